What follows belongs to an exercise in optimizing a design on an open flow for small area; a production flow would make more cautious choices.
At most, simulation tests tie the RTL to the original design; equivalence was not proved.
Order is by start time. A run may have started before the one above it ended, and the first run may already hold edits.
Not every run is shown, and edits may drop behaviour that the tests do not exercise.
Function not checked in runs 2, 11 and 12: the RTL went through the layout flow alone.
No activity file was given, so power comes from the tool's default toggle rates. The flow treats the clock pin as an ideal source, which a real chip does not have.

[flow/design.v]
typedef logic [31:0] ThirtyTwoInput;
module ThirtyTwoByThirtyTwoMux(input ThirtyTwoInput [31:0] data_i, 
	input [4:0] selector_bits,
	output logic[31:0] data_o);
	generate
	   for(genvar iter=0;iter<32;iter++)begin
	      ThirtyTwoToOneMux muxArray(
					 .input_lines(
	{data_i[31][iter], data_i[30][iter], data_i[29][iter], data_i[28][iter],
	 data_i[27][iter], data_i[26][iter], data_i[25][iter], data_i[24][iter],
	 data_i[23][iter], data_i[22][iter], data_i[21][iter], data_i[20][iter],
	 data_i[19][iter], data_i[18][iter], data_i[17][iter], data_i[16][iter],
	 data_i[15][iter], data_i[14][iter], data_i[13][iter], data_i[12][iter],
	 data_i[11][iter], data_i[10][iter], data_i[ 9][iter], data_i[ 8][iter],
	 data_i[ 7][iter], data_i[ 6][iter], data_i[ 5][iter], data_i[ 4][iter],
	 data_i[ 3][iter], data_i[ 2][iter], data_i[ 1][iter], data_i[ 0][iter]
	                                               }),
					 .selector_bits(selector_bits),
					 .output_line(data_o[iter]));
	   end
	endgenerate
endmodule	 
module FourToOneMux(
		    input [3:0]  input_lines,
		    input [1:0]  selector_bits,
		    output logic output_line);
   always_comb begin
      case (selector_bits)
	2'b00: output_line = input_lines[0];
	2'b01: output_line = input_lines[1];
	2'b10: output_line = input_lines[2];
	2'b11: output_line = input_lines[3];  
      endcase
   end
endmodule
module EightToOneMux(
	input [7:0]input_lines,
	input [2:0]selector_bits,
	output logic output_line);
	logic muxZeroOut;
	logic muxOneOut;
	FourToOneMux mux0(
		.input_lines(input_lines[3:0]),
		.selector_bits(selector_bits[1:0]),
		.output_line(muxZeroOut));
	FourToOneMux mux1(
		.input_lines(input_lines[7:4]),
		.selector_bits(selector_bits[1:0]),
		.output_line(muxOneOut));
	always_comb begin
	   output_line =  
			  (muxOneOut & selector_bits[2])
	                  |
			  (muxZeroOut & (~selector_bits[2]));
	end
endmodule
module ThirtyTwoToOneMux(
	input [31:0] input_lines,
	input [4:0]  selector_bits,
	output logic output_line);
	logic muxZeroOut;
	logic muxOneOut;	
	logic muxTwoOut;
	logic muxThreeOut;
	logic[3:0] muxOutputs;
	EightToOneMux mux0(
		.input_lines(input_lines[7:0]),
		.selector_bits(selector_bits[2:0]),
		.output_line(muxZeroOut));
	EightToOneMux mux1(
		.input_lines(input_lines[15:8]),
		.selector_bits(selector_bits[2:0]),
		.output_line(muxOneOut));
	EightToOneMux mux2(
		.input_lines(input_lines[23:16]),
		.selector_bits(selector_bits[2:0]),
		.output_line(muxTwoOut));
	EightToOneMux mux3(
		.input_lines(input_lines[31:24]),
		.selector_bits(selector_bits[2:0]),
		.output_line(muxThreeOut));
	always_comb begin
		muxOutputs[0] = muxZeroOut;
		muxOutputs[1] = muxOneOut;
		muxOutputs[2] = muxTwoOut;
		muxOutputs[3] = muxThreeOut;
	end
	FourToOneMux mux4(
		.input_lines(muxOutputs),
		.selector_bits(selector_bits[4:3]),
		.output_line(output_line));
endmodule  
module priority_encoder(input[31:0] data_i,output logic[4:0] data_o, output logic valid_o);
	always_comb begin
		casex(data_i)
		  32'bxxxxxxxxxxxxxxxxxxxxxxxxxxxxxxx1: data_o= 5'b00000;
		  32'bxxxxxxxxxxxxxxxxxxxxxxxxxxxxxx10: data_o= 5'b00001; 
		  32'bxxxxxxxxxxxxxxxxxxxxxxxxxxxxx100: data_o= 5'b00010; 
		  32'bxxxxxxxxxxxxxxxxxxxxxxxxxxxx1000: data_o= 5'b00011; 
		  32'bxxxxxxxxxxxxxxxxxxxxxxxxxxx10000: data_o= 5'b00100; 
		  32'bxxxxxxxxxxxxxxxxxxxxxxxxxx100000: data_o= 5'b00101; 
		  32'bxxxxxxxxxxxxxxxxxxxxxxxxx1000000: data_o= 5'b00110; 
		  32'bxxxxxxxxxxxxxxxxxxxxxxxx10000000: data_o= 5'b00111; 
		  32'bxxxxxxxxxxxxxxxxxxxxxxx100000000: data_o= 5'b01000; 
		  32'bxxxxxxxxxxxxxxxxxxxxxx1000000000: data_o= 5'b01001; 
		  32'bxxxxxxxxxxxxxxxxxxxxx10000000000: data_o= 5'b01010; 
		  32'bxxxxxxxxxxxxxxxxxxxx100000000000: data_o= 5'b01011; 
		  32'bxxxxxxxxxxxxxxxxxxx1000000000000: data_o= 5'b01100; 
		  32'bxxxxxxxxxxxxxxxxxx10000000000000: data_o= 5'b01101; 
		  32'bxxxxxxxxxxxxxxxxx100000000000000: data_o= 5'b01110; 
		  32'bxxxxxxxxxxxxxxxx1000000000000000: data_o= 5'b01111; 
		  32'bxxxxxxxxxxxxxxx10000000000000000: data_o= 5'b10000; 
		  32'bxxxxxxxxxxxxxx100000000000000000: data_o= 5'b10001; 
		  32'bxxxxxxxxxxxxx1000000000000000000: data_o= 5'b10010; 
		  32'bxxxxxxxxxxxx10000000000000000000: data_o= 5'b10011; 
		  32'bxxxxxxxxxxx100000000000000000000: data_o= 5'b10100; 
		  32'bxxxxxxxxxx1000000000000000000000: data_o= 5'b10101; 
		  32'bxxxxxxxxx10000000000000000000000: data_o= 5'b10110; 
		  32'bxxxxxxxx100000000000000000000000: data_o= 5'b10111; 
		  32'bxxxxxxx1000000000000000000000000: data_o= 5'b11000; 
		  32'bxxxxxx10000000000000000000000000: data_o= 5'b11001; 
		  32'bxxxxx100000000000000000000000000: data_o= 5'b11010; 
		  32'bxxxx1000000000000000000000000000: data_o= 5'b11011; 
		  32'bxxx10000000000000000000000000000: data_o= 5'b11100; 
		  32'bxx100000000000000000000000000000: data_o= 5'b11101; 
		  32'bx1000000000000000000000000000000: data_o= 5'b11110; 
		  default: data_o= 5'b11111; 
		endcase  
	   if(data_i == '0) valid_o = '0;
	   else valid_o = '1;
	end  
endmodule
module cam_decoder #(parameter WIDTH = 32,
		     parameter ADDR_WIDTH = 5,
	             parameter DEPTH = (1<<ADDR_WIDTH)
		    )
   (
    input 			write_enable_i,
    input [ADDR_WIDTH - 1 : 0] 	write_index_i,
    output logic [DEPTH - 1 :0 ] write_enable_o
    );
   logic [DEPTH -1 : 0] 	en_addr_write; 
   always_comb begin      
	for(int iter = 0; iter < DEPTH; iter++) begin
		en_addr_write[iter] = (iter == write_index_i);
		write_enable_o[iter] = en_addr_write[iter] & write_enable_i;
	end  
   end  
endmodule  
module flipflop
(
    input 	 clk,
    input 	 reset, 
    input 	 data_i,
    input 	 write_enable_i,
    input 	 search_enable_i,
    input 	 search_i,
    output reg 	 data_o,
    output logic match_o
);
   always_ff @(posedge clk) begin
      if (reset) data_o <= '0;
      else if (write_enable_i) data_o <= data_i;
   end
   always_comb begin
      match_o = search_enable_i & (search_i == data_o);
   end
endmodule
module row #(parameter WIDTH=32)
(
 input 			clk,
 input 			reset, 
 input [WIDTH-1:0] 	data_i,
 input 			write_enable_i,
 input 			search_enable_i,
 input [WIDTH-1:0] 	search_data_i,
 output reg [WIDTH-1:0] data_o,
 output 		match_o,
 output reg 		read_valid_o 		
);
   logic [WIDTH-1:0]      match;
   always_ff @(posedge clk) begin
      if (reset) read_valid_o <= '0;
      else if (write_enable_i) read_valid_o <= '1;
   end
   generate 
      for (genvar j = 0; j < WIDTH; j++) begin
         flipflop membit(.clk,
			 .reset,
                         .data_i(data_i[j]),
                         .write_enable_i,
                         .search_enable_i,
                         .search_i(search_data_i[j]),
                         .data_o(data_o[j]),
                         .match_o(match[j])
                        );
      end                
   endgenerate
   logic combined;
   always_comb begin
      combined = &match;
   end
   assign match_o = combined & read_valid_o;
endmodule
module cam #(parameter WIDTH = 32,parameter ADDR_WIDTH = 5)
  (
   input 			clk_i, 
   input 			rst_i,
   input 			read_enable_i, 
   input [ADDR_WIDTH - 1 : 0 ] 	read_index_i,
   input 			write_enable_i,
   input [ADDR_WIDTH - 1 : 0 ] 	write_index_i,
   input [WIDTH - 1 : 0 ] 	write_data_i,
   input 			search_enable_i, 
   input [WIDTH - 1 : 0 ] 	search_data_i,
   output logic			read_valid_o,
   output [WIDTH - 1 : 0] 	read_value_o,
   output 			search_valid_o,
   output [ADDR_WIDTH - 1 : 0 ] search_index_o
   );  
   wire [ADDR_WIDTH - 1 : 0 ] 	read_index;
   wire [WIDTH - 1 : 0] 	dec_write_enable;
   typedef logic [31:0] 	ThirtyTwoInput;
   ThirtyTwoInput [WIDTH - 1 : 0] row_out_into_mux;
   wire [ADDR_WIDTH - 1 : 0 ] 	selector_bits;
   wire [WIDTH - 1 : 0] 	input_line;
   logic [WIDTH - 1 : 0] 	match;   
   logic [WIDTH - 1 : 0] 	readlogic;
   cam_decoder decoder(.*,.write_enable_o(dec_write_enable));
   generate 
      for (genvar j = 0; j < WIDTH; j++) begin
         row		 membit(.clk(clk_i),
				.reset(rst_i),
				.data_i(write_data_i), 
				.write_enable_i(dec_write_enable[j]),
				.search_enable_i,
				.search_data_i, 
				.data_o(row_out_into_mux[j]), 
				.match_o(match[j]),
				.read_valid_o(readlogic[j])
				);
      end                
   endgenerate
   always_comb begin
      read_valid_o = readlogic[read_index_i];
   end
   ThirtyTwoByThirtyTwoMux mux(.data_i(row_out_into_mux),.selector_bits(read_index_i),.data_o(read_value_o) );
   priority_encoder priority_en(.data_i(match),.data_o(search_index_o),.valid_o(search_valid_o));
endmodule  
[flow/run.sh]
#!/bin/bash
# synth_recipe.tcl (not shown) runs the flow's synth.tcl, then flattens the netlist and writes it again
# the make line also repeats each setting of config.mk as NAME=value (left out here)
make -C /OpenROAD-flow-scripts/flow DESIGN_CONFIG=/design/flow/config.mk WORK_HOME=/design/flow/orfs CLKGATE_MAP_FILE= SYNTH_SCRIPT=/design/flow/synth_recipe.tcl finish
[flow/config.mk]
export PLATFORM = sky130hd
export DESIGN_NAME = cam
export DESIGN_NICKNAME = cam
export VERILOG_FILES = /design/flow/design.v
export SDC_FILE = /design/flow/constraint.sdc
export NUM_CORES = 4
export LEC_CHECK = 0
export CAP_MARGIN = 20
export CORE_MARGIN = 2
export CORE_UTILIZATION = 40
export SETUP_SLACK_MARGIN = 0.3
export SLEW_MARGIN = 20
[flow/constraint.sdc]
create_clock -name core_clock -period 10.0 [get_ports {clk_i}]
set_input_delay 2.0000 -clock core_clock [delete_from_list [all_inputs] [get_ports {clk_i}]]
set_output_delay 2.0000 -clock core_clock [all_outputs]
set_load 0.01 [all_outputs]
==> impl_metrics.tcl, run 1 <==
set metrics [dict create \
    status "complete, no violations" \
    cap_violations 0 \
    p_comb_frac 0.124 \
    r2r_slack_ns 9.06 \
    route.detailed.drc 0 \
    yosysTopAreaCell "dfxtp_1" \
    cts-root-buf "clkbuf_16" \
    fin_skew_ns 0 \
    cts_buffer_depth 3 \
    r2r_end "genblk1[12].membit.read_valid_o$_SDFFE_PP0P_" \
    synth_enable_flop_cells 0 \
    slew-limit-headroom 0.04309 \
    fmax_ghz 0.1130 \
    finalSetupViolations 0 \
    area_growth_pct 9.559 \
    critPathLaunchType "input port" \
    die_h_microns 385.5 \
    swShare 0.2874 \
    grt_pass1_vias 51760 \
    synthFlopType "dfxtp_1" \
    dieArea_sq_um 148600 \
    hp-start "genblk1[25].membit.genblk1[14].membit.data_o$_SDFFE_PP0P_" \
    ys_seq_area_frac 0.3631 \
    fin_crit_sh 0.8851 \
    initial_utilization 0.4043 \
    hold_class "flop to flop" \
    antenna_found_initial 20 \
    layout_min_cycle_time_ns 8.851 \
    worstReg2RegStart "genblk1[12].membit.read_valid_o$_SDFFE_PP0P_" \
    async_flop_share 0 \
    seq_power_share 0.428 \
    synth_top_area_frac 0.3631 \
    ios 118 \
    fin_tns_setup_ns 0 \
    drt_pre_antenna_iters 6 \
    crit_fanout 12 \
    path_class "input port to primary output" \
    drt_wl_total_microns 283000 \
    finalMaxSlewViolations 0 \
    final_nets 7108 \
    worstPathRequired_ns 8.00 \
    crit_path_end_kind "primary output" \
    ys_seq_elements 1056 \
    postCtsResizedCells 0 \
    port_buffers 116 \
    pwr-share-clk 0.448 \
    vias 56720 \
    ys_types 61 \
    synthCells 7306 \
    holdPathStages 2 \
    ctsHoldBuffers 0 \
    hold_end "genblk1[25].membit.genblk1[14].membit.data_o$_SDFFE_PP0P_" \
    clk_latency_ns 0.77 \
    postSynthAreaPerCell_sq_um 7.969 \
    gp_congestion 1.098 \
    cts_sinks 1056 \
    yosys-top-cells-area "dfxtp_1 36%, nand2_1 14%, a21oi_1 9.5%" \
    rr_worst_depth 2 \
    drtAntennaViolNets 0 \
    final_common_cell "nand2_1" \
    peakVddDrop_mv 0.1409 \
    place_ws_ns 1.573 \
    numCtsBuffers 114 \
    clkSlewWorstSetupHoldPaths_ns 0.06 \
    switchingPower_mw 2.867 \
    wire_per_inst_microns 31.35 \
    die_w_microns 385.5 \
    p_per_area_nw_per_um2 156.4 \
    grt_max_degree 218 \
    drt_iter0_drc 9448 \
    fin_area_sq_um 63780 \
    grt_pass1_wl_microns 390100 \
    fin_ws_ns 1.149 \
    hold_ws_ns 0.4666 \
    cp.arrival_ns 6.85 \
    worst_pin_slew_ns 1.427 \
    overflow 0 \
    layout_common_cells "2101 x nand2_1, 1106 x a21oi_1, 1056 x dfxtp_1, 578 x xor2_1, 435 x xnor2_1" \
    cts_tree "built" \
    ys_warn_count 8 \
    post_cts_buffers 0 \
    htree_levels 3 \
    grt_use_total 0.3668 \
    power_leakage_nw 21.74 \
    dpl.hpwl_microns 184100 \
    p_int_mw 7.109 \
    num_rows 139 \
    drive_gt1_frac 0.1133 \
    core_sq_um 144000 \
    grt_setup_unrepaired "false" \
    netlist_area_sq_um 58220 \
    avgViaCountPerCell 6.284 \
    timing.final.hold_violations 0 \
    placed_area_sq_um 59900 \
]
## worst max path at each step
| stage | start | endpoint | slack (ns) | depth (start not counted) |
|---|---|---|---|---|
| after floorplan | search_data_i[28] | search_index_o[1] | 3.88 | 11 |
| after global placement | search_data_i[24] | search_index_o[2] | 1.59 | 12 |
| after detailed placement | search_data_i[24] | search_index_o[2] | 1.57 | 12 |
| after CTS | search_data_i[8] | search_index_o[2] | 1.52 | 12 |
| after global routing | search_data_i[24] | search_index_o[2] | 1.29 | 12 |
| final | search_data_i[1] | search_index_o[0] | 1.15 | 11 |
## cell usage after synthesis, types with 3 or more instances
master	n
o21ai_0	65
a31oi_1	3
nand2_1	2106
mux2_2	160
o211ai_1	15
buf_1	28
or4_1	12
nor3_1	38
mux4_2	119
clkbuf_1	516
mux2i_1	66
nor4_2	12
and4_1	5
o32ai_1	10
a211oi_1	57
a21o_1	18
dfxtp_1	1056
inv_1	11
a221oi_1	112
xnor2_1	435
nor4_1	149
a21oi_1	1106
buf_2	50
xor2_1	578
nand4_1	125
nand3_1	50
buf_4	62
nor2_1	147
nor3_2	3
a22oi_1	64
nor2b_1	7
o221ai_1	12
buf_6	58
nand2b_1	10
a221o_1	5
o2111ai_1	6
## worst max-delay path, stage by stage
cell             delay (ns)
buf_2                  0.66
buf_4                  0.46
xor2_1                 0.11
nor4_1                 0.33
nand4_1                0.20
nor4_1                 1.15
o21ba_2                0.30
nor2_1                 0.04
o32ai_1                0.57
a211o_1                0.37
clkdlybuf4s50_1        0.61
## registers in the layout, indices dropped and copies added (netlist names)
| register | count |
|---|---|
| genblk1.membit.genblk1.membit.data_o | 1024 |
| genblk1.membit.read_valid_o | 32 |
## power groups by stage
stage	clock network [mW]	logic, mW	registers [mW]
2_1_floorplan	0	0.668	4.35
3_3_place_gp	0	1.15	4.36
3_5_place_dp	0	1.15	4.36
4_1_cts	4.47	1.15	4.27
5_1_grt	4.64	1.22	4.27
6_report	4.46	1.24	4.27
## per-stage QoR
step	power, mW	instances	util
detailed placement	5.514	8815	0.4160
finish	9.977	9026	0.4429
global placement	5.513	8815	0.4160
global route	10.14	9020	0.4428
CTS	9.892	9017	0.4426
floorplan	5.021	7306	-
## logic make-up (layout without fill, tap and decap cells)
kind of cell / count (synthesis) / count (layout) / synth area share
buf+inv: 728 / 537 / 0.05977
compound gates: 1487 / 1487 / 0.1447
mux: 345 / 345 / 0.08833
other cells: 0 / 8 / 0
flops: 1056 / 1056 / 0.3631
xor+xnor: 1015 / 1015 / 0.1530
simple gates: 2675 / 2675 / 0.1912
## final cells by class
class	instances	area, sq um
fillers	14240	80220
multi-input cells	5522	33750
flip-flops and latches	1056	21140
clock buffers	170	3427
repair buffers	322	2603
well taps	1903	2381
clock inverters	32	414.1
inverters	13	51.30
diodes	8	20.02
## layer usage
metal  part of all wire  vias up  GRT usage  wire (microns)
li1                   -    24120          -               -
met1               0.37    26980     0.4762          103900
met2               0.39     4573     0.4992          110600
met3               0.16     1027     0.1470           46270
met4              0.078       26     0.2345           22000
met5            0.00061        -          0             173
==> run 2, diff against run 1 <==
==> flow/design.v (replaced) <==
module read_col (input [31:0] sel, input [31:0] d, output y);
   assign y = |(sel & d);
endmodule
module row_match (input [31:0] q, input [31:0] s, input v, output m);
   assign m = v & (q == s);
endmodule
module cam #(parameter WIDTH = 32, parameter ADDR_WIDTH = 5)
  (
   input                         clk_i,
   input                         rst_i,
   input                         read_enable_i,
   input  [ADDR_WIDTH - 1 : 0]   read_index_i,
   input                         write_enable_i,
   input  [ADDR_WIDTH - 1 : 0]   write_index_i,
   input  [WIDTH - 1 : 0]        write_data_i,
   input                         search_enable_i,
   input  [WIDTH - 1 : 0]        search_data_i,
   output logic                  read_valid_o,
   output logic [WIDTH - 1 : 0]  read_value_o,
   output logic                  search_valid_o,
   output logic [ADDR_WIDTH - 1 : 0] search_index_o
   );
   localparam DEPTH = 1 << ADDR_WIDTH;
   logic [DEPTH - 1 : 0][WIDTH - 1 : 0] mem;
   logic [WIDTH - 1 : 0][DEPTH - 1 : 0] mem_t;
   logic [DEPTH - 1 : 0] valid;
   logic [DEPTH - 1 : 0] wen;
   logic [DEPTH - 1 : 0] rsel;
   logic [DEPTH - 1 : 0] match;
   generate
      for (genvar j = 0; j < DEPTH; j++) begin : g_row
         assign wen[j] = write_enable_i & (write_index_i == j);
         always_ff @(posedge clk_i)
           if (wen[j]) mem[j] <= write_data_i;
         always_ff @(posedge clk_i)
           if (rst_i) valid[j] <= 1'b0;
           else if (wen[j]) valid[j] <= 1'b1;
         assign rsel[j]  = (read_index_i == j);
         row_match u_match (.q(mem[j]), .s(search_data_i), .v(valid[j]), .m(match[j]));
         for (genvar b = 0; b < WIDTH; b++) begin : g_t
            assign mem_t[b][j] = mem[j][b];
         end
      end
      for (genvar b = 0; b < WIDTH; b++) begin : g_col
         read_col u_col (.sel(rsel), .d(mem_t[b]), .y(read_value_o[b]));
      end
   endgenerate
   assign read_valid_o = |(rsel & valid);
   always_comb begin
      search_valid_o = search_enable_i & (|match);
      search_index_o = '0;
      for (int j = DEPTH - 1; j >= 0; j--)
        if (match[j]) search_index_o = j[ADDR_WIDTH - 1 : 0];
   end
endmodule
--- a/flow/config.mk
+++ b/flow/config.mk
@@ -9,4 +9,6 @@
 export CORE_MARGIN = 2
-export CORE_UTILIZATION = 40
+export CORE_UTILIZATION = 60
 export SETUP_SLACK_MARGIN = 0.3
 export SLEW_MARGIN = 20
+export SYNTH_HIERARCHICAL = 1
+export SYNTH_MINIMUM_KEEP_SIZE = 0
==> run 2 against run 1 <==
Compared with the run above:
- total power is 4.5% lower
- via count is 40% lower
- hold slack better by 0.038 ns
- sequential power is 16% higher
- clock skew stayed put
- highest routed layer unchanged
- largest cell class is now sequential cells
- combinational power is 43% lower
==> impl_metrics.tcl, run 2 <==
set metrics [dict create \
    status "complete, no violations" \
    numCtsBuffers 108 \
    slew-limit-headroom 0.1218 \
    cts_tree "built" \
    peakVddDrop_mv 0.1639 \
    vias 33980 \
    crit_path_end_kind "primary output" \
    slowest_stage "nor4_1" \
    cts-root-buf "clkbuf_16" \
    dpl.hpwl_microns 115900 \
    fin_crit_sh 0.8516 \
    postCtsResizedCells 0 \
    gp_congestion 0.9913 \
    htree_levels 3 \
    fin_skew_ns 0 \
    ys_warn_count 7 \
    max_stage_delay_ns 0.97 \
    r2r_end "valid[5]$_SDFFE_PP0P_" \
    post_cts_buffers 0 \
    drive_gt1_frac 0.1164 \
    hold_end "valid[10]$_SDFFE_PP0P_" \
    startpoint "search_data_i[2]" \
    drtAntennaViolNets 0 \
    antenna_found_initial 8 \
    holdPathStages 2 \
    power_leakage_nw 18.36 \
    drt_pre_antenna_iters 6 \
    clkSlewWorstSetupHoldPaths_ns 0.06 \
    netlist_area_sq_um 49340 \
    hold_class "flop to flop" \
    ys_seq_area_frac 0.6362 \
    timing.final.hold_violations 0 \
    initial_utilization 0.6038 \
    cts_buffer_depth 3 \
    critPathLaunchType "input port" \
    ios 118 \
    synthCells 3437 \
    num_rows 105 \
    crit_fanout 26 \
    multi_input_area_sq_um 18260 \
    worst_pin_slew_ns 1.314 \
    route.detailed.drc 0 \
    clk_latency_ns 0.67 \
    cap_violations 0 \
    wire_per_inst_microns 33.99 \
    layout_min_cycle_time_ns 8.516 \
    grt_use_total 0.3931 \
    path_class "input port to primary output" \
    die_h_microns 290.8 \
    ys_types 49 \
    top_regs "mem: 1024 flops, valid: 32 flops" \
    ctsHoldBuffers 0 \
    drt_iter0_drc 4136 \
    rr_worst_depth 2 \
    fmax_ghz 0.1174 \
    core_sq_um 81720 \
    async_flop_share 0 \
    synth_top_area_frac 0.6233 \
    layout_common_cells "1024 x edfxtp_1, 992 x xor2_1, 480 x a22oi_1, 229 x nor4_1, 161 x nand4_1" \
    crit_family "simple AND/OR/NAND/NOR gates" \
    synth_enable_flop_cells 1024 \
    fin_ws_ns 1.484 \
    ys_seq_elements 1056 \
    avgViaCountPerCell 6.899 \
    largest_reg_flops 1024 \
    overflow 0 \
    cts_sinks 1056 \
    path_depth 11 \
    port_buffers 116 \
    hp-start "valid[10]$_SDFFE_PP0P_" \
    final_nets 3841 \
    finalMaxSlewViolations 0 \
    worstReg2RegStart "valid[5]$_SDFFE_PP0P_" \
    top_register "mem" \
    finalSetupViolations 0 \
    r2r_slack_ns 9.35 \
    netlist_top_cells_count "1024 x edfxtp_1, 992 x xor2_1, 480 x a22oi_1" \
    yosys-top-cells-area "edfxtp_1 62%, xor2_1 18%, a22oi_1 7.3%" \
    fin_tns_setup_ns 0 \
    grt_pass1_vias 33750 \
    crit_chain "buf_2 -> xor2_1 -> nor4_1 -> nand4_1 -> nor3_2 -> nor2_1 -> o31ai_1 -> a211oi_1 -> o311ai_0 -> a32o_1 -> clkdlybuf4s50_1" \
    synthFlopType "edfxtp_1" \
    cp.arrival_ns 6.52 \
    grt_max_degree 34 \
    area_growth_pct 14.37 \
    dieArea_sq_um 84540 \
    worstPathRequired_ns 8.00 \
    final_common_cell "edfxtp_1" \
    yosysTopAreaCell "edfxtp_1" \
    drt_wl_total_microns 167400 \
    grt_setup_unrepaired "false" \
    die_w_microns 290.8 \
    fillCellCount 5695 \
    p_per_area_nw_per_um2 168.8 \
    yosysMostFrequentCell "edfxtp_1" \
    grt_pass1_wl_microns 235300 \
    cp_num_buf_inv 2 \
    postSynthAreaPerCell_sq_um 14.35 \
    regArea_sq_um 31390 \
    hold_ws_ns 0.5045 \
    place_ws_ns 1.589 \
]
[run 2: cell types whose count changed after synthesis, sizes merged, moves of 68 or more]
| cell | before | now |
|---|---|---|
| nand2 | 2106 | 20 |
| dfxtp | 1056 | 32 |
| xor2 | 579 | 992 |
| mux4 | 119 | 0 |
| a22oi | 64 | 512 |
| xnor2 | 436 | 32 |
| mux2 | 160 | 1 |
| buf | 199 | 10 |
| edfxtp | 0 | 1024 |
| a21oi | 1106 | 9 |
| clkbuf | 516 | 11 |
| nor4 | 162 | 230 |
| a221oi | 112 | 4 |
[run 2: worst min-delay path, stage by stage (launching register included)]
cell and delay (ns):
dfxtp_1 0.35, nor2_1 0.05, nor2_1 0.07
[run 2: stage by stage]
step / cell area, sq um / std cells / util / power [mW]
finish: 56430 / 4925 / 0.6905 / 9.524
CTS: 56280 / 4912 / 0.6887 / 9.529
floorplan: 49340 / 3437 / - / 5.320
global route: 56420 / 4922 / 0.6904 / 9.761
global placement: 52820 / 4710 / 0.6464 / 5.711
detailed placement: 52910 / 4715 / 0.6475 / 5.733
[run 2: cell families (layout without fill, tap and decap cells)]
family                 Yosys count  after routing  synth area share
buffers and inverters           28            440          0.002764
other                            0              6                 0
AND/OR/NAND/NOR                769            769           0.09074
multiplexers                     3              3         0.0007100
XOR/XNOR                      1024           1024            0.1818
AO/OA/AOI/OAI                  557            557           0.08777
flip-flops                    1056           1056            0.6362
[run 2: Yosys stat by module, one instance, submodules excluded]
module | flops+latches | times used
cam | 1056 | 1
row_match | 0 | 32
read_col | 0 | 32
[run 2: power breakdown]
| part | internal [mW] | switching (mW) |
|---|---|---|
| registers | 4.91 | 0.0335 |
| logic | 0.236 | 0.478 |
| clock network | 2.18 | 1.69 |
[run 2: cell type report]
type	count	share of cell area
clock inverter	69	0.01007
antenna	6	0.0002661
clock buffer	128	0.04960
inverter	7	0.0004657
tap	1070	0.02373
multi-input combinational	2353	0.3237
timing repair buffer	236	0.03588
sequential	1056	0.5563
[run 2: worst max path at each step]
stage | to | slack, ns
5_1_grt | search_index_o[1] | 1.44
3_3_place_gp | search_index_o[1] | 1.58
4_1_cts | search_index_o[1] | 1.57
3_5_place_dp | search_index_o[1] | 1.59
6_report | search_index_o[1] | 1.48
2_1_floorplan | read_value_o[0] | 3.05
[run 2: per-layer routing]
layer | track usage | wire length (microns) | share of wire
met4 | 0.2752 | 13530 | 0.081
met2 | 0.6389 | 79180 | 0.47
met5 | 0 | 26 | 0.00016
met1 | 0.4708 | 57820 | 0.35
met3 | 0.08313 | 16820 | 0.10
==> run 3, diff against run 2 <==
--- a/flow/design.v
+++ b/flow/design.v
@@ -1,3 +1,18 @@
+module aoi222 (input a1, a2, b1, b2, c1, c2, output y);
+   assign y = ~((a1 & a2) | (b1 & b2) | (c1 & c2));
+endmodule
+module ao221 (input a1, a2, b1, b2, c, output y);
+   assign y = (a1 & a2) | (b1 & b2) | c;
+endmodule
 module read_col (input [31:0] sel, input [31:0] d, output y);
-   assign y = |(sel & d);
+   logic [9:0] t;
+   logic [2:0] u;
+   for (genvar k = 0; k < 10; k++) begin : g_t
+      aoi222 u_t (.a1(sel[3*k]), .a2(d[3*k]), .b1(sel[3*k+1]), .b2(d[3*k+1]),
+                  .c1(sel[3*k+2]), .c2(d[3*k+2]), .y(t[k]));
+   end
+   assign u[0] = ~&t[3:0];
+   assign u[1] = ~&t[7:4];
+   assign u[2] = ~&t[9:8];
+   ao221 u_last (.a1(sel[30]), .a2(d[30]), .b1(sel[31]), .b2(d[31]), .c(|u), .y(y));
 endmodule
--- a/flow/config.mk
+++ b/flow/config.mk
@@ -7,7 +7,10 @@
 export LEC_CHECK = 0
-export CAP_MARGIN = 20
+export CAP_MARGIN = 0
 export CORE_MARGIN = 2
 export CORE_UTILIZATION = 60
+export CTS_BUF_LIST = sky130_fd_sc_hd__clkbuf_8
+export CTS_CLUSTER_DIAMETER = 50
+export CTS_CLUSTER_SIZE = 16
 export SETUP_SLACK_MARGIN = 0.3
-export SLEW_MARGIN = 20
+export SLEW_MARGIN = 0
 export SYNTH_HIERARCHICAL = 1
==> run 3 against run 2 <==
Compared with the run above:
- still clean on timing, DRC and antenna
- sequential share of layout area up 2.1 points
- total power fell by 8.2%
- combinational power rose by 2%
- worst setup slack better by 0.14 ns
- via count down 4.3%
- global-route usage fell by 3.6 points
- sequential cell count is the same
- cell area is 3.6% lower
- hold slack better by 0.017 ns
- critical path type unchanged
- critical endpoint is now search_index_o[0]
==> impl_metrics.tcl, run 3 <==
set metrics [dict create \
    power_leakage_nw 17.92 \
    final_common_cell "edfxtp_1" \
    yosys-top-cells-area "edfxtp_1 63%, xor2_1 18%, a222oi_1 6.6%" \
    crit_top_cell "a221oi_1" \
    highest_layer "met5" \
    grt_pass1_wl_microns 213700 \
    layout_min_cycle_time_ns 8.380 \
    drt_wl_total_microns 149900 \
    initial_utilization 0.6045 \
    crit_path_end_kind "primary output" \
    synth_top_area_frac 0.6335 \
    async_flop_share 0 \
    area_growth_pct 12.02 \
    dp_cells 4511 \
    yosysMostFrequentCell "edfxtp_1" \
    fin_crit_sh 0.8380 \
    cts_sinks 1056 \
    status "complete, no violations" \
    grt_setup_unrepaired "false" \
    grt_pass1_vias 31720 \
    ctsHoldBuffers 0 \
    netlist_top_cells_count "1024 x edfxtp_1, 992 x xor2_1, 320 x a222oi_1" \
    overflow 0 \
    dpl.hpwl_microns 100500 \
    drt_pre_antenna_iters 9 \
    fin_skew_ns 0 \
    drtAntennaViolNets 0 \
    synthFlopType "edfxtp_1" \
    wire_per_inst_microns 31.76 \
    cts_tree "built" \
    worstPathRequired_ns 8.00 \
    max_stage_delay_ns 0.74 \
    finalSetupViolations 0 \
    drt_iter0_drc 5246 \
    port_buffers 116 \
    finalMaxSlewViolations 0 \
    ys_warn_count 7 \
    postSynthAreaPerCell_sq_um 14.96 \
    grt_use_total 0.3575 \
    cp.arrival_ns 6.38 \
    numCtsBuffers 111 \
    layout_common_cells "1024 x edfxtp_1, 992 x xor2_1, 320 x a222oi_1, 230 x nor4_1, 113 x clkbuf_8" \
    p_per_area_nw_per_um2 160.7 \
    num_rows 104 \
    yosysTopAreaCell "edfxtp_1" \
    ys_types 49 \
    die_w_microns 288.4 \
    top_regs "mem: 1024 flops, valid: 32 flops" \
    htree_levels 3 \
    cap_violations 0 \
    wl_met3_microns 15450 \
    synthCells 3245 \
    largest_reg_flops 1024 \
    die_h_microns 288.4 \
    worst_pin_slew_ns 1.263 \
    drive_gt1_frac 0.1205 \
    avgViaCountPerCell 6.893 \
    ys_seq_area_frac 0.6467 \
    critPathLaunchType "input port" \
    post_cts_buffers 0 \
    final_nets 3643 \
    synth_enable_flop_cells 1024 \
    slowest_stage "nor4_1" \
    route.detailed.drc 0 \
    dieArea_sq_um 83190 \
    slew-limit-headroom 0.1555 \
    crit_chain "buf_2 -> xor2_1 -> nor4_1 -> nand4_1 -> nor3_2 -> nor2b_1 -> o21bai_1 -> a221oi_1 -> o221ai_1 -> a221oi_1 -> clkdlybuf4s50_1" \
    ys_seq_elements 1056 \
    top_register "mem" \
    cts-root-buf "clkbuf_8" \
    fmax_ghz 0.1193 \
    path_class "input port to primary output" \
    postCtsResizedCells 0 \
    crit_fanout 21 \
    vias 32520 \
    netlist_area_sq_um 48540 \
    antenna_found_initial 6 \
    fin_tns_setup_ns 0 \
    fin_cells 4718 \
    clk_latency_ns 0.76 \
    cts_buffer_depth 3 \
    wl_met1_microns 56140 \
    peakVddDrop_mv 0.1541 \
    grt_max_degree 34 \
    core_sq_um 80290 \
    timing.final.hold_violations 0 \
    hold_class "flop to flop" \
    ios 118 \
    clkSlewWorstSetupHoldPaths_ns 0.09 \
    gp_congestion 1.018 \
    route.met2.wl_microns 71520 \
]
-- run 3: cell count changes in the layout (fill, tap and decap cells not counted), sizes merged, moves of 26 or more --
| cell | delta |
|---|---|
| a221o | +32 |
| or4 | -32 |
| clkinv | -26 |
| or3 | +32 |
| a222oi | +320 |
| nand4 | -64 |
| a22oi | -512 |
| inv | +38 |
| nand2 | +32 |
-- run 3: worst paths after layout --
kind	start	end	slack, ns	cells after the start
worst max-delay path	search_data_i[28]	search_index_o[0]	1.62	11
worst min-delay path	valid[6]$_SDFFE_PP0P_	valid[6]$_SDFFE_PP0P_	0.52	2
worst max register to register	valid[1]$_SDFFE_PP0P_	valid[1]$_SDFFE_PP0P_	9.23	2
worst min register to register	valid[6]$_SDFFE_PP0P_	valid[6]$_SDFFE_PP0P_	0.52	2
-- run 3: layout make-up --
type	count	area, sq um
Antenna cell	6	15.01
Clock buffer	113	1555
Clock inverter	88	913.4
Fill cell	5626	25920
Inverter	7	26.28
Multi-Input combinational cell	2161	17310
Sequential cell	1056	31390
Tap cell	1060	1326
Timing Repair Buffer	227	1834
-- run 3: worst max-delay path, delay by kind of cell --
kind	cells	cell delay [ns]
XOR/XNOR	1	0.18
AND/OR/NAND/NOR	4	1.67
AO/OA/AOI/OAI	4	1.33
buffers and inverters	2	1.19
-- run 3: cells by family after synthesis --
| logic type | count (synthesis) | share of synthesized area |
|---|---|---|
| flops | 1056 | 0.6467 |
| buf+inv | 28 | 0.002810 |
| xor+xnor | 1024 | 0.1848 |
| compound gates | 397 | 0.07932 |
| mux | 3 | 0.0007217 |
| simple gates | 737 | 0.08564 |
-- run 3: power breakdown --
| group | leakage (nW) | total (mW) | internal (mW) | switching [mW] |
|---|---|---|---|---|
| combinational | 7.18 | 0.726 | 0.249 | 0.477 |
| sequential | 9.48 | 4.93 | 4.90 | 0.0336 |
| clock | 1.25 | 3.08 | 1.36 | 1.72 |
| total | 17.9 | 8.74 | 6.51 | 2.23 |
-- run 3: per-stage QoR --
step | utilization | instance area, sq um | setup WS, ns | total power, mW | hold slack (ns)
after floorplan | - | 48540 | 3.562 | 5.336 | 0.4541
after global placement | 0.6463 | 51890 | 1.782 | 5.731 | 0.4917
after detailed placement | 0.6463 | 51890 | 1.724 | 5.746 | 0.5047
after CTS | 0.6770 | 54360 | 1.714 | 8.762 | 0.5216
after global routing | 0.6771 | 54360 | 1.491 | 8.981 | 0.5472
final | 0.6772 | 54370 | 1.620 | 8.740 | 0.5212
-- run 3: modules after synthesis, one instance, submodules excluded --
module / cell area, sq um / cells
row_match: 355.3 / 44
aoi222: 10.01 / 1
read_col: 22.52 / 4
cam: 32920 / 1357
ao221: 10.01 / 1
-- run 3: metal layers --
| layer | global-route usage | vias up |
|---|---|---|
| li1 | - | 13870 |
| met1 | 0.4778 | 16370 |
| met2 | 0.5886 | 1986 |
| met3 | 0.05932 | 290 |
| met4 | 0.1430 | 4 |
| met5 | 0 | - |
==> run 4, diff against run 3 <==
--- a/flow/config.mk
+++ b/flow/config.mk
@@ -10,5 +10,5 @@
 export CORE_UTILIZATION = 60
-export CTS_BUF_LIST = sky130_fd_sc_hd__clkbuf_8
-export CTS_CLUSTER_DIAMETER = 50
-export CTS_CLUSTER_SIZE = 16
+export CTS_BUF_LIST = sky130_fd_sc_hd__clkbuf_16
+export CTS_CLUSTER_DIAMETER = 80
+export CTS_CLUSTER_SIZE = 28
 export SETUP_SLACK_MARGIN = 0.3
==> run 4 against run 3 <==
Compared with the run above:
- first-iteration DRC count fell by 0.27%
- largest power group unchanged
- clock skew stayed put
- largest cell class unchanged
- utilization fell by 1.1 points
- non-clock buffer count unchanged
- sequential share of layout area increased by 0.95 points
- worst setup slack worse by 0.067 ns
- still clean
- cell count down 2.6%
- clock-buffer cell count decreased by 61
- sequential cell count unchanged
==> impl_metrics.tcl, run 4 <==
set metrics [dict create \
    status "complete, no violations" \
    synthCells 3245 \
    final_common_cell "edfxtp_1" \
    final_core_util 0.6663 \
    critPathLaunchType "input port" \
    top_regs "mem: 1024 flops, valid: 32 flops" \
    post_cts_buffers 0 \
    drtAntennaViolNets 0 \
    ios 118 \
    largest_reg_flops 1024 \
    p_per_area_nw_per_um2 151.6 \
    synth_xor_area_frac 0.1848 \
    cp_num_buf_inv 2 \
    layout_common_cells "1024 x edfxtp_1, 992 x xor2_1, 320 x a222oi_1, 230 x nor4_1, 111 x buf_4" \
    avgViaCountPerCell 6.989 \
    postCtsResizedCells 0 \
    numCtsBuffers 49 \
    cp.arrival_ns 6.45 \
    muxShareOfSynthArea 0.0007218 \
    fmax_ghz 0.1184 \
    ys_warn_count 7 \
    path_class "input port to primary output" \
    grt_pass1_vias 31240 \
    drt_pre_antenna_iters 9 \
    finalMaxSlewViolations 0 \
    postSynthAreaPerCell_sq_um 14.96 \
    netlist_area_sq_um 48540 \
    grt_max_degree 34 \
    rr_worst_depth 2 \
    port_buffers 116 \
    route.detailed.drc 0 \
    grt_use_total 0.3532 \
    fin_area_sq_um 53500 \
    slowest_stage "nor4_1" \
    synth-compound-area-share 0.07932 \
    clk_latency_ns 0.65 \
    layout_min_cycle_time_ns 8.447 \
    synth_top_family_by_area "XOR/XNOR gates" \
    crit_chain "buf_2 -> xor2_1 -> nor4_1 -> nand4_1 -> nor3_2 -> nor2b_1 -> o21bai_1 -> a221oi_1 -> o221ai_1 -> a221oi_1 -> clkdlybuf4s50_1" \
    async_flop_share 0 \
    final_nets 3581 \
    dpl.hpwl_microns 100500 \
    r2r_slack_ns 9.25 \
    worstReg2RegStart "valid[1]$_SDFFE_PP0P_" \
    fin_cells 4595 \
    gp_congestion 1.018 \
    hold_class "flop to flop" \
    vias 32120 \
    cts_tree "built" \
    drt_iter0_drc 5232 \
    power_leakage_nw 17.49 \
    clkSlewWorstSetupHoldPaths_ns 0.09 \
    drt_wl_total_microns 148600 \
    yosysMostFrequentCell "edfxtp_1" \
    cts_sinks 1056 \
    crit_top_cell "a221oi_1" \
    top_register "mem" \
    crit_fanout 21 \
    grt_pass1_wl_microns 211300 \
    grt_setup_unrepaired "false" \
    hp-start "valid[11]$_SDFFE_PP0P_" \
    cts_buffer_depth 3 \
    num_rows 104 \
    die_h_microns 288.4 \
    wire_per_inst_microns 32.34 \
    die_w_microns 288.4 \
    antenna_found_initial 2 \
    htree_levels 2 \
    fin_crit_sh 0.8447 \
    ctsHoldBuffers 0 \
    worstPathRequired_ns 8.00 \
    core_sq_um 80290 \
    cap_violations 0 \
    initial_utilization 0.6045 \
    ys_types 49 \
    r2r_end "valid[1]$_SDFFE_PP0P_" \
    synth_top_area_frac 0.6335 \
    worst_pin_slew_ns 1.321 \
    drive_gt1_frac 0.09055 \
    crit_path_end_kind "primary output" \
    cts-root-buf "clkbuf_16" \
    dieArea_sq_um 83190 \
    area_growth_pct 10.22 \
    finalSetupViolations 0 \
    synthFlopType "edfxtp_1" \
    crit_family "simple AND/OR/NAND/NOR gates" \
    hold_end "valid[11]$_SDFFE_PP0P_" \
    placed_area_sq_um 51890 \
    netlist_top_cells_count "1024 x edfxtp_1, 992 x xor2_1, 320 x a222oi_1" \
    timing.final.hold_violations 0 \
    ys_seq_elements 1056 \
    holdPathStages 2 \
    fin_tns_setup_ns 0 \
    overflow 0 \
    post_synth_fa_ha_maj_area_fraction 0 \
    peakVddDrop_mv 0.2013 \
    fillCellCount 5677 \
    yosysTopAreaCell "edfxtp_1" \
    slew-limit-headroom 0.1165 \
    synth-simple-area-share 0.08564 \
    ys_seq_area_frac 0.6467 \
    fin_skew_ns 0 \
    dp_cells 4511 \
    synth_enable_flop_cells 1024 \
    p_total_mw 8.111 \
    yosys-top-cells-area "edfxtp_1 63%, xor2_1 18%, a222oi_1 6.6%" \
    max_stage_delay_ns 0.69 \
]
run 4: cell counts after synthesis:
No cell type changed its count.
run 4: layout make-up:
cell class              count  area (sq um)  share of cell area
clock inverters            31         304.0            0.005684
diodes                      1         2.502          0.00004678
well taps                1060          1326             0.02479
repair buffers            227          1834             0.03429
clock buffers              52          1301             0.02432
flip-flops and latches   1056         31390              0.5868
multi-input cells        2161         17310              0.3236
inverters                   7         26.28           0.0004912
run 4: modules after synthesis (local to each module, per instance):
module | cell area, sq um | times used | flip-flops and latches
row_match | 355.3 | 32 | 0
aoi222 | 10.01 | 320 | 0
read_col | 22.52 | 32 | 0
ao221 | 10.01 | 32 | 0
cam | 32920 | 1 | 1056
run 4: kinds of logic after synthesis:
| family | Yosys count |
|---|---|
| flip-flops | 1056 |
| XOR/XNOR | 1024 |
| AND/OR/NAND/NOR | 737 |
| AO/OA/AOI/OAI | 397 |
| buffers and inverters | 28 |
| multiplexers | 3 |
run 4: worst max-delay path by stage:
| stage | slack [ns] | endpoint | startpoint | cells after the start |
|---|---|---|---|---|
| 3_3_place_gp | 1.78 | search_index_o[0] | search_data_i[28] | 11 |
| 5_1_grt | 1.47 | search_index_o[0] | search_data_i[28] | 11 |
| 2_1_floorplan | 3.56 | read_value_o[0] | read_index_i[3] | 8 |
| 4_1_cts | 1.71 | search_index_o[0] | search_data_i[28] | 11 |
| 3_5_place_dp | 1.72 | search_index_o[0] | search_data_i[28] | 11 |
| 6_report | 1.55 | search_index_o[0] | search_data_i[28] | 11 |
run 4: layer usage:
| metal | vias up | wire length (microns) | GRT usage |
|---|---|---|---|
| met5 | - | 11 | 0 |
| met4 | 2 | 6455 | 0.1337 |
| met3 | 278 | 15150 | 0.04676 |
| met2 | 2034 | 71420 | 0.5875 |
| met1 | 16130 | 55550 | 0.4781 |
| li1 | 13670 | - | - |
run 4: worst register-to-register path: cells and delay by family (launching register included):
family,cells,cell delay [ns]
DFF,1,0.49
and+or+nand+nor,2,0.20
run 4: stage by stage:
stage | setup WS [ns] | hold WS [ns]
3_5_place_dp | 1.724 | 0.5047
5_1_grt | 1.474 | 0.5482
2_1_floorplan | 3.562 | 0.4541
3_3_place_gp | 1.782 | 0.4917
6_report | 1.553 | 0.5271
4_1_cts | 1.714 | 0.5233
run 4: power by group:
part           switching (mW)  internal, mW  leakage [nW]
combinational           0.477         0.249          7.18
clock                    1.42          1.03         0.823
sequential             0.0335          4.90          9.48
total                    1.93          6.18          17.5
==> run 5, diff against run 4 <==
==> flow/flow/run.sh (new file) <==
#!/bin/bash
# Own flow: the standard layout (standard.sh), with these changes:
#  - the port buffers are sky130 buf_2 cells instead of the resizer's default
#  - clock tree: larger sink clusters on clkbuf_16, no dummy loads
#  - power recovery after global routing downsizes cells with slack to spare
# Each step's full output goes to the ORFS logs under orfs/logs/, and
# standard.sh's own output to standard.log in this folder.
set -euo pipefail
export BUFFER_PORTS_ARGS="-buffer_cell sky130_fd_sc_hd__buf_2"
export CTS_ARGS="-sink_clustering_enable -repair_clock_nets -sink_clustering_size 28 -sink_clustering_max_diameter 80 -buf_list sky130_fd_sc_hd__clkbuf_16 -dont_use_dummy_load"
export RECOVER_POWER=100
bash standard.sh finish > standard.log 2>&1
==> flow/standard.sh (new file) <==
#!/bin/bash
# synth_recipe.tcl (not shown) runs the flow's synth.tcl, then flattens the netlist and writes it again
# the make line also repeats each setting of config.mk as NAME=value (left out here)
make -C /OpenROAD-flow-scripts/flow DESIGN_CONFIG=/design/flow/config.mk WORK_HOME=/design/flow/orfs CLKGATE_MAP_FILE= SYNTH_SCRIPT=/design/flow/synth_recipe.tcl "${@:-finish}"
--- a/flow/config.mk
+++ b/flow/config.mk
@@ -10,5 +10,2 @@
 export CORE_UTILIZATION = 60
-export CTS_BUF_LIST = sky130_fd_sc_hd__clkbuf_16
-export CTS_CLUSTER_DIAMETER = 80
-export CTS_CLUSTER_SIZE = 28
 export SETUP_SLACK_MARGIN = 0.3
removed: flow/run.sh
==> run 5 against run 4 <==
Compared with the run above:
- now fails the layout checks on capacitance limit, slew limit
- clock skew stayed put
- critical path depth stayed put
- sequential power hardly changed
- hold slack worse by 0.015 ns
- combinational power is 6.2% lower
- clock power is 11% lower
- sequential share of layout area is 1.4 points higher
- clock-buffer cell count is 3 lower
- utilization is 1.5 points lower
- die area stayed put
- highest routed layer unchanged
==> impl_metrics.tcl, run 5 <==
set metrics [dict create \
    postSynthAreaPerCell_sq_um 14.96 \
    port_buffers 116 \
    swShare 0.2321 \
    placed_area_sq_um 51290 \
    ys_seq_area_frac 0.6467 \
    hold_class "flop to flop" \
    grt_setup_unrepaired "false" \
    post_cts_buffers 0 \
    crit_path_end_kind "primary output" \
    cts-root-buf "clkbuf_16" \
    avgViaCountPerCell 7.025 \
    synth-compound-area-share 0.07932 \
    finalMaxSlewViolations 2133 \
    largest_reg_flops 1024 \
    power_leakage_nw 16.86 \
    dieArea_sq_um 83190 \
    path_class "input port to primary output" \
    fin_skew_ns 0 \
    synth_top_area_frac 0.6335 \
    holdPathStages 2 \
    rr_worst_depth 2 \
    ys_warn_count 7 \
    grtUsageMet3 0.05363 \
    switchingPower_mw 1.810 \
    top_regs "mem: 1024 flops, valid: 32 flops" \
    grt-busiest-layer "met2" \
    p_comb_frac 0.087 \
    post_synth_fa_ha_maj_area_fraction 0 \
    worstPathRequired_ns 8.00 \
    ctsHoldBuffers 0 \
    use_met2 0.6005 \
    peakVddDrop_mv 0.1784 \
    layout_common_cells "1024 x edfxtp_1, 992 x xor2_1, 320 x a222oi_1, 230 x nor4_1, 97 x nand4_1" \
    die_h_microns 288.4 \
    wire_per_inst_microns 33.06 \
    synth_xor_area_frac 0.1848 \
    fin_tns_setup_ns 0 \
    initial_utilization 0.6045 \
    netlist_top_cells_count "1024 x edfxtp_1, 992 x xor2_1, 320 x a222oi_1" \
    p_per_area_nw_per_um2 149.2 \
    ys_types 49 \
    cts_sinks 1056 \
    num_rows 104 \
    grt_pass1_wl_microns 212200 \
    netlist_area_sq_um 48540 \
    yosysTopAreaCell "edfxtp_1" \
    grt_use_met1 0.4700 \
    timing.final.hold_violations 0 \
    area_growth_pct 7.659 \
    cts_buffer_depth 3 \
    synth-simple-area-share 0.08564 \
    final_common_cell "edfxtp_1" \
    fmax_ghz 0.1114 \
    drt_wl_total_microns 150200 \
    hold_ws_ns 0.5119 \
    drtAntennaViolNets 0 \
    final_nets 3558 \
    crit_fanout 21 \
    synth_top_family_by_area "XOR/XNOR gates" \
    violations "capacitance limit, slew limit" \
    core_sq_um 80290 \
    layout_min_cycle_time_ns 8.977 \
    grt_max_degree 34 \
    cap_violations 65 \
    numCtsBuffers 49 \
    startpoint "search_data_i[28]" \
    worst_pin_slew_ns 3.706 \
    muxShareOfSynthArea 0.0007218 \
    ios 118 \
    gp_congestion 0.9712 \
    critPathLaunchType "input port" \
    cp.arrival_ns 6.98 \
    synthFlopType "edfxtp_1" \
    vias 31910 \
    drt_iter0_drc 4919 \
    async_flop_share 0 \
    clk_latency_ns 0.65 \
    synthCells 3245 \
    fin_area_sq_um 52250 \
    slew-limit-headroom -1.480 \
    fin_crit_sh 0.8977 \
    p_int_mw 5.987 \
    grt_use_total 0.3571 \
    grt_pass1_vias 31080 \
    htree_levels 2 \
    yosys-top-cells-area "edfxtp_1 63%, xor2_1 18%, a222oi_1 6.6%" \
    finalSetupViolations 0 \
    top_register "mem" \
    drt_pre_antenna_iters 14 \
    die_w_microns 288.4 \
    drive_gt1_frac 0.07075 \
    antenna_found_initial 7 \
    synth_enable_flop_cells 1024 \
    pwr-share-clk 0.279 \
    r2r_end "valid[30]$_SDFFE_PP0P_" \
    r2r_slack_ns 9.15 \
    seq_power_share 0.634 \
    yosysMostFrequentCell "edfxtp_1" \
    dpl.hpwl_microns 100900 \
    route.detailed.drc 0 \
    hold_end "valid[8]$_SDFFE_PP0P_" \
    postCtsResizedCells 0 \
    ys_seq_elements 1056 \
    clkSlewWorstSetupHoldPaths_ns 0.11 \
    status "complete, but fails checks" \
    worstReg2RegStart "valid[30]$_SDFFE_PP0P_" \
    hp-start "valid[8]$_SDFFE_PP0P_" \
    overflow 0 \
    cts_tree "built" \
]
[run 5: cell counts after synthesis]
No cell type changed its count.
[run 5: layout make-up]
type                            count  area, sq um
Multi-Input combinational cell   2161        17220
Antenna cell                        5        12.51
Timing Repair Buffer              204         1057
Fill cell                        5825        28030
Tap cell                         1060         1326
Inverter                            7        26.28
Sequential cell                  1056        31390
Clock buffer                       49         1226
[run 5: worst max-delay path by stage]
stage	endpoint	slack [ns]
final	search_index_o[0]	1.02
after global routing	search_valid_o	1.02
after CTS	search_index_o[0]	2.20
after detailed placement	search_index_o[0]	2.22
after global placement	search_index_o[0]	2.19
after floorplan	read_value_o[0]	3.56
[run 5: cells by family after synthesis]
| family | after synthesis |
|---|---|
| compound gates | 397 |
| xor+xnor | 1024 |
| flops | 1056 |
| buf+inv | 28 |
| simple gates | 737 |
| mux | 3 |
[run 5: power by group through the flow]
stage	Sequential, mW	Clock, mW	Combinational [mW]
6_report	4.94	2.18	0.681
5_1_grt	4.95	2.33	0.715
4_1_cts	4.93	2.19	0.683
3_5_place_dp	5.03	0	0.679
3_3_place_gp	5.03	0	0.665
2_1_floorplan	5.03	0	0.309
[run 5: stage by stage]
stage	util	cells	power, mW	setup slack (ns)
2_1_floorplan	-	3245	5.336	3.562
3_3_place_gp	0.6389	4488	5.696	2.187
3_5_place_dp	0.6389	4488	5.714	2.216
4_1_cts	0.6542	4537	7.803	2.205
5_1_grt	0.6507	4539	7.987	1.017
6_report	0.6508	4542	7.797	1.023
[run 5: routing by layer]
| metal | routed length, microns | share of wire |
|---|---|---|
| met5 | 46 | 0.00031 |
| met3 | 14840 | 0.099 |
| met4 | 6941 | 0.046 |
| met2 | 72800 | 0.48 |
| met1 | 55540 | 0.37 |
[run 5: per-module statistics from Yosys (local to each module, per instance)]
module | cell area [sq um] | flip-flops and latches | times used
read_col | 22.52 | 0 | 32
aoi222 | 10.01 | 0 | 320
cam | 32920 | 1056 | 1
row_match | 355.3 | 0 | 32
ao221 | 10.01 | 0 | 32
[run 5: worst max-delay path, cell delays in order]
cell	delay [ns]
clkbuf_1	1.29
clkbuf_1	0.77
xor2_1	0.15
nor4_1	0.79
nand4_1	0.38
nor3_2	0.44
a21oi_1	0.08
nor2_1	0.25
nor3_1	0.08
a221oi_1	0.47
buf_2	0.23
==> run 6, diff against run 5 <==
--- a/flow/flow/run.sh
+++ b/flow/flow/run.sh
@@ -4,3 +4,2 @@
 #  - clock tree: larger sink clusters on clkbuf_16, no dummy loads
-#  - power recovery after global routing downsizes cells with slack to spare
 # Each step's full output goes to the ORFS logs under orfs/logs/, and
@@ -10,3 +9,2 @@
 export CTS_ARGS="-sink_clustering_enable -repair_clock_nets -sink_clustering_size 28 -sink_clustering_max_diameter 80 -buf_list sky130_fd_sc_hd__clkbuf_16 -dont_use_dummy_load"
-export RECOVER_POWER=100
 bash standard.sh finish > standard.log 2>&1
==> run 6 against run 5 <==
Compared with the run above:
- now clean on timing, DRC and antenna
- clock skew unchanged
- combinational power is 1% higher
- via count down 0.52%
- wire length is 0.12% lower
- critical path type unchanged
- clock power about the same
- highest routed layer unchanged
- global-route usage is the same
- utilization increased by 0.36 points
- register-to-register slack better by 0.08 ns
==> impl_metrics.tcl, run 6 <==
set metrics [dict create \
    grt_pass1_wl_microns 212200 \
    crit_path_end_kind "primary output" \
    grt_use_total 0.3571 \
    switchingPower_mw 1.810 \
    numCtsBuffers 49 \
    ctsHoldBuffers 0 \
    postCtsResizedCells 0 \
    cap_violations 0 \
    p_comb_frac 0.089 \
    ys_warn_count 7 \
    grt_pass1_vias 31080 \
    placed_area_sq_um 51290 \
    layout_common_cells "1024 x edfxtp_1, 992 x xor2_1, 320 x a222oi_1, 230 x nor4_1, 116 x buf_2" \
    critPathLaunchType "input port" \
    cts-root-buf "clkbuf_16" \
    startpoint "search_data_i[1]" \
    grt_setup_unrepaired "false" \
    p_int_mw 5.990 \
    hp-start "valid[8]$_SDFFE_PP0P_" \
    p_per_area_nw_per_um2 148.5 \
    worstPathRequired_ns 8.00 \
    clkSlewWorstSetupHoldPaths_ns 0.11 \
    synthFlopType "edfxtp_1" \
    ys_types 49 \
    drtAntennaViolNets 0 \
    top_regs "mem: 1024 flops, valid: 32 flops" \
    pwr-share-clk 0.279 \
    worst_pin_slew_ns 1.299 \
    die_w_microns 288.4 \
    antenna_found_initial 10 \
    worstReg2RegStart "valid[30]$_SDFFE_PP0P_" \
    yosysMostFrequentCell "edfxtp_1" \
    yosys-top-cells-area "edfxtp_1 63%, xor2_1 18%, a222oi_1 6.6%" \
    avgViaCountPerCell 6.984 \
    ys_seq_area_frac 0.6467 \
    crit_fanout 18 \
    synth_top_area_frac 0.6335 \
    dpl.hpwl_microns 100900 \
    postSynthAreaPerCell_sq_um 14.96 \
    core_sq_um 80290 \
    hold_class "flop to flop" \
    drt_pre_antenna_iters 10 \
    grt_max_degree 34 \
    synthCells 3245 \
    async_flop_share 0 \
    drt_iter0_drc 5177 \
    ys_seq_elements 1056 \
    fin_cells 4545 \
    post_cts_buffers 0 \
    timing.final.hold_violations 0 \
    place_ws_ns 2.216 \
    rr_worst_depth 2 \
    finalSetupViolations 0 \
    area_growth_pct 8.249 \
    route.detailed.drc 0 \
    largest_reg_flops 1024 \
    peakVddDrop_mv 0.1778 \
    dieArea_sq_um 83190 \
    power_leakage_nw 17.19 \
    port_buffers 116 \
    cts_tree "built" \
    synth_enable_flop_cells 1024 \
    initial_utilization 0.6045 \
    slew-limit-headroom 0.1342 \
    cts_sinks 1056 \
    vias 31740 \
    path_class "input port to primary output" \
    die_h_microns 288.4 \
    cts_buffer_depth 3 \
    r2r_slack_ns 9.23 \
    fin_area_sq_um 52540 \
    netlist_top_cells_count "1024 x edfxtp_1, 992 x xor2_1, 320 x a222oi_1" \
    ios 118 \
    yosysTopAreaCell "edfxtp_1" \
    clk_latency_ns 0.65 \
    fin_skew_ns 0 \
    drive_gt1_frac 0.1030 \
    htree_levels 2 \
    top_register "mem" \
    num_rows 104 \
    swShare 0.2321 \
    holdPathStages 2 \
    fin_ws_ns 2.048 \
    status "complete, no violations" \
    netlist_area_sq_um 48540 \
    fin_tns_setup_ns 0 \
    seq_power_share 0.633 \
    finalMaxSlewViolations 0 \
    overflow 0 \
    hold_end "valid[8]$_SDFFE_PP0P_" \
    final_core_util 0.6544 \
    final_common_cell "edfxtp_1" \
    drt_wl_total_microns 150000 \
    dp_cells 4488 \
    fin_crit_sh 0.7952 \
    r2r_end "valid[30]$_SDFFE_PP0P_" \
    cp.arrival_ns 5.95 \
    gp_congestion 0.9712 \
    final_nets 3558 \
    fmax_ghz 0.1258 \
    wire_per_inst_microns 33.00 \
    layout_min_cycle_time_ns 7.952 \
]
## run 6: logic make-up (layout without fill, tap and decap cells)
family,Yosys count,count (layout),synth area share
DFF,1056,1056,0.6467
xor gates and xnor gates,1024,1024,0.1848
and+or+nand+nor,737,737,0.08564
AOI/OAI and AO/OA,397,397,0.07932
buffers and inverters,28,260,0.002810
muxes,3,3,0.0007217
other,0,8,0
## run 6: per-module statistics from Yosys, one instance, submodules excluded
module	flops+latches	copies in the design	cell area [sq um]
cam	1056	1	32920
row_match	0	32	355.3
read_col	0	32	22.52
ao221	0	32	10.01
aoi222	0	320	10.01
## run 6: critical path, cell delays in order
cell	delay [ns]
buf_2	0.39
buf_4	0.42
xor2_1	0.13
nor4_1	0.85
nand4_1	0.39
nor3_2	0.48
nor3_1	0.13
o21ai_0	0.10
o221ai_1	0.27
a221oi_1	0.51
buf_2	0.23
## run 6: power groups by stage
stage / Sequential [mW] / Clock, mW / Combinational (mW)
after floorplan: 5.03 / 0 / 0.309
final: 4.93 / 2.18 / 0.691
after detailed placement: 5.03 / 0 / 0.679
after global placement: 5.03 / 0 / 0.665
after CTS: 4.93 / 2.19 / 0.683
after global routing: 4.94 / 2.33 / 0.726
## run 6: how the worst max path moves through the flow
stage	endpoint	slack, ns	depth (start not counted)
global route	search_index_o[0]	2.02	11
CTS	search_index_o[0]	2.20	11
detailed placement	search_index_o[0]	2.22	11
finish	search_index_o[0]	2.05	11
global placement	search_index_o[0]	2.19	11
floorplan	read_value_o[0]	3.56	8
## run 6: routing by layer
| metal | track usage | vias to the layer above | part of all wire |
|---|---|---|---|
| met4 | 0.1422 | 8 | 0.046 |
| met3 | 0.05363 | 286 | 0.096 |
| met2 | 0.6005 | 1796 | 0.49 |
| li1 | - | 13600 | - |
| met5 | 0 | - | 0.00031 |
| met1 | 0.4700 | 16060 | 0.37 |
## run 6: area by class of cell
cell class	count	area, sq um
tap	1060	1326
timing repair buffer	204	1241
antenna	8	20.02
multi-input combinational	2161	17310
inverter	7	26.28
clock buffer	49	1226
fill	5736	27750
sequential	1056	31390
## run 6: through the flow
step | hold slack (ns) | total power, mW
6_report | 0.5147 | 7.800
5_1_grt | 0.5528 | 7.991
4_1_cts | 0.5110 | 7.803
3_5_place_dp | 0.4906 | 5.714
3_3_place_gp | 0.4828 | 5.696
2_1_floorplan | 0.4541 | 5.336
==> run 7, diff against run 6 <==
==> flow/flow/run.sh (replaced) <==
#!/bin/bash
# Own flow: the standard layout (standard.sh), with these changes:
#  - the port buffers are sky130 buf_1 cells instead of the resizer's default
#  - clock tree: larger sink clusters on clkbuf_16, no dummy loads
# Each step's full output goes to the ORFS logs under orfs/logs/, and
# standard.sh's own output to standard.log in this folder.
set -euo pipefail
export BUFFER_PORTS_ARGS="-buffer_cell sky130_fd_sc_hd__buf_1"
export CTS_ARGS="-sink_clustering_enable -repair_clock_nets -sink_clustering_size 28 -sink_clustering_max_diameter 80 -buf_list sky130_fd_sc_hd__clkbuf_16 -dont_use_dummy_load"
bash standard.sh finish > standard.log 2>&1
==> run 7 against run 6 <==
Compared with the run above:
- register-to-register slack gained 0.02 ns
- combinational power down 0.7%
- critical path depth unchanged
- fmax fell by 0.43%
- worst setup slack worse by 0.035 ns
- utilization rose by 0.16 points
- cell area grew 0.25%
- wire length down 1.6%
- die area unchanged
- critical path type unchanged
- critical endpoint unchanged
==> impl_metrics.tcl, run 7 <==
set metrics [dict create \
    top_register "mem" \
    die_h_microns 288.4 \
    die_w_microns 288.4 \
    ys_types 49 \
    holdPathStages 2 \
    drive_gt1_frac 0.08798 \
    crit_family "simple AND/OR/NAND/NOR gates" \
    synth_enable_flop_cells 1024 \
    yosysTopAreaCell "edfxtp_1" \
    clkSlewWorstSetupHoldPaths_ns 0.10 \
    peakVddDrop_mv 0.2005 \
    status "complete, no violations" \
    largest_reg_flops 1024 \
    core_sq_um 80290 \
    htree_levels 2 \
    dieArea_sq_um 83190 \
    synth_top_area_frac 0.6335 \
    finalSetupViolations 0 \
    route.detailed.drc 0 \
    cap_violations 0 \
    synthFlopType "edfxtp_1" \
    hold_ws_ns 0.5093 \
    drt_iter0_drc 5263 \
    path_depth 11 \
    r2r_end "valid[28]$_SDFFE_PP0P_" \
    crit_path_end_kind "primary output" \
    grt_use_total 0.3510 \
    postSynthAreaPerCell_sq_um 14.96 \
    drt_wl_total_microns 147600 \
    fmax_ghz 0.1252 \
    cp_num_buf_inv 3 \
    worstReg2RegStart "valid[28]$_SDFFE_PP0P_" \
    drt_pre_antenna_iters 10 \
    path_class "input port to primary output" \
    fin_crit_sh 0.7987 \
    numCtsBuffers 48 \
    fin_ws_ns 2.014 \
    worstPathRequired_ns 8.00 \
    final_nets 3593 \
    slew-limit-headroom 0.1061 \
    cts-root-buf "clkbuf_16" \
    ios 118 \
    power_leakage_nw 17.10 \
    cp.arrival_ns 5.99 \
    num_rows 104 \
    hold_end "valid[8]$_SDFFE_PP0P_" \
    cts_tree "built" \
    cts_buffer_depth 3 \
    r2r_slack_ns 9.25 \
    timing.final.hold_violations 0 \
    gp_congestion 0.9989 \
    postCtsResizedCells 0 \
    hold_class "flop to flop" \
    overflow 0 \
    grt_setup_unrepaired "false" \
    grt_pass1_wl_microns 210700 \
    cts_sinks 1056 \
    port_buffers 116 \
    synthCells 3245 \
    antenna_found_initial 2 \
    worst_pin_slew_ns 1.341 \
    dpl.hpwl_microns 99830 \
    ys_warn_count 7 \
    dp_cells 4524 \
    area_growth_pct 8.517 \
    clk_latency_ns 0.65 \
    drtAntennaViolNets 0 \
    crit_fanout 18 \
    wire_per_inst_microns 32.27 \
    vias 31870 \
    max_stage_delay_ns 0.78 \
    yosysMostFrequentCell "edfxtp_1" \
    crit_chain "clkbuf_2 -> buf_4 -> xor2_1 -> nor4_1 -> nand4_1 -> nor3_2 -> a21oi_1 -> o21ai_0 -> o221ai_1 -> a221oi_1 -> buf_1" \
    initial_utilization 0.6045 \
    netlist_top_cells_count "1024 x edfxtp_1, 992 x xor2_1, 320 x a222oi_1" \
    yosys-top-cells-area "edfxtp_1 63%, xor2_1 18%, a222oi_1 6.6%" \
    async_flop_share 0 \
    ys_seq_area_frac 0.6467 \
    finalMaxSlewViolations 0 \
    fin_tns_setup_ns 0 \
    post_cts_buffers 0 \
    place_ws_ns 2.212 \
    avgViaCountPerCell 6.965 \
    ctsHoldBuffers 0 \
    grt_pass1_vias 31060 \
    p_per_area_nw_per_um2 147.6 \
    ys_seq_elements 1056 \
    slowest_stage "nor4_1" \
    hp-start "valid[8]$_SDFFE_PP0P_" \
    fin_skew_ns 0 \
    fin_cells 4576 \
    rr_worst_depth 2 \
    netlist_area_sq_um 48540 \
    layout_min_cycle_time_ns 7.986 \
    layout_common_cells "1024 x edfxtp_1, 992 x xor2_1, 320 x a222oi_1, 230 x nor4_1, 124 x buf_4" \
    critPathLaunchType "input port" \
    top_regs "mem: 1024 flops, valid: 32 flops" \
    final_common_cell "edfxtp_1" \
    grt_max_degree 34 \
]
[run 7: changes by cell type in the layout (fill, tap and decap cells not counted), sizes merged]
cell    before  now
buf        204  208
clkbuf      49   80
diode        8    4
[run 7: where the power goes]
part           internal (mW)  switching, mW
combinational          0.214          0.472
sequential              4.90         0.0337
clock                  0.860           1.29
[run 7: worst reg2reg max path, stage by stage (launching register included)]
cell and delay (ns):
dfxtp_1 0.52, nor2_1 0.09, nor2_1 0.09
[run 7: cell families (layout without fill, tap and decap cells)]
group	after synthesis	count (layout)	synth area share
muxes	3	3	0.0007217
and+or+nand+nor	737	737	0.08564
AOI/OAI and AO/OA	397	397	0.07932
xor gates and xnor gates	1024	1024	0.1848
DFF	1056	1056	0.6467
buffers and inverters	28	295	0.002810
other	0	4	0
[run 7: final cells by class]
class | count | area (sq um)
diodes | 4 | 10.01
clock buffers | 48 | 1201
fillers | 5711 | 27620
inverters | 7 | 26.28
multi-input cells | 2161 | 17310
flip-flops and latches | 1056 | 31390
well taps | 1060 | 1326
repair buffers | 240 | 1406
[run 7: layer usage]
layer / GRT usage / vias up / wire, microns
li1: - / 13670 / -
met1: 0.4689 / 16040 / 54930
met2: 0.5871 / 1891 / 71250
met3: 0.05656 / 264 / 15320
met4: 0.1240 / 2 / 6129
met5: 0.001136 / - / 12
[run 7: per-module statistics from Yosys (local to each module, per instance)]
module     cells inside  flip-flops and latches  cell area [sq um]
aoi222                1                       0              10.01
ao221                 1                       0              10.01
read_col              4                       0              22.52
row_match            44                       0              355.3
cam                1357                    1056              32920
[run 7: how the worst max path moves through the flow]
stage / from / endpoint / slack (ns)
5_1_grt: search_data_i[4] / search_index_o[0] / 2.02
2_1_floorplan: read_index_i[3] / read_value_o[0] / 3.56
3_5_place_dp: search_data_i[28] / search_index_o[0] / 2.21
4_1_cts: search_data_i[28] / search_index_o[0] / 2.21
3_3_place_gp: search_data_i[28] / search_index_o[0] / 2.24
6_report: search_data_i[28] / search_index_o[0] / 2.01
[run 7: metrics by stage]
| step | cell area, sq um | total power [mW] | utilization |
|---|---|---|---|
| 2_1_floorplan | 48540 | 5.336 | - |
| 3_3_place_gp | 51460 | 5.691 | 0.6409 |
| 3_5_place_dp | 51460 | 5.707 | 0.6409 |
| 4_1_cts | 52660 | 7.786 | 0.6559 |
| 6_report | 52670 | 7.772 | 0.6560 |
| 5_1_grt | 52660 | 7.975 | 0.6559 |
==> run 8, diff against run 7 <==
==> flow/flow/run.sh (replaced) <==
#!/bin/bash
# Own flow: the standard layout (standard.sh), with these changes:
#  - the port buffers are sky130 buf_2 cells instead of the resizer's default
#  - clock tree: larger sink clusters on clkbuf_16, no dummy loads
# Each step's full output goes to the ORFS logs under orfs/logs/, and
# standard.sh's own output to standard.log in this folder.
set -euo pipefail
export BUFFER_PORTS_ARGS="-buffer_cell sky130_fd_sc_hd__buf_2"
export CTS_ARGS="-sink_clustering_enable -repair_clock_nets -sink_clustering_size 30 -sink_clustering_max_diameter 90 -buf_list sky130_fd_sc_hd__clkbuf_16 -dont_use_dummy_load"
bash standard.sh finish > standard.log 2>&1
==> run 8 against run 7 <==
Compared with the run above:
- still clean on timing, DRC and antenna
- clock-buffer cell count down 5
- first-iteration DRC count down 3.1%
- die area unchanged
- via count down 0.30%
- critical path depth unchanged
- hold slack better by 0.0017 ns
- critical path type unchanged
- largest cell class unchanged
- largest power group unchanged
- highest routed layer unchanged
==> impl_metrics.tcl, run 8 <==
set metrics [dict create \
    cts_tree "built" \
    ctsHoldBuffers 0 \
    cts_buffer_depth 3 \
    ys_types 49 \
    grt-busiest-layer "met2" \
    holdPathStages 2 \
    path_class "input port to primary output" \
    antenna_found_initial 9 \
    max_stage_delay_ns 0.81 \
    dpl.hpwl_microns 100900 \
    grt_use_met1 0.4708 \
    timing.final.hold_violations 0 \
    clk_latency_ns 0.64 \
    fin_ws_ns 2.033 \
    grt_max_degree 34 \
    numCtsBuffers 43 \
    netlist_top_cells_count "1024 x edfxtp_1, 992 x xor2_1, 320 x a222oi_1" \
    slowest_stage "nor4_1" \
    path_depth 11 \
    power_leakage_nw 17.11 \
    num_rows 104 \
    dp_cells 4488 \
    p_per_area_nw_per_um2 146.5 \
    synthCells 3245 \
    ys_seq_area_frac 0.6467 \
    synth_enable_flop_cells 1024 \
    fin_tns_setup_ns 0 \
    cp_num_buf_inv 3 \
    fin_crit_sh 0.7967 \
    drtAntennaViolNets 0 \
    grt_pass1_vias 31060 \
    overflow 0 \
    drive_gt1_frac 0.1014 \
    synthFlopType "edfxtp_1" \
    grt_setup_unrepaired "false" \
    dieArea_sq_um 83190 \
    top_regs "mem: 1024 flops, valid: 32 flops" \
    ys_seq_elements 1056 \
    status "complete, no violations" \
    netlist_area_sq_um 48540 \
    drt_iter0_drc 5099 \
    ys_warn_count 7 \
    crit_path_end_kind "primary output" \
    die_h_microns 288.4 \
    cap_violations 0 \
    critPathLaunchType "input port" \
    use_met2 0.6014 \
    slew-limit-headroom 0.1412 \
    drt_wl_total_microns 150000 \
    cp.arrival_ns 5.97 \
    grt_pass1_wl_microns 211800 \
    htree_levels 2 \
    finalSetupViolations 0 \
    peakVddDrop_mv 0.1877 \
    ios 118 \
    area_growth_pct 7.909 \
    cts-root-buf "clkbuf_16" \
    cts_sinks 1056 \
    place_ws_ns 2.216 \
    crit_chain "buf_2 -> buf_4 -> xor2_1 -> nor4_1 -> nand4_1 -> nor3_2 -> a21oi_1 -> o21ai_0 -> o221ai_1 -> a221oi_1 -> buf_2" \
    hold_class "flop to flop" \
    post_cts_buffers 0 \
    die_w_microns 288.4 \
    yosysTopAreaCell "edfxtp_1" \
    avgViaCountPerCell 7.009 \
    worstPathRequired_ns 8.00 \
    clkSlewWorstSetupHoldPaths_ns 0.10 \
    rr_worst_depth 2 \
    layout_min_cycle_time_ns 7.967 \
    fin_skew_ns 0 \
    gp_congestion 0.9712 \
    crit_fanout 18 \
    port_buffers 116 \
    drt_pre_antenna_iters 10 \
    top_register "mem" \
    crit_top_cell "buf_2" \
    route.detailed.drc 0 \
    wire_per_inst_microns 33.10 \
    finalMaxSlewViolations 0 \
    final_common_cell "edfxtp_1" \
    final_nets 3552 \
    worst_pin_slew_ns 1.288 \
    yosys-top-cells-area "edfxtp_1 63%, xor2_1 18%, a222oi_1 6.6%" \
    async_flop_share 0 \
    vias 31770 \
    largest_reg_flops 1024 \
    postCtsResizedCells 0 \
    fin_cells 4533 \
    postSynthAreaPerCell_sq_um 14.96 \
    synth_top_area_frac 0.6335 \
    fmax_ghz 0.1255 \
    grtUsageMet3 0.05166 \
    core_sq_um 80290 \
    initial_utilization 0.6045 \
    grt_use_total 0.3566 \
    layout_common_cells "1024 x edfxtp_1, 992 x xor2_1, 320 x a222oi_1, 230 x nor4_1, 116 x buf_2" \
    yosysMostFrequentCell "edfxtp_1" \
    crit_family "simple AND/OR/NAND/NOR gates" \
]
-- run 8: cell count changes in the layout (fill, tap and decap cells not counted) --
cell and delta:
clkbuf_2 -32, diode_2 -2, buf_4 -36, buf_2 +116, buf_1 -84, clkbuf_16 -5
-- run 8: stage by stage --
step / power, mW / instance area, sq um / hold WS [ns] / util
floorplan: 5.336 / 48540 / 0.4541 / -
global placement: 5.696 / 51290 / 0.4828 / 0.6389
detailed placement: 5.714 / 51290 / 0.4906 / 0.6389
CTS: 7.680 / 52370 / 0.5101 / 0.6523
global route: 7.860 / 52370 / 0.5521 / 0.6523
finish: 7.675 / 52380 / 0.5110 / 0.6524
-- run 8: logic make-up after synthesis --
kind of cell,Yosys count,synth area share
simple gates,737,0.08564
buf+inv,28,0.002810
mux,3,0.0007217
compound gates,397,0.07932
xor+xnor,1024,0.1848
flops,1056,0.6467
-- run 8: cell type report --
class | instances | area, sq um
diodes | 2 | 5.005
clock buffers | 43 | 1076
fillers | 5762 | 27910
inverters | 7 | 26.28
multi-input cells | 2161 | 17310
flip-flops and latches | 1056 | 31390
well taps | 1060 | 1326
repair buffers | 204 | 1241
-- run 8: Yosys stat by module (local to each module, per instance) --
module / cell area [sq um] / cells / copies in the design / flops+latches
aoi222: 10.01 / 1 / 320 / 0
ao221: 10.01 / 1 / 32 / 0
read_col: 22.52 / 4 / 32 / 0
cam: 32920 / 1357 / 1 / 1056
row_match: 355.3 / 44 / 32 / 0
-- run 8: metal layers --
metal / share of wire / vias to the layer above
li1: - / 13570
met1: 0.37 / 16120
met2: 0.49 / 1799
met3: 0.096 / 278
met4: 0.043 / 10
met5: 0.00043 / -
-- run 8: final timing paths --
kind / from / endpoint / slack, ns
max reg2reg: valid[30]$_SDFFE_PP0P_ / valid[30]$_SDFFE_PP0P_ / 9.23
min: valid[8]$_SDFFE_PP0P_ / valid[8]$_SDFFE_PP0P_ / 0.51
min reg2reg: valid[8]$_SDFFE_PP0P_ / valid[8]$_SDFFE_PP0P_ / 0.51
max: search_data_i[1] / search_index_o[0] / 2.03
-- run 8: worst reg2reg max path: cells and delay by family, from the launching register on --
kind | cells | cell delay [ns]
DFF | 1 | 0.50
and+or+nand+nor | 2 | 0.22
-- run 8: report_power, final --
group	internal, mW	total, mW	switching, mW
clock	0.777	2.05	1.27
combinational	0.213	0.691	0.478
sequential	4.90	4.93	0.0333
total	5.89	7.68	1.78
==> run 9, diff against run 8 <==
--- a/flow/config.mk
+++ b/flow/config.mk
@@ -9,3 +9,3 @@
 export CORE_MARGIN = 2
-export CORE_UTILIZATION = 60
+export CORE_UTILIZATION = 67
 export SETUP_SLACK_MARGIN = 0.3
==> run 9 against run 8 <==
Compared with the run above:
- still clean
- clock skew stayed put
- fmax fell by 0.85%
- global-route usage grew 2.7 points
- combinational power is 1% lower
- first-iteration DRC count rose by 14%
- critical path depth did not move
- largest power group unchanged
==> impl_metrics.tcl, run 9 <==
set metrics [dict create \
    htree_levels 2 \
    slowest_stage "buf_2" \
    ys_warn_count 7 \
    postSynthAreaPerCell_sq_um 14.96 \
    route.detailed.drc 0 \
    drt_pre_antenna_iters 11 \
    die_w_microns 273.2 \
    fillCellCount 4649 \
    area_growth_pct 7.419 \
    worstPathRequired_ns 8.00 \
    drt_wl_total_microns 144500 \
    p_per_area_nw_per_um2 145.9 \
    status "complete, no violations" \
    synthCells 3245 \
    ios 118 \
    overflow 0 \
    die_h_microns 273.2 \
    final_common_cell "edfxtp_1" \
    cts-root-buf "clkbuf_16" \
    clk_latency_ns 0.62 \
    yosys-top-cells-area "edfxtp_1 63%, xor2_1 18%, a222oi_1 6.6%" \
    crit_path_end_kind "primary output" \
    grt_max_degree 34 \
    finalMaxSlewViolations 0 \
    swShare 0.2303 \
    port_buffers 116 \
    ys_seq_area_frac 0.6467 \
    finalSetupViolations 0 \
    fin_tns_setup_ns 0 \
    top_register "mem" \
    fin_crit_sh 0.8035 \
    grt_pass1_vias 31200 \
    final_nets 3542 \
    clkSlewWorstSetupHoldPaths_ns 0.11 \
    dieArea_sq_um 74610 \
    wire_per_inst_microns 32.71 \
    numCtsBuffers 41 \
    antenna_found_initial 8 \
    core_sq_um 71610 \
    crit_fanout 32 \
    placed_area_sq_um 51100 \
    fmax_ghz 0.1245 \
    post_cts_buffers 0 \
    ys_types 49 \
    layout_min_cycle_time_ns 8.035 \
    power_leakage_nw 17.05 \
    p_comb_frac 0.090 \
    cp.arrival_ns 6.04 \
    num_rows 98 \
    cts_buffer_depth 3 \
    crit_family "simple AND/OR/NAND/NOR gates" \
    cp_num_buf_inv 2 \
    worst_pin_slew_ns 1.292 \
    fin_area_sq_um 52140 \
    netlist_area_sq_um 48540 \
    cap_violations 0 \
    timing.final.hold_violations 0 \
    initial_utilization 0.6778 \
    drt_iter0_drc 5794 \
    ys_seq_elements 1056 \
    peakVddDrop_mv 0.1475 \
    grt_setup_unrepaired "false" \
    layout_common_cells "1024 x edfxtp_1, 992 x xor2_1, 320 x a222oi_1, 230 x nor4_1, 116 x buf_2" \
    grt_use_met1 0.5099 \
    avgViaCountPerCell 7.319 \
    grt_use_total 0.3834 \
    pwr-share-clk 0.262 \
    critPathLaunchType "input port" \
    vias 32330 \
    crit_chain "buf_2 -> xor2_1 -> nor4_1 -> nand4_1 -> nor3_2 -> nor2b_1 -> o21bai_1 -> a221oi_1 -> o221ai_1 -> a221oi_1 -> buf_2" \
    drive_gt1_frac 0.09882 \
    grt_pass1_wl_microns 206500 \
    max_stage_delay_ns 0.79 \
    slew-limit-headroom 0.1366 \
    async_flop_share 0 \
    cts_sinks 1056 \
    synthFlopType "edfxtp_1" \
    dpl.hpwl_microns 98000 \
    switchingPower_mw 1.752 \
    postCtsResizedCells 0 \
    grt-busiest-layer "met2" \
    yosysTopAreaCell "edfxtp_1" \
    gp_congestion 1.011 \
    seq_power_share 0.649 \
    fin_skew_ns 0 \
    top_regs "mem: 1024 flops, valid: 32 flops" \
    hold_class "flop to flop" \
    netlist_top_cells_count "1024 x edfxtp_1, 992 x xor2_1, 320 x a222oi_1" \
    yosysMostFrequentCell "edfxtp_1" \
    hold_ws_ns 0.5145 \
    largest_reg_flops 1024 \
    grtUsageMet3 0.06634 \
    synth_top_area_frac 0.6335 \
    p_int_mw 5.855 \
    drtAntennaViolNets 0 \
    ctsHoldBuffers 0 \
    cts_tree "built" \
    path_class "input port to primary output" \
    synth_enable_flop_cells 1024 \
    use_met2 0.6308 \
]
## run 9: changes by cell type in the layout (fill, tap and decap cells not counted), sizes merged
cell,delta
buf,-8
diode,+4
clkbuf,-2
## run 9: routing by layer
layer  wire length, microns  share of wire
met4                   7025          0.049
met5                     37        0.00026
met3                  17070           0.12
met1                  50850           0.35
met2                  69480           0.48
## run 9: cell families after synthesis
| logic type | synth area share |
|---|---|
| simple gates | 0.08564 |
| buf+inv | 0.002810 |
| mux | 0.0007217 |
| compound gates | 0.07932 |
| xor+xnor | 0.1848 |
| flops | 0.6467 |
## run 9: power by group through the flow
stage / sequential (mW) / combinational (mW) / clock, mW
global route: 4.94 / 0.716 / 2.14
floorplan: 5.03 / 0.309 / 0
detailed placement: 5.03 / 0.667 / 0
global placement: 5.03 / 0.648 / 0
finish: 4.93 / 0.683 / 1.99
CTS: 4.93 / 0.671 / 1.99
## run 9: path summary, 6_finish.rpt
check	from	to	slack [ns]	depth (start not counted)
hold reg to reg	valid[31]$_SDFFE_PP0P_	valid[31]$_SDFFE_PP0P_	0.51	2
setup / recovery	search_data_i[7]	search_index_o[0]	1.96	11
setup reg to reg	valid[28]$_SDFFE_PP0P_	valid[28]$_SDFFE_PP0P_	9.24	2
hold / removal	valid[31]$_SDFFE_PP0P_	valid[31]$_SDFFE_PP0P_	0.51	2
## run 9: area by class of cell
cell class / count / area (sq um) / area share
antenna: 6 / 15.01 / 0.0002880
clock buffer: 41 / 1026 / 0.01968
inverter: 7 / 26.28 / 0.0005040
multi-input combinational: 2161 / 17310 / 0.3320
sequential: 1056 / 31390 / 0.6021
tap: 950 / 1189 / 0.02280
timing repair buffer: 196 / 1181 / 0.02265
## run 9: per-module statistics from Yosys, one instance, submodules excluded
module / times used / flip-flops and latches / cell area (sq um) / cells inside
row_match: 32 / 0 / 355.3 / 44
aoi222: 320 / 0 / 10.01 / 1
cam: 1 / 1056 / 32920 / 1357
ao221: 32 / 0 / 10.01 / 1
read_col: 32 / 0 / 22.52 / 4
## run 9: through the flow
stage	total power, mW	instances	utilization	setup WS (ns)
floorplan	5.336	3245	-	3.562
global placement	5.678	4370	0.7136	2.148
detailed placement	5.701	4370	0.7136	2.103
CTS	7.598	4411	0.7279	2.085
global route	7.791	4414	0.7280	1.832
finish	7.607	4417	0.7281	1.965
## run 9: worst reg2reg max path: stages (launching register included)
cell and delay, ns:
dfxtp_1 0.53, nor2_1 0.09, nor2_1 0.09
==> run 10, diff against run 9 <==
--- a/flow/flow/run.sh
+++ b/flow/flow/run.sh
@@ -8,3 +8,3 @@
 export BUFFER_PORTS_ARGS="-buffer_cell sky130_fd_sc_hd__buf_2"
-export CTS_ARGS="-sink_clustering_enable -repair_clock_nets -sink_clustering_size 30 -sink_clustering_max_diameter 90 -buf_list sky130_fd_sc_hd__clkbuf_16 -dont_use_dummy_load"
+export CTS_ARGS="-sink_clustering_enable -repair_clock_nets -sink_clustering_size 34 -sink_clustering_max_diameter 70 -buf_list sky130_fd_sc_hd__clkbuf_16 -dont_use_dummy_load"
 bash standard.sh finish > standard.log 2>&1
==> run 10 against run 9 <==
Compared with the run above:
- cell count is 0.23% higher
- worst setup slack better by 0.028 ns
- critical path depth stayed put
- sequential power about the same
- utilization increased by 0.29 points
- non-clock buffer count unchanged
- sequential cell count unchanged
- first-iteration DRC count fell by 3.1%
- global-route usage is 0.16 points higher
- hold slack worse by 0.0069 ns
- via count decreased by 0.29%
- critical endpoint unchanged
- highest routed layer unchanged
==> impl_metrics.tcl, run 10 <==
set metrics [dict create \
    drtAntennaViolNets 0 \
    cp.arrival_ns 6.01 \
    regArea_sq_um 31390 \
    path_class "input port to primary output" \
    initial_utilization 0.6778 \
    power_leakage_nw 17.15 \
    die_h_microns 273.2 \
    crit_path_end_kind "primary output" \
    largest_reg_flops 1024 \
    num_rows 98 \
    htree_levels 2 \
    cts_sinks 1056 \
    cap_violations 0 \
    synthCells 3245 \
    postSynthAreaPerCell_sq_um 14.96 \
    crit_fanout 32 \
    peakVddDrop_mv 0.2207 \
    startpoint "search_data_i[7]" \
    crit_end "search_index_o[0]" \
    ys_types 49 \
    grt_pass1_vias 31230 \
    postCtsResizedCells 0 \
    core_sq_um 71610 \
    yosysTopAreaCell "edfxtp_1" \
    final_common_cell "edfxtp_1" \
    route.detailed.drc 0 \
    multi_input_area_sq_um 17310 \
    timing.final.hold_violations 0 \
    post_cts_buffers 0 \
    gp_congestion 1.011 \
    ios 118 \
    finalSetupViolations 0 \
    ctsHoldBuffers 0 \
    max_stage_delay_ns 0.77 \
    crit_chain "buf_2 -> xor2_1 -> nor4_1 -> nand4_1 -> nor3_2 -> nor2b_1 -> o21bai_1 -> a221oi_1 -> o221ai_1 -> a221oi_1 -> buf_2" \
    ys_seq_area_frac 0.6467 \
    avgViaCountPerCell 7.281 \
    layout_min_cycle_time_ns 8.007 \
    clk_latency_ns 0.63 \
    vias 32240 \
    grt_pass1_wl_microns 207300 \
    top_regs "mem: 1024 flops, valid: 32 flops" \
    dpl.hpwl_microns 98000 \
    worstPathRequired_ns 8.00 \
    final_nets 3550 \
    rr_worst_depth 2 \
    area_growth_pct 7.842 \
    overflow 0 \
    fmax_ghz 0.1249 \
    hold_class "flop to flop" \
    finalMaxSlewViolations 0 \
    yosys-top-cells-area "edfxtp_1 63%, xor2_1 18%, a222oi_1 6.6%" \
    synth_enable_flop_cells 1024 \
    fin_tns_setup_ns 0 \
    p_total_mw 7.770 \
    numCtsBuffers 49 \
    grt_use_total 0.3851 \
    top_register "mem" \
    port_buffers 116 \
    dieArea_sq_um 74610 \
    r2r_slack_ns 9.24 \
    async_flop_share 0 \
    layout_common_cells "1024 x edfxtp_1, 992 x xor2_1, 320 x a222oi_1, 230 x nor4_1, 116 x buf_2" \
    wire_per_inst_microns 32.64 \
    slowest_stage "buf_2" \
    drt_wl_total_microns 144500 \
    status "complete, no violations" \
    clkSlewWorstSetupHoldPaths_ns 0.08 \
    hold_ws_ns 0.5076 \
    worstReg2RegStart "valid[28]$_SDFFE_PP0P_" \
    fillCellCount 4642 \
    cts_buffer_depth 3 \
    drt_pre_antenna_iters 9 \
    netlist_top_cells_count "1024 x edfxtp_1, 992 x xor2_1, 320 x a222oi_1" \
    ys_seq_elements 1056 \
    p_per_area_nw_per_um2 148.5 \
    cts-root-buf "clkbuf_16" \
    drive_gt1_frac 0.1009 \
    yosysMostFrequentCell "edfxtp_1" \
    synthFlopType "edfxtp_1" \
    synth_top_area_frac 0.6335 \
    grt_max_degree 35 \
    antenna_found_initial 11 \
    drt_iter0_drc 5614 \
    fin_skew_ns 0 \
    grt_setup_unrepaired "false" \
    worst_pin_slew_ns 1.260 \
    critPathLaunchType "input port" \
    netlist_area_sq_um 48540 \
    r2r_end "valid[28]$_SDFFE_PP0P_" \
    die_w_microns 273.2 \
    cts_tree "built" \
    fin_crit_sh 0.8007 \
    slew-limit-headroom 0.1581 \
    ys_warn_count 7 \
]
## run 10: worst min path at each step
stage	startpoint	to	slack, ns	cells after the start
floorplan	valid[25]$_SDFFE_PP0P_	valid[25]$_SDFFE_PP0P_	0.45	2
global placement	valid[8]$_SDFFE_PP0P_	valid[8]$_SDFFE_PP0P_	0.49	2
detailed placement	valid[8]$_SDFFE_PP0P_	valid[8]$_SDFFE_PP0P_	0.49	2
CTS	valid[31]$_SDFFE_PP0P_	valid[31]$_SDFFE_PP0P_	0.51	2
global route	valid[8]$_SDFFE_PP0P_	valid[8]$_SDFFE_PP0P_	0.52	2
finish	valid[31]$_SDFFE_PP0P_	valid[31]$_SDFFE_PP0P_	0.51	2
## run 10: cells by family (layout without fill, tap and decap cells)
kind of cell	count (synthesis)	after routing	share of synthesized area
AO/OA/AOI/OAI	397	397	0.07932
XOR/XNOR	1024	1024	0.1848
buffers and inverters	28	252	0.002810
flip-flops	1056	1056	0.6467
multiplexers	3	3	0.0007217
other	0	8	0
AND/OR/NAND/NOR	737	737	0.08564
## run 10: final cells by class
cell class                 count  area share
multi-input combinational   2161      0.3307
sequential                  1056      0.5997
tap                          950     0.02271
clock buffer                  49     0.02343
timing repair buffer         196     0.02257
inverter                       7   0.0005020
antenna                        8   0.0003825
## run 10: Yosys stat by module, one instance, submodules excluded
module | flops+latches | times used | cell area [sq um]
cam | 1056 | 1 | 32920
row_match | 0 | 32 | 355.3
read_col | 0 | 32 | 22.52
ao221 | 0 | 32 | 10.01
aoi222 | 0 | 320 | 10.01
## run 10: where the power goes
group	internal, mW	switching, mW
Clock	0.875	1.28
Combinational	0.211	0.472
Sequential	4.90	0.0337
Total	5.99	1.78
## run 10: metal layers
layer | GRT usage | vias up | routed length, microns
met2 | 0.6338 | 2281 | 69240
met4 | 0.1605 | 10 | 7291
met3 | 0.06388 | 326 | 16890
met1 | 0.5140 | 16040 | 51010
li1 | - | 13580 | -
met5 | 0 | - | 45
## run 10: through the flow
stage          worst slack [ns]  std cells  cell area, sq um    util
2_1_floorplan             3.562       3245             48540       -
3_3_place_gp              2.148       4370             51100  0.7136
3_5_place_dp              2.103       4370             51100  0.7136
4_1_cts                   2.085       4419             52320  0.7307
5_1_grt                   1.832       4423             52330  0.7308
6_report                  1.993       4427             52340  0.7310
## run 10: worst max-delay path, delay by kind of cell
kind                   cells  cell delay [ns]
buffers and inverters      2             0.99
AO/OA/AOI/OAI              4             1.35
XOR/XNOR                   1             0.16
AND/OR/NAND/NOR            4             1.47
==> run 11, diff against run 10 <==
--- a/flow/design.v
+++ b/flow/design.v
@@ -17,2 +17,7 @@
    ao221 u_last (.a1(sel[30]), .a2(d[30]), .b1(sel[31]), .b2(d[31]), .c(|u), .y(y));
+endmodule
+module cam_decoder (input en, input [4:0] idx, output logic [31:0] dec);
+   always_comb
+     for (int j = 0; j < 32; j++)
+       dec[j] = en & (idx == j);
 endmodule
@@ -41,4 +46,4 @@
    logic [DEPTH - 1 : 0] valid;
-   logic [DEPTH - 1 : 0] wen;
-   logic [DEPTH - 1 : 0] rsel;
+   logic [DEPTH - 1 : 0] wen_lo, wen_hi;
+   logic [DEPTH - 1 : 0] rsel_lo, rsel_hi;
    logic [DEPTH - 1 : 0] match;
@@ -46,9 +51,9 @@
       for (genvar j = 0; j < DEPTH; j++) begin : g_row
-         assign wen[j] = write_enable_i & (write_index_i == j);
          always_ff @(posedge clk_i)
-           if (wen[j]) mem[j] <= write_data_i;
+           if (wen_lo[j]) mem[j][WIDTH/2 - 1 : 0] <= write_data_i[WIDTH/2 - 1 : 0];
+         always_ff @(posedge clk_i)
+           if (wen_hi[j]) mem[j][WIDTH - 1 : WIDTH/2] <= write_data_i[WIDTH - 1 : WIDTH/2];
          always_ff @(posedge clk_i)
            if (rst_i) valid[j] <= 1'b0;
-           else if (wen[j]) valid[j] <= 1'b1;
-         assign rsel[j]  = (read_index_i == j);
+           else if (wen_lo[j]) valid[j] <= 1'b1;
          row_match u_match (.q(mem[j]), .s(search_data_i), .v(valid[j]), .m(match[j]));
@@ -58,7 +63,14 @@
       end
-      for (genvar b = 0; b < WIDTH; b++) begin : g_col
-         read_col u_col (.sel(rsel), .d(mem_t[b]), .y(read_value_o[b]));
+      for (genvar b = 0; b < WIDTH/2; b++) begin : g_col_lo
+         read_col u_col (.sel(rsel_lo), .d(mem_t[b]), .y(read_value_o[b]));
+      end
+      for (genvar b = WIDTH/2; b < WIDTH; b++) begin : g_col_hi
+         read_col u_col (.sel(rsel_hi), .d(mem_t[b]), .y(read_value_o[b]));
       end
    endgenerate
-   assign read_valid_o = |(rsel & valid);
+   cam_decoder u_wdec_lo (.en(write_enable_i), .idx(write_index_i), .dec(wen_lo));
+   cam_decoder u_wdec_hi (.en(write_enable_i), .idx(write_index_i), .dec(wen_hi));
+   cam_decoder u_rdec_lo (.en(1'b1), .idx(read_index_i), .dec(rsel_lo));
+   cam_decoder u_rdec_hi (.en(1'b1), .idx(read_index_i), .dec(rsel_hi));
+   read_col u_vcol (.sel(rsel_hi), .d(valid), .y(read_valid_o));
    always_comb begin
--- a/flow/flow/run.sh
+++ b/flow/flow/run.sh
@@ -8,3 +8,3 @@
 export BUFFER_PORTS_ARGS="-buffer_cell sky130_fd_sc_hd__buf_2"
-export CTS_ARGS="-sink_clustering_enable -repair_clock_nets -sink_clustering_size 34 -sink_clustering_max_diameter 70 -buf_list sky130_fd_sc_hd__clkbuf_16 -dont_use_dummy_load"
+export CTS_ARGS="-sink_clustering_enable -repair_clock_nets -sink_clustering_size 30 -sink_clustering_max_diameter 90 -buf_list sky130_fd_sc_hd__clkbuf_16 -dont_use_dummy_load"
 bash standard.sh finish > standard.log 2>&1
==> run 11 against run 10 <==
Compared with the run above:
- the layout now fails its checks (capacitance limit, slew limit)
- synthesized area increased by 0.51%
- largest cell class unchanged
- synthesized cell count increased by 1.1%
- first-iteration DRC count increased by 28%
- critical path type unchanged
- global-route usage increased by 5.9 points
==> impl_metrics.tcl, run 11 <==
set metrics [dict create \
    top_regs "mem: 1024 flops, valid: 32 flops" \
    top_register "mem" \
    hold_class "flop to flop" \
    drive_gt1_frac 0.1167 \
    port_buffers 116 \
    drt_iter0_drc 7203 \
    antenna_found_initial 5 \
    drt_wl_total_microns 168000 \
    drtAntennaViolNets 0 \
    r2r_slack_ns 9.33 \
    grt_pass1_vias 33310 \
    finalSetupViolations 0 \
    cts_tree "built" \
    crit_chain "buf_2 -> xor2_1 -> nor4_1 -> nand4_1 -> nor3_2 -> nor3b_2 -> nor3_1 -> o31ai_2 -> o2111ai_1 -> a221oi_2 -> buf_2" \
    synth_xor_area_frac 0.1839 \
    postSynthAreaPerCell_sq_um 14.87 \
    yosysTopAreaCell "edfxtp_1" \
    synthFlopType "edfxtp_1" \
    crit_end "search_index_o[0]" \
    gp_congestion 1.088 \
    ys_types 48 \
    synthCells 3281 \
    largest_reg_flops 1024 \
    rr_worst_depth 2 \
    violations "capacitance limit, slew limit" \
    max_stage_delay_ns 1.11 \
    cp.arrival_ns 6.38 \
    overflow 0 \
    synth_enable_flop_cells 1024 \
    grt_use_total 0.4445 \
    fin_tns_setup_ns 0 \
    grt_setup_unrepaired "false" \
    muxShareOfSynthArea 0 \
    crit_path_end_kind "primary output" \
    die_h_microns 273.8 \
    yosys-top-cells-area "edfxtp_1 63%, xor2_1 18%, a222oi_1 6.8%" \
    async_flop_share 0 \
    post_cts_buffers 0 \
    worstPathRequired_ns 8.00 \
    final_nets 3663 \
    netlist_top_cells_count "1024 x edfxtp_1, 992 x xor2_1, 330 x a222oi_1" \
    htree_levels 2 \
    synth-simple-area-share 0.09213 \
    initial_utilization 0.6801 \
    drt_pre_antenna_iters 10 \
    status "complete, but fails checks" \
    synth_top_area_frac 0.6303 \
    slowest_stage "nor4_1" \
    route.detailed.drc 0 \
    cap_violations 6 \
    area_growth_pct 8.336 \
    cts_buffer_depth 3 \
    worstReg2RegStart "valid[10]$_SDFFE_PP0P_" \
    wire_per_inst_microns 37.07 \
    startpoint "search_data_i[2]" \
    grt_pass1_wl_microns 232500 \
    ios 118 \
    vias 34360 \
    final_common_cell "edfxtp_1" \
    dp_cells 4487 \
    slew-limit-headroom -0.06907 \
    crit_fanout 29 \
    post_synth_fa_ha_maj_area_fraction 0 \
    die_w_microns 273.8 \
    netlist_area_sq_um 48780 \
    worst_pin_slew_ns 1.589 \
    clkSlewWorstSetupHoldPaths_ns 0.11 \
    ys_seq_area_frac 0.6435 \
    clk_latency_ns 0.60 \
    peakVddDrop_mv 0.1754 \
    power_leakage_nw 17.59 \
    ys_warn_count 8 \
    avgViaCountPerCell 7.581 \
    critPathLaunchType "input port" \
    crit_top_cell "buf_2" \
    ctsHoldBuffers 0 \
    holdPathStages 2 \
    fin_skew_ns 0 \
    synth_top_family_by_area "XOR/XNOR gates" \
    fin_crit_sh 0.8376 \
    ys_seq_elements 1056 \
    finalMaxSlewViolations 22 \
    fin_cells 4533 \
    yosysMostFrequentCell "edfxtp_1" \
    synth-compound-area-share 0.07877 \
    p_per_area_nw_per_um2 144.7 \
    core_sq_um 71730 \
    grt_max_degree 33 \
    cts-root-buf "clkbuf_16" \
    num_rows 98 \
    timing.final.hold_violations 0 \
    layout_min_cycle_time_ns 8.376 \
    postCtsResizedCells 0 \
    r2r_end "valid[10]$_SDFFE_PP0P_" \
    numCtsBuffers 42 \
    fmax_ghz 0.1194 \
    cts_sinks 1056 \
    layout_common_cells "1024 x edfxtp_1, 992 x xor2_1, 330 x a222oi_1, 226 x nor4_1, 140 x buf_4" \
    path_class "input port to primary output" \
    final_core_util 0.7368 \
    dieArea_sq_um 74980 \
    dpl.hpwl_microns 118600 \
]
run 11: area by class of cell:
class,instances,area [sq um]
Antenna cell,1,2.502
Clock buffer,42,1051
Fill cell,4631,18880
Inverter,7,26.28
Multi-Input combinational cell,2218,17540
Sequential cell,1056,31390
Tap cell,950,1189
Timing Repair Buffer,259,1654
run 11: modules after synthesis (local to each module, per instance):
module	flip-flops and latches	area (sq um)
cam_decoder	0	234.0
row_match	0	355.3
cam	1056	32100
read_col	0	22.52
ao221	0	10.01
aoi222	0	10.01
run 11: cells by family after synthesis:
family	after synthesis
AOI/OAI and AO/OA	387
other	1
xor gates and xnor gates	1024
DFF	1056
buffers and inverters	22
and+or+nand+nor	791
run 11: how the worst min path moves through the flow:
stage | from | to | slack, ns
after floorplan | valid[0]$_SDFFE_PP0P_ | valid[0]$_SDFFE_PP0P_ | 0.46
after global placement | valid[18]$_SDFFE_PP0P_ | valid[18]$_SDFFE_PP0P_ | 0.47
after detailed placement | valid[28]$_SDFFE_PP0P_ | valid[28]$_SDFFE_PP0P_ | 0.49
after CTS | valid[2]$_SDFFE_PP0P_ | valid[2]$_SDFFE_PP0P_ | 0.50
after global routing | valid[4]$_SDFFE_PP0P_ | valid[4]$_SDFFE_PP0P_ | 0.52
final | valid[28]$_SDFFE_PP0P_ | valid[28]$_SDFFE_PP0P_ | 0.51
run 11: metrics by stage:
stage	hold WS [ns]	setup WS, ns	cell area, sq um	total power, mW
4_1_cts	0.5045	1.939	52820	7.601
6_report	0.5115	1.624	52850	7.649
5_1_grt	0.5232	1.733	52850	7.798
2_1_floorplan	0.4614	4.337	48840	5.302
3_3_place_gp	0.4729	2.038	51770	5.646
3_5_place_dp	0.4878	1.963	51770	5.668
run 11: routing by layer:
metal | vias up | track usage | share of wire | wire length, microns
met2 | 3152 | 0.6352 | 0.42 | 70780
li1 | 13830 | - | - | -
met1 | 16920 | 0.6017 | 0.34 | 57220
met5 | - | 0.001284 | 0.00065 | 110
met3 | 460 | 0.1952 | 0.19 | 31870
met4 | 10 | 0.1731 | 0.048 | 8037
run 11: power breakdown:
group	total [mW]	leakage (nW)	internal (mW)	switching, mW
combinational	0.667	7.59	0.195	0.472
sequential	4.93	9.48	4.90	0.0338
clock	2.05	0.518	0.761	1.29
total	7.65	17.6	5.86	1.79
run 11: critical path, delay by kind of cell:
family	cells	cell delay, ns
buffers and inverters	2	0.92
AOI/OAI and AO/OA	3	1.19
and+or+nand+nor	5	2.07
xor gates and xnor gates	1	0.16
==> run 12, diff against run 11 <==
--- a/flow/design.v
+++ b/flow/design.v
@@ -18,9 +18,4 @@
 endmodule
-module cam_decoder (input en, input [4:0] idx, output logic [31:0] dec);
-   always_comb
-     for (int j = 0; j < 32; j++)
-       dec[j] = en & (idx == j);
-endmodule
-module row_match (input [31:0] q, input [31:0] s, input v, output m);
-   assign m = v & (q == s);
+module row_match (input [31:0] q, input [31:0] s, input v, output m_n);
+   assign m_n = ~(v & (q == s));
 endmodule
@@ -46,15 +41,17 @@
    logic [DEPTH - 1 : 0] valid;
-   logic [DEPTH - 1 : 0] wen_lo, wen_hi;
-   logic [DEPTH - 1 : 0] rsel_lo, rsel_hi;
+   logic [DEPTH - 1 : 0] wen;
+   logic [DEPTH - 1 : 0] rsel;
+   logic [DEPTH - 1 : 0] match_n;
    logic [DEPTH - 1 : 0] match;
+   assign match = ~match_n;
    generate
       for (genvar j = 0; j < DEPTH; j++) begin : g_row
+         assign wen[j] = write_enable_i & (write_index_i == j);
          always_ff @(posedge clk_i)
-           if (wen_lo[j]) mem[j][WIDTH/2 - 1 : 0] <= write_data_i[WIDTH/2 - 1 : 0];
-         always_ff @(posedge clk_i)
-           if (wen_hi[j]) mem[j][WIDTH - 1 : WIDTH/2] <= write_data_i[WIDTH - 1 : WIDTH/2];
+           if (wen[j]) mem[j] <= write_data_i;
          always_ff @(posedge clk_i)
            if (rst_i) valid[j] <= 1'b0;
-           else if (wen_lo[j]) valid[j] <= 1'b1;
-         row_match u_match (.q(mem[j]), .s(search_data_i), .v(valid[j]), .m(match[j]));
+           else if (wen[j]) valid[j] <= 1'b1;
+         assign rsel[j]  = (read_index_i == j);
+         row_match u_match (.q(mem[j]), .s(search_data_i), .v(valid[j]), .m_n(match_n[j]));
          for (genvar b = 0; b < WIDTH; b++) begin : g_t
@@ -63,14 +60,7 @@
       end
-      for (genvar b = 0; b < WIDTH/2; b++) begin : g_col_lo
-         read_col u_col (.sel(rsel_lo), .d(mem_t[b]), .y(read_value_o[b]));
-      end
-      for (genvar b = WIDTH/2; b < WIDTH; b++) begin : g_col_hi
-         read_col u_col (.sel(rsel_hi), .d(mem_t[b]), .y(read_value_o[b]));
+      for (genvar b = 0; b < WIDTH; b++) begin : g_col
+         read_col u_col (.sel(rsel), .d(mem_t[b]), .y(read_value_o[b]));
       end
    endgenerate
-   cam_decoder u_wdec_lo (.en(write_enable_i), .idx(write_index_i), .dec(wen_lo));
-   cam_decoder u_wdec_hi (.en(write_enable_i), .idx(write_index_i), .dec(wen_hi));
-   cam_decoder u_rdec_lo (.en(1'b1), .idx(read_index_i), .dec(rsel_lo));
-   cam_decoder u_rdec_hi (.en(1'b1), .idx(read_index_i), .dec(rsel_hi));
-   read_col u_vcol (.sel(rsel_hi), .d(valid), .y(read_valid_o));
+   assign read_valid_o = |(rsel & valid);
    always_comb begin
==> run 12 against run 11 <==
Compared with the run above:
- the run now finishes clean
- synthesized cell count shrank 1.6%
- via count is 6.8% lower
- non-clock buffer count fell by 74
- sequential share of layout area grew 1.0 points
- synthesized area decreased by 0.80%
- die area is 0.79% lower
- sequential cell count unchanged
==> impl_metrics.tcl, run 12 <==
set metrics [dict create \
    status "complete, no violations" \
    slew-limit-headroom 0.1372 \
    cts_buffer_depth 3 \
    fin_cells 4393 \
    async_flop_share 0 \
    power_leakage_nw 15.47 \
    finalMaxSlewViolations 0 \
    fillCellCount 4673 \
    yosys-top-cells-area "edfxtp_1 64%, xnor2_1 16%, a222oi_1 6.6%" \
    grt_use_total 0.3842 \
    peakVddDrop_mv 0.1362 \
    crit_fanout 32 \
    regArea_sq_um 31390 \
    worstPathRequired_ns 8.00 \
    fin_area_sq_um 51930 \
    wire_per_inst_microns 32.78 \
    path_class "input port to primary output" \
    timing.final.hold_violations 0 \
    ys_types 57 \
    layout_common_cells "1024 x edfxtp_1, 896 x xnor2_1, 320 x a222oi_1, 266 x nand4_1, 128 x xor2_1" \
    finalSetupViolations 0 \
    worstReg2RegStart "valid[22]$_SDFFE_PP0P_" \
    top_register "mem" \
    synthCells 3229 \
    cts_sinks 1056 \
    die_h_microns 272.7 \
    postCtsResizedCells 0 \
    ys_seq_area_frac 0.6487 \
    drt_pre_antenna_iters 9 \
    post_cts_buffers 0 \
    crit_end "search_index_o[1]" \
    overflow 0 \
    dieArea_sq_um 74390 \
    synth_top_area_frac 0.6354 \
    grt_pass1_vias 30820 \
    top_regs "mem: 1024 flops, valid: 32 flops" \
    antenna_found_initial 11 \
    area_growth_pct 7.323 \
    drt_iter0_drc 5803 \
    layout_min_cycle_time_ns 8.240 \
    fin_tns_setup_ns 0 \
    cp.arrival_ns 6.24 \
    multi_input_area_sq_um 17160 \
    initial_utilization 0.6769 \
    critPathLaunchType "input port" \
    postSynthAreaPerCell_sq_um 14.99 \
    hold_class "flop to flop" \
    dp_cells 4347 \
    cts_tree "built" \
    netlist_top_cells_count "1024 x edfxtp_1, 896 x xnor2_1, 320 x a222oi_1" \
    clk_latency_ns 0.61 \
    drive_gt1_frac 0.08811 \
    htree_levels 2 \
    synth_enable_flop_cells 1024 \
    ys_seq_elements 1056 \
    ys_warn_count 7 \
    yosysMostFrequentCell "edfxtp_1" \
    cap_violations 0 \
    fin_crit_sh 0.8240 \
    cts-root-buf "clkbuf_16" \
    clkSlewWorstSetupHoldPaths_ns 0.12 \
    yosysTopAreaCell "edfxtp_1" \
    drt_wl_total_microns 144000 \
    r2r_end "valid[22]$_SDFFE_PP0P_" \
    fin_skew_ns 0 \
    placed_area_sq_um 50870 \
    fmax_ghz 0.1214 \
    rr_worst_depth 1 \
    grt_setup_unrepaired "false" \
    largest_reg_flops 1024 \
    startpoint "search_data_i[11]" \
    r2r_slack_ns 9.25 \
    avgViaCountPerCell 7.292 \
    drtAntennaViolNets 0 \
    die_w_microns 272.7 \
    ios 118 \
    gp_congestion 0.9998 \
    dpl.hpwl_microns 96390 \
    grt_max_degree 34 \
    numCtsBuffers 42 \
    netlist_area_sq_um 48390 \
    synthFlopType "edfxtp_1" \
    ctsHoldBuffers 0 \
    route.detailed.drc 0 \
    worst_pin_slew_ns 1.291 \
    vias 32030 \
    final_common_cell "edfxtp_1" \
    p_per_area_nw_per_um2 147.8 \
    grt_pass1_wl_microns 205900 \
    port_buffers 116 \
    crit_path_end_kind "primary output" \
    core_sq_um 71490 \
    final_core_util 0.7265 \
    final_nets 3520 \
    num_rows 98 \
]
==> run 12: layer usage <==
layer	GRT usage	vias to the layer above	share of wire
li1	-	13490	-
met2	0.6338	2209	0.48
met3	0.06695	331	0.12
met4	0.1689	12	0.051
met1	0.5057	15990	0.35
met5	0	-	0.00046
==> run 12: where the power goes <==
part	switching [mW]	internal, mW	leakage, nW
registers	0.0339	4.90	9.48
clock network	1.25	0.761	0.518
logic	0.470	0.256	5.47
total	1.76	5.92	15.5
==> run 12: metrics by stage <==
stage	hold slack (ns)	total power, mW	worst slack, ns
after detailed placement	0.4894	5.745	2.186
after floorplan	0.4455	5.381	3.564
after CTS	0.5110	7.669	2.185
after global routing	0.5279	7.862	1.821
after global placement	0.4788	5.722	2.224
final	0.5120	7.674	1.760
==> run 12: cell type report <==
type	count	share of cell area
clock buffers	42	0.02024
well taps	950	0.02289
flip-flops and latches	1056	0.6044
diodes	4	0.0001927
inverters	9	0.0006505
multi-input cells	2147	0.3305
repair buffers	185	0.02115
==> run 12: Yosys stat by module (local to each module, per instance) <==
module | cells | cell area, sq um | copies in the design | flip-flops and latches
cam | 1341 | 32900 | 1 | 1056
ao221 | 1 | 10.01 | 32 | 0
aoi222 | 1 | 10.01 | 320 | 0
row_match | 44 | 351.6 | 32 | 0
read_col | 4 | 22.52 | 32 | 0
==> run 12: kinds of logic after synthesis <==
group	count (synthesis)	synth area share
flip-flops	1056	0.6487
XOR/XNOR	1024	0.1853
AND/OR/NAND/NOR	724	0.08256
AO/OA/AOI/OAI	391	0.07886
buffers and inverters	26	0.002870
multiplexers	8	0.001681
==> run 12: worst min-delay path by stage <==
stage | start | to | cells past startpoint
4_1_cts | valid[30]$_SDFFE_PP0P_ | valid[30]$_SDFFE_PP0P_ | 2
2_1_floorplan | valid[18]$_SDFFE_PP0P_ | valid[18]$_SDFFE_PP0P_ | 2
3_5_place_dp | valid[30]$_SDFFE_PP0P_ | valid[30]$_SDFFE_PP0P_ | 2
3_3_place_gp | valid[30]$_SDFFE_PP0P_ | valid[30]$_SDFFE_PP0P_ | 2
5_1_grt | valid[19]$_SDFFE_PP0P_ | valid[19]$_SDFFE_PP0P_ | 2
6_report | valid[30]$_SDFFE_PP0P_ | valid[30]$_SDFFE_PP0P_ | 2
==> run 12: worst max-delay path, stage by stage <==
cell	delay, ns
buf_2	0.81
xnor2_1	0.19
nand4_1	0.26
nor4_1	0.83
nand3_1	0.33
nand2_1	0.15
a311oi_1	0.06
a311oi_1	0.85
o31ai_1	0.23
a21oi_1	0.31
buf_2	0.19
==> run 13, diff against run 12 <==
--- a/flow/design.v
+++ b/flow/design.v
@@ -17,2 +17,16 @@
    ao221 u_last (.a1(sel[30]), .a2(d[30]), .b1(sel[31]), .b2(d[31]), .c(|u), .y(y));
+endmodule
+module sel_and2 (input a, input b, output y);
+   assign y = a & b;
+endmodule
+module cam_decoder (input en, input [4:0] idx, output logic [31:0] dec);
+   logic [3:0] lo;
+   logic [7:0] hi;
+   always_comb begin
+      for (int k = 0; k < 4; k++) lo[k] = en & (idx[1:0] == k);
+      for (int k = 0; k < 8; k++) hi[k] = (idx[4:2] == k);
+   end
+   for (genvar j = 0; j < 32; j++) begin : g_dec
+      sel_and2 u_and (.a(lo[j % 4]), .b(hi[j / 4]), .y(dec[j]));
+   end
 endmodule
@@ -48,3 +62,2 @@
       for (genvar j = 0; j < DEPTH; j++) begin : g_row
-         assign wen[j] = write_enable_i & (write_index_i == j);
          always_ff @(posedge clk_i)
@@ -54,3 +67,2 @@
            else if (wen[j]) valid[j] <= 1'b1;
-         assign rsel[j]  = (read_index_i == j);
          row_match u_match (.q(mem[j]), .s(search_data_i), .v(valid[j]), .m_n(match_n[j]));
@@ -64,2 +76,4 @@
    endgenerate
+   cam_decoder u_wdec (.en(write_enable_i), .idx(write_index_i), .dec(wen));
+   cam_decoder u_rdec (.en(1'b1), .idx(read_index_i), .dec(rsel));
    assign read_valid_o = |(rsel & valid);
==> run 13 against run 12 <==
Compared with the run above:
- cell count down 0.89%
- combinational power decreased by about 10%
- first-iteration DRC count increased by 3.2%
- clock power about the same
- cell area shrank 0.67%
- critical path type unchanged
- critical endpoint unchanged
==> impl_metrics.tcl, run 13 <==
set metrics [dict create \
    numCtsBuffers 41 \
    cap_violations 0 \
    grt_pass1_wl_microns 208400 \
    fmax_ghz 0.1302 \
    grt_pass1_vias 31120 \
    top_register "mem" \
    worstPathRequired_ns 8.00 \
    vias 32010 \
    core_sq_um 71360 \
    power_leakage_nw 15.58 \
    drtAntennaViolNets 0 \
    drt_wl_total_microns 146000 \
    cp.arrival_ns 5.68 \
    async_flop_share 0 \
    synth_enable_flop_cells 1024 \
    layout_min_cycle_time_ns 7.678 \
    fin_tns_setup_ns 0 \
    grt_max_degree 34 \
    layout_common_cells "1024 x edfxtp_1, 896 x xnor2_1, 320 x a222oi_1, 267 x nand4_1, 128 x xor2_1" \
    postSynthAreaPerCell_sq_um 15.17 \
    grt_use_total 0.3921 \
    synthFlopType "edfxtp_1" \
    gp_congestion 1.005 \
    worstReg2RegStart "valid[20]$_SDFFE_PP0P_" \
    ctsHoldBuffers 0 \
    status "complete, no violations" \
    r2r_slack_ns 9.20 \
    cts_tree "built" \
    drt_iter0_drc 5991 \
    antenna_found_initial 3 \
    cts_buffer_depth 3 \
    rr_worst_depth 2 \
    grt_setup_unrepaired "false" \
    critPathLaunchType "input port" \
    hp-start "valid[8]$_SDFFE_PP0P_" \
    route.detailed.drc 0 \
    yosysTopAreaCell "edfxtp_1" \
    slew-limit-headroom 0.1359 \
    fin_crit_sh 0.7678 \
    dieArea_sq_um 74240 \
    yosysMostFrequentCell "edfxtp_1" \
    die_h_microns 272.5 \
    ios 118 \
    ys_seq_area_frac 0.6500 \
    wire_per_inst_microns 33.53 \
    netlist_top_cells_count "1024 x edfxtp_1, 896 x xnor2_1, 320 x a222oi_1" \
    r2r_end "valid[20]$_SDFFE_PP0P_" \
    dp_cells 4311 \
    holdPathStages 2 \
    largest_reg_flops 1024 \
    ys_warn_count 8 \
    num_rows 98 \
    path_class "input port to primary output" \
    overflow 0 \
    clk_latency_ns 0.61 \
    fin_skew_ns 0 \
    clkSlewWorstSetupHoldPaths_ns 0.11 \
    worst_pin_slew_ns 1.293 \
    top_regs "mem: 1024 flops, valid: 32 flops" \
    postCtsResizedCells 0 \
    place_ws_ns 2.567 \
    die_w_microns 272.5 \
    hold_end "valid[8]$_SDFFE_PP0P_" \
    synthCells 3184 \
    timing.final.hold_violations 0 \
    finalMaxSlewViolations 0 \
    ys_types 47 \
    final_nets 3483 \
    drive_gt1_frac 0.07701 \
    final_common_cell "edfxtp_1" \
    p_per_area_nw_per_um2 147.1 \
    cts-root-buf "clkbuf_16" \
    cts_sinks 1056 \
    area_growth_pct 6.822 \
    port_buffers 116 \
    drt_pre_antenna_iters 8 \
    yosys-top-cells-area "edfxtp_1 64%, xnor2_1 16%, a222oi_1 6.6%" \
    hold_class "flop to flop" \
    ys_seq_elements 1056 \
    netlist_area_sq_um 48290 \
    crit_path_end_kind "primary output" \
    finalSetupViolations 0 \
    avgViaCountPerCell 7.352 \
    fin_ws_ns 2.322 \
    crit_fanout 25 \
    htree_levels 2 \
    initial_utilization 0.6767 \
    fillCellCount 4781 \
    dpl.hpwl_microns 95650 \
    synth_top_area_frac 0.6367 \
    peakVddDrop_mv 0.2280 \
    fin_cells 4354 \
    post_cts_buffers 0 \
    hold_ws_ns 0.5102 \
]
-- run 13: cell families (layout without fill, tap and decap cells) --
logic type / count (synthesis) / in the layout / synth area share
flip-flops: 1056 / 1056 / 0.6500
XOR/XNOR: 1024 / 1024 / 0.1857
AND/OR/NAND/NOR: 703 / 703 / 0.08439
AO/OA/AOI/OAI: 391 / 391 / 0.07910
buffers and inverters: 9 / 224 / 0.0006995
other: 1 / 6 / 0.00007765
-- run 13: metrics by stage --
step	util	total power [mW]	area (sq um)
floorplan	-	5.337	48300
global placement	0.7084	5.650	50550
detailed placement	0.7084	5.671	50550
CTS	0.7228	7.579	51580
global route	0.7229	7.770	51590
finish	0.7229	7.587	51590
-- run 13: how the worst max path moves through the flow --
stage | startpoint | end
finish | search_data_i[16] | search_index_o[1]
CTS | search_data_i[16] | search_index_o[0]
global route | search_data_i[1] | search_index_o[1]
floorplan | read_index_i[1] | read_value_o[0]
global placement | search_data_i[26] | search_index_o[0]
detailed placement | search_data_i[16] | search_index_o[0]
-- run 13: report_power, final --
part / switching (mW) / total [mW] / internal, mW / leakage (nW)
registers: 0.0338 / 4.93 / 4.90 / 9.48
logic: 0.418 / 0.651 / 0.233 / 5.59
clock network: 1.26 / 2.00 / 0.744 / 0.505
-- run 13: area by class of cell --
class	count	area (sq um)	area share
multi-input cells	2122	16920	0.3279
flip-flops and latches	1056	31390	0.6085
inverters	6	22.52	0.0004366
clock buffers	41	1026	0.01989
diodes	2	5.005	0.00009702
repair buffers	177	1039	0.02013
well taps	950	1189	0.02304
-- run 13: per-module statistics from Yosys (local to each module, per instance) --
module	cells	flip-flops and latches
sel_and2	1	0
ao221	1	0
aoi222	1	0
cam_decoder	12	0
cam	1208	1056
read_col	4	0
row_match	44	0
-- run 13: worst max-delay path, stage by stage --
cell      delay (ns)
buf_2           0.66
xnor2_1         0.19
nand4_1         0.24
nor4_1          0.69
nand3_1         0.29
a31oi_1         0.23
o211ai_1        0.10
a311oi_1        0.70
o22ai_1         0.32
buf_2           0.21
-- run 13: layer usage --
metal	vias to the layer above	track usage	part of all wire
li1	13350	-	-
met2	2336	0.6367	0.48
met4	0	0.1787	0.052
met3	346	0.06727	0.12
met5	-	0	0
met1	15980	0.5237	0.35
==> run 14, diff against run 13 <==
--- a/flow/config.mk
+++ b/flow/config.mk
@@ -9,3 +9,3 @@
 export CORE_MARGIN = 2
-export CORE_UTILIZATION = 67
+export CORE_UTILIZATION = 75
 export SETUP_SLACK_MARGIN = 0.3
==> run 14 against run 13 <==
Compared with the run above:
- synthesized area did not move
- synthesized cell count did not move
- clock-buffer cell count did not move
- sequential cell count did not move
- clock skew did not move
- highest routed layer is now met5
- critical endpoint unchanged
- non-clock buffer count fell by 2
- largest cell class unchanged
- first-iteration DRC count rose by 6.8%
- clock power barely moved
==> impl_metrics.tcl, run 14 <==
set metrics [dict create \
    fin_ws_ns 2.090 \
    drt_pre_antenna_iters 10 \
    placed_area_sq_um 50420 \
    route.detailed.drc 0 \
    ys_seq_elements 1056 \
    area_growth_pct 6.563 \
    ios 118 \
    drt_wl_total_microns 143000 \
    final_common_cell "edfxtp_1" \
    hold_class "flop to flop" \
    fmax_ghz 0.1264 \
    synth_top_area_frac 0.6367 \
    netlist_area_sq_um 48290 \
    worstPathRequired_ns 8.00 \
    final_nets 3481 \
    netlist_top_cells_count "1024 x edfxtp_1, 896 x xnor2_1, 320 x a222oi_1" \
    startpoint "search_data_i[4]" \
    ys_types 47 \
    peakVddDrop_mv 0.1824 \
    postCtsResizedCells 0 \
    dp_cells 4214 \
    synth_enable_flop_cells 1024 \
    grt_pass1_vias 31710 \
    yosysMostFrequentCell "edfxtp_1" \
    dpl.hpwl_microns 94290 \
    timing.final.hold_violations 0 \
    cts_tree "built" \
    postSynthAreaPerCell_sq_um 15.17 \
    drt_iter0_drc 6397 \
    layout_min_cycle_time_ns 7.910 \
    place_ws_ns 2.380 \
    slew-limit-headroom 0.1561 \
    layout_common_cells "1024 x edfxtp_1, 896 x xnor2_1, 320 x a222oi_1, 267 x nand4_1, 128 x xor2_1" \
    hp-start "valid[10]$_SDFFE_PP0P_" \
    grt_setup_unrepaired "false" \
    grt_pass1_wl_microns 207000 \
    regArea_sq_um 31390 \
    die_h_microns 257.8 \
    ys_warn_count 8 \
    avgViaCountPerCell 7.655 \
    p_per_area_nw_per_um2 147.0 \
    multi_input_area_sq_um 16910 \
    path_class "input port to primary output" \
    fin_skew_ns 0 \
    ctsHoldBuffers 0 \
    clk_latency_ns 0.62 \
    yosysTopAreaCell "edfxtp_1" \
    fillCellCount 3441 \
    cts_buffer_depth 3 \
    fin_crit_sh 0.7910 \
    crit_path_end_kind "primary output" \
    fin_cells 4262 \
    swShare 0.2232 \
    die_w_microns 257.8 \
    port_buffers 116 \
    p_comb_frac 0.086 \
    switchingPower_mw 1.688 \
    seq_power_share 0.652 \
    grt_use_total 0.4298 \
    vias 32620 \
    top_regs "mem: 1024 flops, valid: 32 flops" \
    ys_seq_area_frac 0.6500 \
    finalSetupViolations 0 \
    wire_per_inst_microns 33.55 \
    post_cts_buffers 0 \
    cap_violations 0 \
    initial_utilization 0.7546 \
    numCtsBuffers 41 \
    dieArea_sq_um 66440 \
    clkSlewWorstSetupHoldPaths_ns 0.11 \
    p_total_mw 7.565 \
    htree_levels 2 \
    async_flop_share 0 \
    gp_congestion 1.004 \
    fin_area_sq_um 51460 \
    core_sq_um 64000 \
    cp.arrival_ns 5.91 \
    finalMaxSlewViolations 0 \
    largest_reg_flops 1024 \
    worstReg2RegStart "valid[20]$_SDFFE_PP0P_" \
    synthCells 3184 \
    overflow 0 \
    cts_sinks 1056 \
    top_register "mem" \
    status "complete, no violations" \
    fin_tns_setup_ns 0 \
    worst_pin_slew_ns 1.263 \
    p_int_mw 5.876 \
    drtAntennaViolNets 0 \
    critPathLaunchType "input port" \
    crit_fanout 17 \
    synthFlopType "edfxtp_1" \
    drive_gt1_frac 0.07559 \
    cts-root-buf "clkbuf_16" \
    pwr-share-clk 0.262 \
    grt_max_degree 34 \
    power_leakage_nw 15.57 \
    antenna_found_initial 9 \
    num_rows 93 \
    yosys-top-cells-area "edfxtp_1 64%, xnor2_1 16%, a222oi_1 6.6%" \
]
-- run 14: cell counts after synthesis --
Identical to the previous run, type by type.
-- run 14: per-module statistics from Yosys, one instance, submodules excluded --
module	flops+latches	cells inside
cam	1056	1208
row_match	0	44
cam_decoder	0	12
read_col	0	4
ao221	0	1
aoi222	0	1
sel_and2	0	1
-- run 14: power by group through the flow --
stage	Sequential, mW	Clock, mW	Combinational (mW)
5_1_grt	4.94	2.11	0.677
3_3_place_gp	5.03	0	0.606
4_1_cts	4.93	1.97	0.633
6_report	4.94	1.98	0.648
3_5_place_dp	5.04	0	0.628
2_1_floorplan	5.03	0	0.311
-- run 14: cells by family after synthesis --
logic type                after synthesis  share of synthesized area
other                                   1                 0.00007765
and+or+nand+nor                       703                    0.08439
xor gates and xnor gates             1024                     0.1857
AOI/OAI and AO/OA                     391                    0.07910
DFF                                  1056                     0.6500
buffers and inverters                   9                  0.0006995
-- run 14: layout make-up --
class / instances / area share
Antenna cell: 7 / 0.0003404
Clock buffer: 41 / 0.01994
Inverter: 6 / 0.0004376
Multi-Input combinational cell: 2122 / 0.3286
Sequential cell: 1056 / 0.6100
Tap cell: 855 / 0.02079
Timing Repair Buffer: 175 / 0.01989
-- run 14: layer usage --
layer	track usage	wire [microns]
met5	0	45
met4	0.2172	9218
met3	0.07813	19020
met2	0.6971	67440
met1	0.5663	47280
-- run 14: worst paths after layout --
| path | to | slack (ns) | cells after the start |
|---|---|---|---|
| hold / removal | valid[10]$_SDFFE_PP0P_ | 0.51 | 2 |
| setup / recovery | search_index_o[1] | 2.09 | 11 |
| setup reg to reg | valid[20]$_SDFFE_PP0P_ | 9.24 | 2 |
| hold reg to reg | valid[10]$_SDFFE_PP0P_ | 0.51 | 2 |
-- run 14: per-stage QoR --
step	util	hold slack, ns
after floorplan	-	0.4549
after global placement	0.7878	0.4724
after detailed placement	0.7878	0.4878
after CTS	0.8038	0.5092
after global routing	0.8040	0.5259
final	0.8041	0.5120
-- run 14: critical path, cell delays in order --
cell      delay, ns
buf_2          0.42
buf_4          0.43
xnor2_1        0.16
nand4_1        0.27
nor4_1         0.68
nand3_1        0.30
a31oi_1        0.27
o211ai_1       0.10
a311oi_1       0.73
o22ai_1        0.30
buf_2          0.21
==> run 15, diff against run 14 <==
--- a/flow/flow/run.sh
+++ b/flow/flow/run.sh
@@ -2,3 +2,5 @@
 # Own flow: the standard layout (standard.sh), with these changes:
-#  - the port buffers are sky130 buf_2 cells instead of the resizer's default
+#  - the port buffers are sky130 buf_2 cells instead of the resizer's default,
+#    and the output ports' buffers are then made buf_1 before the
+#    post-placement repair (flow/small_output_buffers.tcl)
 #  - clock tree: larger sink clusters on clkbuf_16, no dummy loads
@@ -8,2 +10,3 @@
 export BUFFER_PORTS_ARGS="-buffer_cell sky130_fd_sc_hd__buf_2"
+export PRE_RESIZE_TCL="$(pwd)/flow/small_output_buffers.tcl"
 export CTS_ARGS="-sink_clustering_enable -repair_clock_nets -sink_clustering_size 30 -sink_clustering_max_diameter 90 -buf_list sky130_fd_sc_hd__clkbuf_16 -dont_use_dummy_load"
==> flow/flow/small_output_buffers.tcl (new file) <==
# Before the post-placement repair (3_4): the buffers that drive output ports
# only drive the port's pin, so make them buf_1; repair_design, which runs
# right after this, sizes up any that then violate a limit.
set block [ord::get_db_block]
set n 0
foreach bterm [$block getBTerms] {
  if { [$bterm getIoType] != "OUTPUT" } { continue }
  set net [$bterm getNet]
  foreach iterm [$net getITerms] {
    if { ![$iterm isOutputSignal] } { continue }
    set inst [$iterm getInst]
    if { [[$inst getMaster] getName] == "sky130_fd_sc_hd__buf_2" } {
      replace_cell [$inst getName] sky130_fd_sc_hd__buf_1
      incr n
    }
  }
}
puts "small_output_buffers: $n output buffers made buf_1"
--- a/flow/config.mk
+++ b/flow/config.mk
@@ -9,3 +9,3 @@
 export CORE_MARGIN = 2
-export CORE_UTILIZATION = 75
+export CORE_UTILIZATION = 67
 export SETUP_SLACK_MARGIN = 0.3
==> run 15 against run 14 <==
Compared with the run above:
- non-clock buffer count up 2
- clock power about the same
- sequential power about the same
- total power up 0.21%
- via count down 2.7%
- largest power group unchanged
- still clean on timing, DRC and antenna
- cell area up 0.15%
==> impl_metrics.tcl, run 15 <==
set metrics [dict create \
    status "complete, no violations" \
    worstPathRequired_ns 8.00 \
    overflow 0 \
    clk_latency_ns 0.64 \
    port_buffers 116 \
    numCtsBuffers 41 \
    p_per_area_nw_per_um2 147.1 \
    largest_reg_flops 1024 \
    htree_levels 2 \
    yosysMostFrequentCell "edfxtp_1" \
    final_common_cell "edfxtp_1" \
    drive_gt1_frac 0.06555 \
    dieArea_sq_um 74240 \
    top_regs "mem: 1024 flops, valid: 32 flops" \
    fin_area_sq_um 51540 \
    ys_types 47 \
    drt_iter0_drc 5904 \
    power_leakage_nw 15.43 \
    synthFlopType "edfxtp_1" \
    dpl.hpwl_microns 95330 \
    finalMaxSlewViolations 0 \
    crit_path_end_kind "primary output" \
    cts_tree "built" \
    path_class "input port to primary output" \
    yosys-top-cells-area "edfxtp_1 64%, xnor2_1 16%, a222oi_1 6.6%" \
    grt_max_degree 34 \
    slew-limit-headroom 0.1887 \
    netlist_area_sq_um 48290 \
    gp_congestion 1.005 \
    grt_use_total 0.3903 \
    multi_input_area_sq_um 16920 \
    area_growth_pct 6.726 \
    synth_enable_flop_cells 1024 \
    cts_sinks 1056 \
    layout_min_cycle_time_ns 7.641 \
    die_w_microns 272.5 \
    critPathLaunchType "input port" \
    placed_area_sq_um 50510 \
    cts-root-buf "clkbuf_16" \
    finalSetupViolations 0 \
    drt_pre_antenna_iters 10 \
    initial_utilization 0.6767 \
    core_sq_um 71360 \
    postSynthAreaPerCell_sq_um 15.17 \
    drt_wl_total_microns 145300 \
    yosysTopAreaCell "edfxtp_1" \
    grt_setup_unrepaired "false" \
    crit_fanout 25 \
    hold_ws_ns 0.5062 \
    peakVddDrop_mv 0.1669 \
    fin_crit_sh 0.7641 \
    hold_class "flop to flop" \
    regArea_sq_um 31390 \
    antenna_found_initial 6 \
    fin_tns_setup_ns 0 \
    async_flop_share 0 \
    fillCellCount 4668 \
    ys_seq_area_frac 0.6500 \
    grt_pass1_vias 30860 \
    ys_warn_count 8 \
    top_register "mem" \
    route.detailed.drc 0 \
    drtAntennaViolNets 0 \
    num_rows 98 \
    ios 118 \
    cts_buffer_depth 3 \
    netlist_top_cells_count "1024 x edfxtp_1, 896 x xnor2_1, 320 x a222oi_1" \
    die_h_microns 272.5 \
    fin_skew_ns 0 \
    clkSlewWorstSetupHoldPaths_ns 0.11 \
    wire_per_inst_microns 33.37 \
    ctsHoldBuffers 0 \
    grt_pass1_wl_microns 207100 \
    synthCells 3184 \
    final_nets 3483 \
    timing.final.hold_violations 0 \
    avgViaCountPerCell 7.287 \
    synth_top_area_frac 0.6367 \
    fmax_ghz 0.1309 \
    postCtsResizedCells 0 \
    ys_seq_elements 1056 \
    cap_violations 0 \
    post_cts_buffers 0 \
    layout_common_cells "1024 x edfxtp_1, 896 x xnor2_1, 320 x a222oi_1, 267 x nand4_1, 128 x xor2_1" \
    vias 31740 \
    worst_pin_slew_ns 1.217 \
    cp.arrival_ns 5.64 \
]
-- run 15: cell counts after synthesis --
Identical to the previous run, type by type.
-- run 15: path summary, 6_finish.rpt --
| path | startpoint | cells after the start | slack, ns | endpoint |
|---|---|---|---|---|
| min | valid[8]$_SDFFE_PP0P_ | 2 | 0.51 | valid[8]$_SDFFE_PP0P_ |
| max | search_data_i[16] | 10 | 2.36 | search_index_o[1] |
| max reg2reg | valid[29]$_SDFFE_PP0P_ | 2 | 9.22 | valid[29]$_SDFFE_PP0P_ |
| min reg2reg | valid[8]$_SDFFE_PP0P_ | 2 | 0.51 | valid[8]$_SDFFE_PP0P_ |
-- run 15: report_power, final --
group | internal (mW) | switching (mW)
registers | 4.90 | 0.0338
logic | 0.228 | 0.417
clock network | 0.744 | 1.26
-- run 15: worst max-delay path, stage by stage --
cell      delay, ns
buf_2          0.66
xnor2_1        0.19
nand4_1        0.24
nor4_1         0.69
nand3_1        0.28
a31oi_1        0.24
o211ai_1       0.10
a311oi_1       0.70
o22ai_1        0.31
buf_1          0.19
-- run 15: per-module statistics from Yosys, one instance, submodules excluded --
module | copies in the design | cells inside | cell area, sq um | flops+latches
ao221 | 32 | 1 | 10.01 | 0
aoi222 | 320 | 1 | 10.01 | 0
cam | 1 | 1208 | 32200 | 1056
cam_decoder | 2 | 12 | 96.34 | 0
read_col | 32 | 4 | 22.52 | 0
row_match | 32 | 44 | 351.6 | 0
sel_and2 | 64 | 1 | 6.256 | 0
-- run 15: cell families (layout without fill, tap and decap cells) --
family          after synthesis  count (layout)  share of synthesized area
flops                      1056            1056                     0.6500
simple gates                703             703                    0.08439
compound gates              391             391                    0.07910
xor+xnor                   1024            1024                     0.1857
buf+inv                       9             224                  0.0006995
other cells                   1               7                 0.00007765
-- run 15: final cells by class --
cell class	instances	area share
inverter	6	0.0004370
multi-input combinational	2122	0.3282
timing repair buffer	177	0.01920
clock buffer	41	0.01991
antenna	3	0.0001457
tap	950	0.02306
sequential	1056	0.6091
-- run 15: metrics by stage --
stage	power [mW]	cells	setup WS [ns]	utilization
after floorplan	5.337	3187	4.232	-
after global placement	5.650	4311	2.620	0.7084
after detailed placement	5.666	4311	2.555	0.7077
after CTS	7.576	4352	2.543	0.7221
after global routing	7.765	4354	2.342	0.7222
final	7.581	4355	2.359	0.7222
-- run 15: metal layers --
layer | part of all wire | up-vias | global-route usage
met1 | 0.35 | 15740 | 0.5192
met4 | 0.051 | 4 | 0.1802
met2 | 0.48 | 2308 | 0.6333
met3 | 0.12 | 330 | 0.06947
met5 | 0.00015 | - | 0
li1 | - | 13360 | -

port drivers added, routing unchanged:
Ports are ideal in the flow. The routed layouts listed here were re-timed in OpenROAD.
Step 1, drivers: a clkbuf_16 drives clk_i and a buf_2 each remaining input, both assumed.
Step 2 also shifts input and output timing later by t, the mid clock arrival at the registers, as if the neighbouring blocks saw the same clock.
a / b / c = ideal ports / drivers / drivers and shift; a / b = the first two.
| run | t, ns | setup slack, ns | clock arrival spread, ns | slew violations |
|---|---|---|---|---|
| run 1 | 0.845 | 1.149 / 1.121 / 1.121 | 0.041 / 0.041 | 0 / 0 |
| run 2 | 0.750 | 1.484 / 1.450 / 1.450 | 0.021 / 0.021 | 0 / 0 |
| run 3 | 0.823 | 1.620 / 1.596 / 1.596 | 0.042 / 0.042 | 0 / 0 |
| run 4 | 0.712 | 1.553 / 1.529 / 1.529 | 0.037 / 0.036 | 0 / 0 |
| run 5 | 0.695 | 1.023 / 0.989 / 0.989 | 0.087 / 0.086 | 2133 / 2165 |
| run 6 | 0.694 | 2.048 / 2.017 / 2.017 | 0.076 / 0.075 | 0 / 0 |
| run 7 | 0.695 | 2.014 / 1.984 / 1.984 | 0.059 / 0.059 | 0 / 0 |
| run 8 | 0.702 | 2.033 / 2.007 / 2.007 | 0.040 / 0.039 | 0 / 0 |
| run 9 | 0.681 | 1.965 / 1.942 / 1.942 | 0.055 / 0.056 | 0 / 0 |
| run 10 | 0.700 | 1.993 / 1.970 / 1.970 | 0.075 / 0.074 | 0 / 0 |
| run 11 | 0.695 | 1.624 / 1.596 / 1.596 | 0.052 / 0.052 | 22 / 22 |
| run 12 | 0.692 | 1.760 / 1.735 / 1.735 | 0.038 / 0.039 | 0 / 0 |
| run 13 | 0.697 | 2.322 / 2.298 / 2.298 | 0.046 / 0.046 | 0 / 0 |
| run 14 | 0.683 | 2.090 / 2.066 / 2.066 | 0.027 / 0.027 | 0 / 0 |
| run 15 | 0.697 | 2.359 / 2.336 / 2.336 | 0.047 / 0.047 | 0 / 0 |
With drivers on, slew violations rise in run 5.
